What follows belongs to an exercise in optimizing a design on an open flow for small area; a production flow would make more cautious choices.
RTL that was checked went through simulation tests only; none was proved equivalent to the original.
Runs are listed by start time; runs that overlapped did not see each other's results, and the first one shown may already differ from the original design.
The series may have gaps, and a smaller design here may also do less where the tests do not look.
For run 1, only the layout was checked, not whether the RTL still works.
Power figures rest on the tool's default switching activity, not on a simulated workload.

--- flow/design.v ---
module registers (
    input [4:0] write_addr,
    input [4:0] read_addr,
    input write,
    input clk,
    input rstn,
    input [32-1:0] write_data,
    output [32-1:0] read_data
);
    reg [32-1:0] regs [0:31];
    reg [5:0] i;
    assign read_data = regs[read_addr];
    always @(posedge clk or negedge rstn) begin
        if (!rstn) begin
            for (i = 0; i < 32; i = i+1) begin
                regs[i[4:0]] <= 'b0;
            end
        end
        else begin
            if (write) begin
                if (write_addr != 0) begin
                    regs[write_addr] <= write_data;
                end
            end
        end
    end
endmodule
--- flow/run.sh ---
#!/bin/bash
# synth_recipe.tcl (not shown) runs the flow's synth.tcl, then flattens the netlist and writes it again
# the make line also repeats each setting of config.mk as NAME=value (left out here)
make -C /OpenROAD-flow-scripts/flow DESIGN_CONFIG=/design/flow/config.mk WORK_HOME=/design/flow/orfs CLKGATE_MAP_FILE= SYNTH_SCRIPT=/design/flow/synth_recipe.tcl finish
--- flow/config.mk ---
export PLATFORM = sky130hd
export DESIGN_NAME = registers
export DESIGN_NICKNAME = registers
export VERILOG_FILES = /design/flow/design.v
export SDC_FILE = /design/flow/constraint.sdc
export NUM_CORES = 4
export LEC_CHECK = 0
export CAP_MARGIN = 20
export CORE_MARGIN = 2
export CORE_UTILIZATION = 40
export SLEW_MARGIN = 20
--- flow/constraint.sdc ---
create_clock -name core_clock -period 6.0 [get_ports {clk}]
set_input_delay 1.2000 -clock core_clock [delete_from_list [all_inputs] [get_ports {clk}]]
set_output_delay 1.2000 -clock core_clock [all_outputs]
set_load 0.01 [all_outputs]
==> results of run 1 <==
[routing by layer]
layer  vias up  wire, um  GRT usage, %
met5         -       101         0.521
met4         4      5230          8.73
met3       282     14900          5.99
met2      1528     74300          42.7
met1     17410     72100          40.4
li1      13176         -             -
[critical path, delay by kind of cell]
| family | cells | cell delay [ns] |
|---|---|---|
| and+or+nand+nor | 3 | 1.56 |
| AOI/OAI and AO/OA | 2 | 0.46 |
| buffers and inverters | 4 | 1.32 |
[logic make-up (layout without fill, tap and decap cells)]
family / Yosys count / count (layout) / share of synthesized area, %
compound gates: 372 / 372 / 6.29
buf+inv: 389 / 458 / 3.44
flops: 1024 / 1024 / 55.7
mux: 1057 / 1057 / 25.9
other cells: 0 / 1 / 0
simple gates: 725 / 725 / 8.71
[cell type report]
cell class / count / share of cell area, %
sequential: 1024 / 48.7
multi-input combinational: 2154 / 36.3
clock buffer: 164 / 6.23
timing repair buffer: 259 / 4.43
tap: 1512 / 3.60
clock inverter: 32 / 0.702
inverter: 3 / 0.0214
antenna: 1 / 0.00476
[report_power, final]
group,internal (mW),switching (mW),total (mW)
Clock,4.05,2.86,6.91
Sequential,8.21,0.673,8.88
Combinational,1.34,1.13,2.47
Total,13.6,4.67,18.3
[worst max-delay path by stage]
stage / endpoint / slack (ns) / depth (start not counted)
after CTS: read_data[1] / 0.31 / 9
final: read_data[1] / 0.22 / 9
after floorplan: read_data[30] / 1.87 / 7
after detailed placement: read_data[1] / 0.34 / 9
after global placement: read_data[24] / 0.29 / 8
after global routing: read_data[1] / 0.22 / 9
[synthesized netlist by cell type (4+ instances only)]
cell type,n
sky130_fd_sc_hd__dfrtp_1,1024
sky130_fd_sc_hd__mux2_2,1002
sky130_fd_sc_hd__nand3_1,304
sky130_fd_sc_hd__clkbuf_1,250
sky130_fd_sc_hd__a22oi_1,164
sky130_fd_sc_hd__nand4_1,114
sky130_fd_sc_hd__and3_1,70
sky130_fd_sc_hd__buf_1,63
sky130_fd_sc_hd__buf_2,63
sky130_fd_sc_hd__nor2_1,62
sky130_fd_sc_hd__nand2_1,47
sky130_fd_sc_hd__mux2i_1,46
sky130_fd_sc_hd__a22o_1,30
sky130_fd_sc_hd__a2111oi_0,27
sky130_fd_sc_hd__o32a_1,27
sky130_fd_sc_hd__and3b_1,19
sky130_fd_sc_hd__o21ai_0,19
sky130_fd_sc_hd__a21oi_1,17
sky130_fd_sc_hd__nor3_1,17
sky130_fd_sc_hd__nand3b_1,15
sky130_fd_sc_hd__or4_1,15
sky130_fd_sc_hd__nand2b_1,14
sky130_fd_sc_hd__a31oi_1,13
sky130_fd_sc_hd__a32oi_1,11
sky130_fd_sc_hd__o22ai_1,9
sky130_fd_sc_hd__buf_4,8
sky130_fd_sc_hd__nor2b_1,8
sky130_fd_sc_hd__nor4_1,8
sky130_fd_sc_hd__a221oi_1,7
sky130_fd_sc_hd__o32ai_1,7
sky130_fd_sc_hd__o2111ai_1,6
sky130_fd_sc_hd__o2bb2ai_1,6
sky130_fd_sc_hd__mux4_2,5
sky130_fd_sc_hd__nor3b_1,5
sky130_fd_sc_hd__and2_1,4
[metrics by stage]
step           std cells  utilization [%]  hold WS [ns]  cell area, um^2
2_1_floorplan       3567                -         0.423            46000
3_3_place_gp        4952             42.9         0.361            49000
3_5_place_dp        4952             42.9         0.366            49000
4_1_cts             5148             46.1         0.380            52700
5_1_grt             5148             46.0         0.387            52600
6_report            5149             46.1         0.379            52600
==> Flow_metrics.wiki, run 1 <==
{| class="wikitable"
! Metric !! Value
|-
| Total detailed-routing wirelength || 167,000 um
|-
| Total number of vias || roughly 32,000
|-
| Deepest level of the CTS H-tree || 3
|-
| Worst R2R Start || regs[25][6]
|-
| Crit Path Category || primary input to primary output
|-
| Ratio of cells with drive above 1 in the final layout || 40.3%
|-
| Count of cell types in the netlist || 68
|-
| Worst path cell trace || buf_4, nand2_1, nor2_1, buf_4, a22oi_1, and4_1, a31oi_1, buf_4, clkdlybuf4s50_1
|-
| Starting density of the core || roughly two fifths
|-
| Worst slew margin relative to its limit || 17.0%
|-
| Worst Hold Launch || regs[0][22]
|-
| Vias in the first global route || ~32,000
|-
| Reg2reg end || regs[25][6]
|-
| Mapped Cells || 3,567
|-
| Setup ws final || 0.222 ns
|-
| Sinks on the clock net || just over 1,000
|-
| Endpoints failing setup || 0
|-
| Static leakage || 23.7 nW
|-
| Final weighted congestion in routability-driven placement || roughly 0.86
|-
| Final Net Count || 3,595
|-
| Sum of negative setup slack || 0 ns
|-
| Area occupied by multi-input gates || around 19,000 um^2
|-
| Seq/Total Area, Yosys || a little under three fifths
|-
| Number of ports placed on the die boundary || between 70 and 80
|-
| Largest regs || regs x1024
|-
| Storage element area || 25,600 um^2
|-
| Leading cell type in the layout, fill and taps excluded || sky130_fd_sc_hd__dfrtp_1
|-
| Number of iterations in the first detailed-routing pass || 6
|-
| Critical Path Source || read_addr[3]
|-
| Number of vias per cell after detailed routing || ~6.3
|-
| Final critical path time including I/O delays and setup || 5.78 ns
|-
| Cell taking the most area after synthesis || sky130_fd_sc_hd__dfrtp_1
|-
| CP max stage delay || ~0.90 ns
|-
| Hold-fix buffers, CTS || 0
|-
| Maximum number of buffers from clock root to sink || 3
|-
| Initial antenna violation count || 5
|-
| Clock latency at the later pin of the worst-skew pair || 0.70 ns
|-
| Run status || complete, no violations
|-
| Worst vdd rail ir drop || about 0.22 mV
|-
| RSZ-0062 raised after global routing || false
|-
| Kind of path behind the tightest hold check || register to register
|-
| Max FO, Critical Path || 28
|-
| Critical Path Most Common Cell || sky130_fd_sc_hd__buf_4
|-
| Post-DR wirelength/cell || 32.4 um
|-
| Global-route total usage across every layer || about 28%
|-
| Hold-critical path endpoint || regs[0][22]
|-
| Warnings from Yosys || 2
|-
| Number of instances resized during post-cts repair || 0
|-
| Register with the most flip-flops || regs
|-
| Worst path required time || 4.80 ns
|-
| Wire length of the first global-routing pass || 240,000 um
|-
| CTS root buf || sky130_fd_sc_hd__clkbuf_16
|-
| Count of port buffers added during placement || 76
|-
| Number of fillers in the final layout || 10,334
|-
| Number of core rows || 124
|-
| Final Skew || 0 ns
|-
| Maximum operating frequency || approximately 170 MHz
|-
| Power Total || 18.3 mW
|-
| Area of the core || 114,000 um^2
|-
| Residual DRC count || 0
|-
| Post-synth EDFFs || 0
|-
| Num CTS Buffers || 108
|-
| TritonCTS clock tree || done
|-
| Flip-flop count of the largest register after layout || 1,024
|-
| Die height || 343 um
|-
| Dpl ws || 0.338 ns
|-
| Die Width || about 340 um
|-
| CP max-delay cell || sky130_fd_sc_hd__nor2_1
|-
| Max-slew violations || 0
|-
| Die Outline Area || ~120,000 um^2
|-
| Biggest area contributors in the synthesized netlist || sky130_fd_sc_hd__dfrtp_1 56%, sky130_fd_sc_hd__mux2_2 25%, sky130_fd_sc_hd__nand3_1 3.3%
|-
| DRC violation total after the first TritonRoute iteration || approximately 3,900
|-
| Pin count of the biggest net entering global routing || 140
|-
| Area share of the largest cell type after synthesis || 55.7%
|-
| Async S/R FF share, synth || 100%
|-
| Top_reg_cell synth || sky130_fd_sc_hd__dfrtp_1
|-
| Arrival time of the worst setup path || 4.58 ns
|-
| Synth-to-Final Area Change || 14.3%
|-
| Area of the mapped netlist || 46,000 um^2
|-
| Startpoint types || primary input
|-
| Worst Setup End Kind || primary output
|-
| Leftover overflow at the end of global routing || 0
|-
| Post-synthesis register bit count || 1,024
|-
| Mean Syn Cell Area || roughly 13 um^2
|-
| Number of setup buffers added after CTS || 0
|-
| Final hold violation count || 0
|-
| Clk pin slew, worst setup/hold paths || 0.06 ns
|-
| Post-route ant nets || 0
|-
| Commonest cells after routing, fill and taps aside || 1,024 x sky130_fd_sc_hd__dfrtp_1, 1,002 x sky130_fd_sc_hd__mux2_2, 302 x sky130_fd_sc_hd__nand3_1
|-
| Post-synthesis net count || 3,612
|-
| Worst setup slack for register-to-register paths || 5.14 ns
|-
| Share of the cycle needed by the critical path after routing || between 90% and 100%
|-
| Instance count along the most critical hold path || 0
|-
| Slew at the pin closest to its max-slew limit || 1.25 ns
|-
| Post-detail-place hpwl || 99,700 um
|-
| Count of max-cap constraint violations || 0
|-
| Cell Pwr Density || 347 nW/um^2
|-
| Worst R2R Path Depth || 1
|}
==> inputs of run 2 (changes only) <==
==> flow/design.v (replaced) <==
module registers_bit_next (
    input  q,
    input  d,
    input  we,
    input  wen,
    output nq
);
    assign nq = (q & wen) | (d & we);
endmodule
module registers_rd3 (
    input  [2:0] a,
    input  [2:0] s,
    output       yn
);
    assign yn = ~|(a & s);
endmodule
module registers_rdsum (
    input  [10:0] yn,
    output        y
);
    assign y = ~&yn;
endmodule
module registers (
    input [4:0] write_addr,
    input [4:0] read_addr,
    input write,
    input clk,
    input rstn,
    input [32-1:0] write_data,
    output [32-1:0] read_data
);
    reg [31:1] valid;
    reg [32-1:0] regs [1:31];
    wire [31:1] wsel;
    wire [31:1] rsel;
    genvar g, b;
    generate
        for (g = 1; g < 32; g = g + 1) begin : row
            wire [32-1:0] nq;
            assign wsel[g] = write && (write_addr == g);
            assign rsel[g] = valid[g] && (read_addr == g);
            wire wen = !wsel[g];
            for (b = 0; b < 32; b = b + 1) begin : bt
                registers_bit_next u_next (
                    .q(regs[g][b]), .d(write_data[b]), .we(wsel[g]), .wen(wen), .nq(nq[b])
                );
            end
            always @(posedge clk)
                regs[g] <= nq;
        end
        for (b = 0; b < 32; b = b + 1) begin : col
            wire [10:0] yn;
            for (g = 0; g < 10; g = g + 1) begin : grp
                registers_rd3 u_rd3 (
                    .a({regs[3*g+3][b], regs[3*g+2][b], regs[3*g+1][b]}),
                    .s(rsel[3*g+3:3*g+1]),
                    .yn(yn[g])
                );
            end
            assign yn[10] = ~(regs[31][b] & rsel[31]);
            registers_rdsum u_sum (.yn(yn), .y(read_data[b]));
        end
    endgenerate
    always @(posedge clk or negedge rstn) begin
        if (!rstn)
            valid <= 31'b0;
        else
            valid <= valid | wsel;
    end
endmodule
--- a/flow/config.mk
+++ b/flow/config.mk
@@ -7,5 +7,6 @@
 export LEC_CHECK = 0
 export CAP_MARGIN = 20
 export CORE_MARGIN = 2
-export CORE_UTILIZATION = 40
+export CORE_UTILIZATION = 60
 export SLEW_MARGIN = 20
+export SYNTH_HIERARCHICAL = 1
==> run 2 against run 1 <==
- fmax fell by 1.4%
- worst hold slack improved by 0.070 ns
- core utilization rose by 25 points
- largest cell class unchanged
==> Flow_metrics.wiki, run 2 <==
{| class="wikitable"
! Metric !! Value
|-
| TritonCTS clock tree || done
|-
| Maximum operating frequency || 171 MHz (-1.4%)
|-
| Arrival time of the worst setup path || 4.66 ns (+0.08 ns)
|-
| Flip-flop count of the largest register after layout || 992 (-3.1%)
|-
| Die Width || 244 um (-29%)
|-
| Synth-to-Final Area Change || 17.7%
|-
| Post-route ant nets || 0 (unchanged)
|-
| Cell Pwr Density || 422 nW/um^2 (+21%)
|-
| Deepest level of the CTS H-tree || 3 (unchanged)
|-
| Startpoint types || primary input
|-
| Worst Setup End Kind || primary output
|-
| Initial antenna violation count || 2 (-3)
|-
| Post-detail-place hpwl || 70,400 um (-29%)
|-
| Register with the most flip-flops || regs
|-
| Post-synthesis register bit count || 1,023 (-0.098%)
|-
| Residual DRC count || 0 (unchanged)
|-
| Number of setup buffers added after CTS || 0 (unchanged)
|-
| Count of cell types in the netlist || 30 (-56%)
|-
| Post-synth EDFFs || 0 (unchanged)
|-
| Run status || complete, no violations
|-
| DRC violation total after the first TritonRoute iteration || 5,373 (+36%)
|-
| Num CTS Buffers || 98 (-9.3%)
|-
| Final critical path time including I/O delays and setup || 5.86 ns (+0.0822 ns)
|-
| Final hold violation count || 0 (unchanged)
|-
| Wire length of the first global-routing pass || 188,000 um (-22%)
|-
| Worst slew margin relative to its limit || 17.6% (+0.69 points)
|-
| Mean Syn Cell Area || 12.9 um^2 (-0.26%)
|-
| Number of ports placed on the die boundary || 77 (unchanged)
|-
| Power Total || 17.2 mW (-6.0%)
|-
| Slew at the pin closest to its max-slew limit || 1.24 ns (-0.0103 ns)
|-
| Max FO, Critical Path || 16 (-43%)
|-
| Async S/R FF share, synth || 3.03% (-97 points)
|-
| Number of core rows || 88 (-29%)
|-
| Number of vias per cell after detailed routing || 7.90 (+26%)
|-
| Max-slew violations || 0 (unchanged)
|-
| Commonest cells in the synthesized netlist || 992 x sky130_fd_sc_hd__a22o_1, 992 x sky130_fd_sc_hd__dfxtp_1, 320 x sky130_fd_sc_hd__a222oi_1
|-
| Number of instances resized during post-cts repair || 0 (unchanged)
|-
| Post-synthesis net count || 2,733 (-24%)
|-
| Commonest cells after routing, fill and taps aside || 992 x sky130_fd_sc_hd__a22o_1, 992 x sky130_fd_sc_hd__dfxtp_1, 320 x sky130_fd_sc_hd__a222oi_1
|-
| Hold-fix buffers, CTS || 0 (unchanged)
|-
| RSZ-0062 raised after global routing || false
|-
| Vias in the first global route || 29,721 (-6.9%)
|-
| Die height || 244 um (-29%)
|-
| Mapped Cells || 2,688 (-25%)
|-
| Endpoints failing setup || 0 (unchanged)
|-
| Clk pin slew, worst setup/hold paths || 0.06 ns (about the same)
|-
| Post-DR wirelength/cell || 33.7 um (+4.2%)
|-
| Seq/Total Area, Yosys || 59.7% (+4.0 points)
|-
| Total number of vias || 30,139 (-7.0%)
|-
| Static leakage || 16.1 nW (-32%)
|-
| Post-route worst hold slack || 0.449 ns (+0.0705 ns)
|-
| Total detailed-routing wirelength || 129,000 um (-23%)
|-
| Global routing usage on met2 || 63.4% (+21 points)
|-
| Top_reg_cell synth || sky130_fd_sc_hd__dfxtp_1
|-
| Count of port buffers added during placement || 76 (unchanged)
|-
| Final Skew || 0 ns (unchanged)
|-
| Fin util || 71.0% (+25 points)
|-
| Met3 track utilization from global routing || 11.4% (+5.4 points)
|-
| Area of the core || 57,400 um^2 (-50%)
|-
| Grt met1 use || 53.1% (+13 points)
|-
| Share of the cycle needed by the critical path after routing || 97.7% (+1.4 points)
|-
| Count of max-cap constraint violations || 0 (unchanged)
|-
| Ratio of cells with drive above 1 in the final layout || 11.0% (-29 points)
|-
| Final weighted congestion in routability-driven placement || 0.942 (+9.6%)
|-
| Sinks on the clock net || 1,023 (-0.098%)
|-
| Instance count along the most critical hold path || 1 (+1)
|-
| Kind of path behind the tightest hold check || register to register
|-
| Maximum number of buffers from clock root to sink || 3 (unchanged)
|-
| Sum of negative setup slack || 0 ns (unchanged)
|-
| Area of the mapped netlist || 34,600 um^2 (-25%)
|-
| Worst vdd rail ir drop || 0.328 mV (+52%)
|-
| Global-route total usage across every layer || 41.5% (+13 points)
|-
| Cell taking the most area after synthesis || sky130_fd_sc_hd__dfxtp_1
|-
| Final Net Count || 3,009 (-16%)
|-
| Area share of the largest cell type after synthesis || 57.4% (+1.7 points)
|-
| Clock latency at the later pin of the worst-skew pair || 0.66 ns (-0.04 ns)
|-
| Pin count of the biggest net entering global routing || 33 (-76%)
|-
| Worst R2R Path Depth || 1 (unchanged)
|-
| Biggest area contributors in the synthesized netlist || sky130_fd_sc_hd__dfxtp_1 57%, sky130_fd_sc_hd__a22o_1 25%, sky130_fd_sc_hd__a222oi_1 9.3%
|-
| Crit Path Category || primary input to primary output
|-
| Die Outline Area || 59,600 um^2 (-49%)
|-
| Worst path required time || 4.80 ns (about the same)
|-
| Largest regs || regs x992, valid x31
|-
| Leftover overflow at the end of global routing || 0 (unchanged)
|-
| Warnings from Yosys || 9 (+7)
|-
| CTS root buf || sky130_fd_sc_hd__clkbuf_16
|-
| Starting density of the core || 60.3% (+20 points)
|-
| GR peak layer || met2
|-
| Number of iterations in the first detailed-routing pass || 11 (+5)
|}
-- run 2: worst paths after layout --
kind,start,to,slack (ns)
min in group asynchronous,rstn,valid[28],0.93
max in group asynchronous,rstn,valid[5],4.76
worst max-delay path,read_addr[1],read_data[3],0.14
worst max register to register,regs[26][15],regs[26][15],5.29
worst min-delay path,valid[13],valid[13],0.45
worst min register to register,valid[13],valid[13],0.45
-- run 2: per-module statistics from Yosys (local to each module, per instance) --
module / cells inside / times used / flops+latches
registers_bit_next: 1 / 992 / 0
registers: 1248 / 1 / 1023
registers_rdsum: 4 / 32 / 0
registers_rd3: 1 / 320 / 0
-- run 2: metal layers --
layer	part of all wire [%]	routed length, um
met1	37	48000
met2	44	57100
met3	13	16500
met4	5.5	7070
met5	0	0
-- run 2: kinds of logic after synthesis --
logic type	count (synthesis)	synth area share [%]
DFF	1023	59.7
buffers and inverters	30	0.441
and+or+nand+nor	292	4.85
AOI/OAI and AO/OA	1343	35.1
-- run 2: metrics by stage --
stage | std cells | setup WS [ns] | cell area (um^2)
after floorplan | 2688 | 1.93 | 34600
after global placement | 3627 | 0.388 | 37400
after detailed placement | 3629 | 0.266 | 37400
after CTS | 3812 | 0.299 | 40700
after global routing | 3814 | 0.124 | 40700
final | 3815 | 0.140 | 40700
-- run 2: where the power goes --
group	switching [mW]	internal [mW]
Sequential	0.772	8.16
Combinational	0.747	1.25
Clock	2.66	3.58
Total	4.18	13.0
-- run 2: area by class of cell --
cell class              instances  area, um^2
diodes                          3        7.51
clock buffers                 144        2870
clock inverters                39         389
fillers                      4100       16700
multi-input cells            1635       14000
flip-flops and latches       1023       20600
well taps                     765         957
repair buffers                206        1900
-- run 2: worst max-delay path, cell delays in order --
cell,delay [ns]
sky130_fd_sc_hd__clkdlybuf4s50_1,0.72
sky130_fd_sc_hd__nor3_1,0.15
sky130_fd_sc_hd__and3_1,0.63
sky130_fd_sc_hd__buf_4,0.39
sky130_fd_sc_hd__a222oi_1,0.47
sky130_fd_sc_hd__nand4_1,0.17
sky130_fd_sc_hd__or3_1,0.42
sky130_fd_sc_hd__clkdlybuf4s50_1,0.49
==> inputs of run 3 (changes only) <==
==> flow/flow/run.sh (new file) <==
#!/bin/bash
# The standard ORFS layout (standard.sh, standard synthesis included),
# with two changes:
#  - port buffers are buf_2 cells instead of the buffer_ports default pick;
#  - clock tree: larger sink clusters, clkbuf_16/clkbuf_8 only, no dummy loads.
# make's full output goes to flow.log; each ORFS step keeps its own log
# under orfs/logs/.
set -euo pipefail
export BUFFER_PORTS_ARGS="-buffer_cell sky130_fd_sc_hd__buf_2"
export CTS_ARGS="-sink_clustering_enable -repair_clock_nets -sink_clustering_size 30 -sink_clustering_max_diameter 60 -buf_list {sky130_fd_sc_hd__clkbuf_16 sky130_fd_sc_hd__clkbuf_8} -dont_use_dummy_load"
bash standard.sh finish > flow.log 2>&1
==> flow/standard.sh (new file) <==
#!/bin/bash
# synth_recipe.tcl (not shown) runs the flow's synth.tcl, then flattens the netlist and writes it again
# the make line also repeats each setting of config.mk as NAME=value (left out here)
make -C /OpenROAD-flow-scripts/flow DESIGN_CONFIG=/design/flow/config.mk WORK_HOME=/design/flow/orfs CLKGATE_MAP_FILE= SYNTH_SCRIPT=/design/flow/synth_recipe.tcl "${@:-finish}"
--- a/flow/config.mk
+++ b/flow/config.mk
@@ -7,6 +7,7 @@
 export LEC_CHECK = 0
 export CAP_MARGIN = 20
 export CORE_MARGIN = 2
-export CORE_UTILIZATION = 60
+export CORE_UTILIZATION = 50
+export SETUP_SLACK_MARGIN = 0.2
 export SLEW_MARGIN = 20
 export SYNTH_HIERARCHICAL = 1
removed: flow/run.sh
==> run 3 against run 2 <==
- still clean on timing, DRC and antenna
- clock skew unchanged
- count of clock-buffer cells in the layout down 84
- worst setup slack better by 0.56 ns
- clock power down 36%
- sequential power about the same
- worst hold slack better by 0.0041 ns
- die area up 20%
- core utilization down 15 points
- critical path depth unchanged
- design area down 5.3%
- global-route usage down 4.6 points
- first-iteration DRC count up 2.0%
==> Flow_metrics.wiki, run 3 <==
{| class="wikitable"
! Metric !! Value
|-
| Run status || complete, no violations
|-
| Area occupied by multi-input gates || 14,000 um^2 (+0.37%)
|-
| Cell taking the most area after synthesis || sky130_fd_sc_hd__dfxtp_1
|-
| Seq/Total Area, Yosys || 59.7% (unchanged)
|-
| Int Pwr || 11.1 mW (-15%)
|-
| Startpoint types || primary input
|-
| Count of max-cap constraint violations || 0 (unchanged)
|-
| Storage element area || 20,600 um^2 (unchanged)
|-
| Sinks on the clock net || 1,023 (unchanged)
|-
| Largest regs || regs x992, valid x31
|-
| Final hold violation count || 0 (unchanged)
|-
| Power Total || 14.8 mW (-14%)
|-
| Post-synthesis register bit count || 1,023 (unchanged)
|-
| Number of iterations in the first detailed-routing pass || 11 (unchanged)
|-
| TritonCTS clock tree || done
|-
| Mean Syn Cell Area || 12.9 um^2 (unchanged)
|-
| Setup ws final || 0.701 ns (+0.561 ns)
|-
| Flip-flop count of the largest register after layout || 992 (unchanged)
|-
| Logic gate share of total power || 12.9% (+1.3 points)
|-
| Dpl ws || 0.744 ns (+0.478 ns)
|-
| Worst vdd rail ir drop || 0.276 mV (-16%)
|-
| Die height || 267 um (+9.4%)
|-
| Number of cells after detailed placement || 3,758 (+3.6%)
|-
| Number of core rows || 96 (+9.1%)
|-
| Total number of vias || 29,651 (-1.6%)
|-
| Async S/R FF share, synth || 3.03% (unchanged)
|-
| Hold-fix buffers, CTS || 0 (unchanged)
|-
| Die Outline Area || 71,300 um^2 (+20%)
|-
| Slew at the pin closest to its max-slew limit || 1.24 ns (+0.00191 ns)
|-
| Number of instances resized during post-cts repair || 0 (unchanged)
|-
| Worst Setup End Kind || primary output
|-
| Leftover overflow at the end of global routing || 0 (unchanged)
|-
| Pin count of the biggest net entering global routing || 33 (unchanged)
|-
| Post-route worst hold slack || 0.453 ns (+0.00414 ns)
|-
| Worst slew margin relative to its limit || 17.3% (-0.32 points)
|-
| Area of the core || 68,600 um^2 (+20%)
|-
| Worst setup slack for register-to-register paths || 5.31 ns (+0.02 ns)
|-
| Post-synthesis net count || 2,733 (unchanged)
|-
| Post-route ant nets || 0 (unchanged)
|-
| Synth-to-Final Area Change || 11.5%
|-
| Total detailed-routing wirelength || 137,000 um (+6.2%)
|-
| Final weighted congestion in routability-driven placement || 0.881 (-6.5%)
|-
| Switch Pwr || 3.71 mW (-11%)
|-
| Cell Area, Placed || 37,000 um^2 (-1.3%)
|-
| Post-DR wirelength/cell || 35.7 um (+5.9%)
|-
| Die Width || 267 um (+9.4%)
|-
| Clock latency at the later pin of the worst-skew pair || 0.66 ns (about the same)
|-
| Warnings from Yosys || 9 (unchanged)
|-
| Final critical path time including I/O delays and setup || 5.30 ns (-0.561 ns)
|-
| Area share of the largest cell type after synthesis || 57.4% (unchanged)
|-
| Max-slew violations || 0 (unchanged)
|-
| DRC violation total after the first TritonRoute iteration || 5,480 (+2.0%)
|-
| CTS root buf || sky130_fd_sc_hd__clkbuf_16
|-
| Maximum operating frequency || 189 MHz (+11%)
|-
| Number of ports placed on the die boundary || 77 (unchanged)
|-
| Global-route total usage across every layer || 37.0% (-4.6 points)
|-
| Top_reg_cell synth || sky130_fd_sc_hd__dfxtp_1
|-
| Cell Pwr Density || 384 nW/um^2 (-9.0%)
|-
| Area of all placed cells without fillers || 38,600 um^2 (-5.3%)
|-
| Worst path required time || 4.80 ns (about the same)
|-
| Register with the most flip-flops || regs
|-
| Ratio of cells with drive above 1 in the final layout || 9.37% (-1.6 points)
|-
| Clk pin slew, worst setup/hold paths || 0.08 ns (+0.02 ns)
|-
| Count of port buffers added during placement || 76 (unchanged)
|-
| Final Skew || 0 ns (unchanged)
|-
| Kind of path behind the tightest hold check || register to register
|-
| Sum of negative setup slack || 0 ns (unchanged)
|-
| RSZ-0062 raised after global routing || false
|-
| Residual DRC count || 0 (unchanged)
|-
| Num CTS Buffers || 60 (-39%)
|-
| Starting density of the core || 50.4% (-9.9 points)
|-
| Number of setup buffers added after CTS || 0 (unchanged)
|-
| Number of vias per cell after detailed routing || 7.75 (-1.9%)
|-
| Deepest level of the CTS H-tree || 2 (-1)
|-
| Endpoints failing setup || 0 (unchanged)
|-
| Commonest cells after routing, fill and taps aside || 992 x sky130_fd_sc_hd__a22o_1, 992 x sky130_fd_sc_hd__dfxtp_1, 320 x sky130_fd_sc_hd__a222oi_1
|-
| Sw Share || 25.1% (+0.70 points)
|-
| Commonest cells in the synthesized netlist || 992 x sky130_fd_sc_hd__a22o_1, 992 x sky130_fd_sc_hd__dfxtp_1, 320 x sky130_fd_sc_hd__a222oi_1
|-
| Final non-filler cell total || 3,825 (+0.26%)
|-
| Post-detail-place hpwl || 73,900 um (+4.8%)
|-
| Crit Path Category || primary input to primary output
|-
| Fin util || 56.2% (-15 points)
|-
| Power share of the sequential group || 60.3% (+8.3 points)
|-
| Final Net Count || 2,938 (-2.4%)
|-
| Initial antenna violation count || 2 (unchanged)
|-
| Post-synth EDFFs || 0 (unchanged)
|-
| Share of the cycle needed by the critical path after routing || 88.3% (-9.3 points)
|-
| Maximum number of buffers from clock root to sink || 3 (unchanged)
|-
| Arrival time of the worst setup path || 4.10 ns (-0.56 ns)
|-
| Area of the mapped netlist || 34,600 um^2 (unchanged)
|-
| Vias in the first global route || 29,085 (-2.1%)
|-
| Number of fillers in the final layout || 5,654 (+38%)
|-
| Portion of total power attributed to the clock network || 26.8% (-9.6 points)
|-
| Count of cell types in the netlist || 30 (unchanged)
|-
| Mapped Cells || 2,688 (unchanged)
|-
| Static leakage || 15.1 nW (-6.2%)
|-
| Max FO, Critical Path || 20 (+4)
|-
| Wire length of the first global-routing pass || 197,000 um (+4.6%)
|-
| Biggest area contributors in the synthesized netlist || sky130_fd_sc_hd__dfxtp_1 57%, sky130_fd_sc_hd__a22o_1 25%, sky130_fd_sc_hd__a222oi_1 9.3%
|}
==> run 3: cell count changes in the layout (fill, tap and decap cells not counted), sizes merged <==
| cell | previous run | this run |
|---|---|---|
| clkinvlp | 2 | 0 |
| clkinv | 26 | 0 |
| buf | 133 | 173 |
| inv | 5 | 0 |
| clkbuf | 144 | 60 |
| bufinv | 6 | 0 |
| clkdlybuf4s50 | 73 | 0 |
==> run 3: power groups by stage <==
stage	clock network, mW	logic [mW]	registers, mW
after floorplan	0	1.40	8.79
after global routing	4.23	2.02	9.04
after detailed placement	0	1.87	9.01
after global placement	0	1.79	8.96
after CTS	3.99	1.87	8.87
final	3.97	1.91	8.92
==> run 3: cell families after synthesis <==
family          after synthesis  share of synthesized area, %
compound gates             1343                          35.1
buf+inv                      30                         0.441
flops                      1023                          59.7
simple gates                292                          4.85
==> run 3: area by class of cell <==
type	instances	share of cell area, %
diodes	3	0.0195
flip-flops and latches	1023	53.5
clock buffers	60	3.89
multi-input cells	1635	36.3
repair buffers	173	3.23
well taps	931	3.02
==> run 3: modules after synthesis (local to each module, per instance) <==
module              times used  cells inside  cell area (um^2)
registers                    1          1248             21900
registers_bit_next         992             1              8.76
registers_rd3              320             1              10.0
registers_rdsum             32             4              23.8
==> run 3: layer usage <==
metal / vias to the layer above / routed length (um) / track usage (%)
met2: 2147 / 60200 / 56.5
li1: 12109 / - / -
met5: - / 39 / 0.554
met4: 2 / 6180 / 17.1
met1: 15021 / 54100 / 49.5
met3: 372 / 16100 / 8.71
==> run 3: final timing paths <==
path,to,start,cells after the start
min,valid[21],valid[21],1
max reg2reg,regs[13][12],regs[13][12],1
max,read_data[15],read_addr[1],8
min in group asynchronous,valid[22],rstn,1
max in group asynchronous,valid[15],rstn,1
min reg2reg,valid[21],valid[21],1
==> run 3: critical path: stages <==
cell                       delay (ns)
sky130_fd_sc_hd__buf_2           0.17
sky130_fd_sc_hd__and3_1          0.18
sky130_fd_sc_hd__and3_1          0.46
sky130_fd_sc_hd__buf_4           0.38
sky130_fd_sc_hd__a222oi_1        0.53
sky130_fd_sc_hd__nand4_1         0.48
sky130_fd_sc_hd__or3_1           0.51
sky130_fd_sc_hd__buf_2           0.17
==> inputs of run 4 (changes only) <==
==> flow/run.sh (new file) <==
#!/bin/bash
# synth_recipe.tcl (not shown) runs the flow's synth.tcl, then flattens the netlist and writes it again
# the make line also repeats each setting of config.mk as NAME=value (left out here)
make -C /OpenROAD-flow-scripts/flow DESIGN_CONFIG=/design/flow/config.mk WORK_HOME=/design/flow/orfs CLKGATE_MAP_FILE= SYNTH_SCRIPT=/design/flow/synth_recipe.tcl finish
--- a/flow/config.mk
+++ b/flow/config.mk
@@ -8,6 +8,9 @@
 export CAP_MARGIN = 20
 export CORE_MARGIN = 2
 export CORE_UTILIZATION = 50
+export CTS_BUF_LIST = sky130_fd_sc_hd__clkbuf_16 sky130_fd_sc_hd__clkbuf_8
+export CTS_CLUSTER_DIAMETER = 60
+export CTS_CLUSTER_SIZE = 30
 export SETUP_SLACK_MARGIN = 0.2
 export SLEW_MARGIN = 20
 export SYNTH_HIERARCHICAL = 1
removed: flow/flow/run.sh
removed: flow/standard.sh
==> run 4 against run 3 <==
- first-iteration DRC count decreased by 9.8%
- synthesized cell count unchanged
- wire length shrank 2.8%
- largest cell class unchanged
- highest routed layer unchanged
==> Flow_metrics.wiki, run 4 <==
{| class="wikitable"
! Metric !! Value
|-
| Grt met1 use || 47.5% (-2.1 points)
|-
| Worst path cell trace || clkdlybuf4s50_1, and2_1, and3_1, buf_4, a222oi_1, nand4_1, or3_1, clkdlybuf4s50_1
|-
| Area share of the largest cell type after synthesis || 57.4% (unchanged)
|-
| Dpl ws || 0.311 ns (-0.433 ns)
|-
| Maximum number of buffers from clock root to sink || 3 (unchanged)
|-
| Count of cell types in the netlist || 30 (unchanged)
|-
| Post-route worst hold slack || 0.455 ns (+0.00178 ns)
|-
| Sinks on the clock net || 1,023 (unchanged)
|-
| Post-synthesis net count || 2,733 (unchanged)
|-
| Static leakage || 15.6 nW (+2.8%)
|-
| Register with the most flip-flops || regs
|-
| Cell Pwr Density || 392 nW/um^2 (+2.2%)
|-
| Global routing usage on met2 || 55.6% (-0.85 points)
|-
| Count of max-cap constraint violations || 0 (unchanged)
|-
| Share of the cycle needed by the critical path after routing || 95.2% (+6.9 points)
|-
| Sw Share || 26.3% (+1.3 points)
|-
| Sum of negative setup slack || 0 ns (unchanged)
|-
| Final Skew || 0 ns (unchanged)
|-
| Flip-flop count of the largest register after layout || 992 (unchanged)
|-
| Commonest cells after routing, fill and taps aside || 992 x sky130_fd_sc_hd__a22o_1, 992 x sky130_fd_sc_hd__dfxtp_1, 320 x sky130_fd_sc_hd__a222oi_1
|-
| Post-synthesis register bit count || 1,023 (unchanged)
|-
| Worst Setup End Kind || primary output
|-
| Logic gate share of total power || 12.7% (-0.2 points)
|-
| Total number of vias || 29,444 (-0.70%)
|-
| Int Pwr || 11.5 mW (+4.0%)
|-
| Area of the core || 68,600 um^2 (unchanged)
|-
| Number of iterations in the first detailed-routing pass || 10 (-1)
|-
| CP max-delay cell || sky130_fd_sc_hd__a222oi_1
|-
| Endpoints failing setup || 0 (unchanged)
|-
| DRC violation total after the first TritonRoute iteration || 4,945 (-9.8%)
|-
| Setup ws final || 0.285 ns (-0.416 ns)
|-
| Mean Syn Cell Area || 12.9 um^2 (unchanged)
|-
| Critical Path Most Common Cell || sky130_fd_sc_hd__clkdlybuf4s50_1
|-
| Leftover overflow at the end of global routing || 0 (unchanged)
|-
| Deepest level of the CTS H-tree || 2 (unchanged)
|-
| Num CTS Buffers || 57 (-5.0%)
|-
| Warnings from Yosys || 9 (unchanged)
|-
| Async S/R FF share, synth || 3.03% (unchanged)
|-
| Mapped Cells || 2,688 (unchanged)
|-
| TritonCTS clock tree || done
|-
| Cell taking the most area after synthesis || sky130_fd_sc_hd__dfxtp_1
|-
| Number of core rows || 96 (unchanged)
|-
| Number of vias per cell after detailed routing || 7.54 (-2.7%)
|-
| Clock latency at the later pin of the worst-skew pair || 0.67 ns (about the same)
|-
| Synth-to-Final Area Change || 15.4%
|-
| Fin util || 58.2% (+2.0 points)
|-
| Worst path required time || 4.80 ns (about the same)
|-
| Post-synth EDFFs || 0 (unchanged)
|-
| GR peak layer || met2
|-
| Count of port buffers added during placement || 76 (unchanged)
|-
| Final critical path time including I/O delays and setup || 5.71 ns (+0.416 ns)
|-
| Number of fillers in the final layout || 5,658 (+0.071%)
|-
| Seq/Total Area, Yosys || 59.7% (unchanged)
|-
| CP bufs+invs || 3 (unchanged)
|-
| Final hold violation count || 0 (unchanged)
|-
| Worst slew margin relative to its limit || 17.4% (+0.068 points)
|-
| Die Outline Area || 71,300 um^2 (unchanged)
|-
| Worst vdd rail ir drop || 0.271 mV (-1.9%)
|-
| Top delay family on crit path || simple AND/OR/NAND/NOR gates
|-
| Max FO, Critical Path || 32 (+60%)
|-
| Global-route total usage across every layer || 35.8% (-1.1 points)
|-
| Hold-fix buffers, CTS || 0 (unchanged)
|-
| Top_reg_cell synth || sky130_fd_sc_hd__dfxtp_1
|-
| CP max stage delay || 0.65 ns (+0.12 ns)
|-
| Crit Path Category || primary input to primary output
|-
| Biggest area contributors in the synthesized netlist || sky130_fd_sc_hd__dfxtp_1 57%, sky130_fd_sc_hd__a22o_1 25%, sky130_fd_sc_hd__a222oi_1 9.3%
|-
| Number of ports placed on the die boundary || 77 (unchanged)
|-
| Post-detail-place hpwl || 71,800 um (-2.8%)
|-
| Total detailed-routing wirelength || 133,000 um (-2.8%)
|-
| Power share of the sequential group || 56.9% (-3.4 points)
|-
| Final Net Count || 2,968 (+1.0%)
|-
| Starting density of the core || 50.4% (unchanged)
|-
| Kind of path behind the tightest hold check || register to register
|-
| Residual DRC count || 0 (unchanged)
|-
| Post-DR wirelength/cell || 34.0 um (-4.7%)
|-
| Clk pin slew, worst setup/hold paths || 0.09 ns (about the same)
|-
| Power Total || 15.7 mW (+5.8%)
|-
| Die height || 267 um (unchanged)
|-
| Arrival time of the worst setup path || 4.51 ns (+0.41 ns)
|-
| Commonest cells in the synthesized netlist || 992 x sky130_fd_sc_hd__a22o_1, 992 x sky130_fd_sc_hd__dfxtp_1, 320 x sky130_fd_sc_hd__a222oi_1
|-
| Storage element area || 20,600 um^2 (unchanged)
|-
| Vias in the first global route || 28,715 (-1.3%)
|-
| Final weighted congestion in routability-driven placement || 0.894 (+1.5%)
|-
| Area occupied by multi-input gates || 14,000 um^2 (about the same)
|-
| Portion of total power attributed to the clock network || 30.4% (+3.6 points)
|-
| Initial antenna violation count || 4 (+2)
|-
| Largest regs || regs x992, valid x31
|-
| Pin count of the biggest net entering global routing || 33 (unchanged)
|-
| RSZ-0062 raised after global routing || false
|-
| CTS root buf || sky130_fd_sc_hd__clkbuf_16
|-
| Die Width || 267 um (unchanged)
|-
| Area of the mapped netlist || 34,600 um^2 (unchanged)
|-
| Switch Pwr || 4.12 mW (+11%)
|-
| Wire length of the first global-routing pass || 191,000 um (-2.6%)
|-
| Met3 track utilization from global routing || 8.14% (-0.57 points)
|-
| Startpoint types || primary input
|-
| Post-route ant nets || 0 (unchanged)
|-
| Slew at the pin closest to its max-slew limit || 1.24 ns (-0.00102 ns)
|-
| Maximum operating frequency || 175 MHz (-7.3%)
|-
| Ratio of cells with drive above 1 in the final layout || 9.08% (-0.29 points)
|-
| Run status || complete, no violations
|-
| Max-slew violations || 0 (unchanged)
|}
run 4: cell counts after synthesis:
No cell type changed its count.
run 4: layout make-up:
cell class	instances	area share [%]
flip-flops and latches	1023	51.7
multi-input cells	1635	35.1
repair buffers	206	5.01
clock buffers	60	3.73
well taps	931	2.92
clock inverters	48	1.60
diodes	1	0.00627
run 4: worst paths after layout:
path                            slack [ns]            to    startpoint  cells after the start
max in group asynchronous             4.77      valid[6]          rstn                      2
worst max register to register        5.30  regs[29][28]  regs[29][28]                      1
worst min-delay path                  0.46     valid[21]     valid[21]                      1
worst min register to register        0.46     valid[21]     valid[21]                      1
min in group asynchronous             0.93     valid[28]          rstn                      2
worst max-delay path                  0.29  read_data[4]  read_addr[3]                      8
run 4: what timing repair did:
action	in CTS	in global routing
buffers inserted	0	0
setup endpoints to repair	0	13
gates resized for setup	0	1
run 4: Yosys stat by module, one instance, submodules excluded:
module | copies in the design | flip-flops and latches | cell area, um^2
registers | 1 | 1023 | 21900
registers_bit_next | 992 | 0 | 8.76
registers_rd3 | 320 | 0 | 10.0
registers_rdsum | 32 | 0 | 23.8
run 4: metal layers:
| metal | share of wire (%) | wire [um] |
|---|---|---|
| met4 | 4.5 | 5960 |
| met1 | 40 | 53100 |
| met2 | 44 | 59000 |
| met3 | 11 | 14800 |
| met5 | 0.021 | 28 |
run 4: power by group through the flow:
| stage | registers (mW) | logic (mW) | clock network, mW |
|---|---|---|---|
| floorplan | 8.79 | 1.40 | 0 |
| global placement | 8.95 | 1.87 | 0 |
| detailed placement | 9.00 | 1.95 | 0 |
| CTS | 8.86 | 1.96 | 4.79 |
| global route | 9.03 | 2.11 | 5.04 |
| finish | 8.91 | 1.99 | 4.76 |
run 4: stage by stage:
step	instances	instance area, um^2
after global routing	3903	39900
after detailed placement	3790	37700
after floorplan	2688	34600
final	3904	39900
after global placement	3786	37600
after CTS	3898	39800
run 4: cells by family after synthesis:
kind of cell           Yosys count  share of synthesized area (%)
and+or+nand+nor                292                           4.85
AOI/OAI and AO/OA             1343                           35.1
buffers and inverters           30                          0.441
DFF                           1023                           59.7
==> inputs of run 5 (changes only) <==
==> flow/flow/run.sh (new file) <==
#!/bin/bash
# The standard ORFS layout (standard.sh, standard synthesis included),
# with two changes:
#  - port buffers are buf_1 cells instead of the buffer_ports default pick;
#  - clock tree: larger sink clusters, clkbuf_8 only, no dummy loads.
# make's full output goes to flow.log; each ORFS step keeps its own log
# under orfs/logs/.
set -euo pipefail
export BUFFER_PORTS_ARGS="-buffer_cell sky130_fd_sc_hd__buf_1"
export CTS_ARGS="-sink_clustering_enable -repair_clock_nets -sink_clustering_size 16 -sink_clustering_max_diameter 60 -buf_list {sky130_fd_sc_hd__clkbuf_8} -dont_use_dummy_load"
bash standard.sh finish > flow.log 2>&1
==> flow/standard.sh (new file) <==
#!/bin/bash
# synth_recipe.tcl (not shown) runs the flow's synth.tcl, then flattens the netlist and writes it again
# the make line also repeats each setting of config.mk as NAME=value (left out here)
make -C /OpenROAD-flow-scripts/flow DESIGN_CONFIG=/design/flow/config.mk WORK_HOME=/design/flow/orfs CLKGATE_MAP_FILE= SYNTH_SCRIPT=/design/flow/synth_recipe.tcl "${@:-finish}"
==> flow/config.mk (replaced) <==
export PLATFORM = sky130hd
export DESIGN_NAME = registers
export DESIGN_NICKNAME = registers
export VERILOG_FILES = /design/flow/design.v
export SDC_FILE = /design/flow/constraint.sdc
export NUM_CORES = 4
export LEC_CHECK = 0
export CAP_MARGIN = 5
export CORE_MARGIN = 2
export CORE_UTILIZATION = 50
export GPL_TIMING_DRIVEN = 0
export SETUP_SLACK_MARGIN = 0.1
export SLEW_MARGIN = 5
export SYNTH_HIERARCHICAL = 1
removed: flow/run.sh
==> run 5 against run 4 <==
- worst setup slack better by 0.037 ns
- core utilization fell by 2.1 points
- largest power group unchanged
- design area is 3.6% lower
- synthesized cell count is the same
- fmax increased by 0.65%
- cell count down 2.2%
- largest cell class unchanged
- count of clock-buffer cells in the layout rose by 15
- sequential power about the same
==> Flow_metrics.wiki, run 5 <==
{| class="wikitable"
! Metric !! Value
|-
| Worst vdd rail ir drop || 0.206 mV (-24%)
|-
| Basic-gate share of the synthesized area counting and, or, nand and nor cells || 4.85% (unchanged)
|-
| Run status || complete, no violations
|-
| Count of port buffers added during placement || 76 (unchanged)
|-
| Register with the most flip-flops || regs
|-
| Number of core rows || 96 (unchanged)
|-
| Area of the core || 68,600 um^2 (unchanged)
|-
| Hold-critical path endpoint || valid[14]
|-
| Commonest cells after routing, fill and taps aside || 992 x sky130_fd_sc_hd__a22o_1, 992 x sky130_fd_sc_hd__dfxtp_1, 320 x sky130_fd_sc_hd__a222oi_1
|-
| Final weighted congestion in routability-driven placement || 0.911 (+1.9%)
|-
| Worst path required time || 4.80 ns (about the same)
|-
| Top delay family on crit path || simple AND/OR/NAND/NOR gates
|-
| Seq/Total Area, Yosys || 59.7% (unchanged)
|-
| Xor and xnor area share after synthesis || 0% (unchanged)
|-
| Mean Syn Cell Area || 12.9 um^2 (unchanged)
|-
| Global-route total usage across every layer || 35.4% (-0.40 points)
|-
| Cell Pwr Density || 366 nW/um^2 (-6.6%)
|-
| Top_reg_cell synth || sky130_fd_sc_hd__dfxtp_1
|-
| Slew at the pin closest to its max-slew limit || 1.10 ns (-0.133 ns)
|-
| Residual DRC count || 0 (unchanged)
|-
| Biggest area contributors in the synthesized netlist || sky130_fd_sc_hd__dfxtp_1 57%, sky130_fd_sc_hd__a22o_1 25%, sky130_fd_sc_hd__a222oi_1 9.3%
|-
| Count of max-cap constraint violations || 0 (unchanged)
|-
| Clock latency at the later pin of the worst-skew pair || 0.70 ns (+0.03 ns)
|-
| Instance count along the most critical hold path || 1 (unchanged)
|-
| Post-route ant nets || 0 (unchanged)
|-
| Max FO, Critical Path || 32 (unchanged)
|-
| Post-synthesis net count || 2,733 (unchanged)
|-
| Post-DR wirelength/cell || 34.1 um (+0.12%)
|-
| Die height || 267 um (unchanged)
|-
| Worst Setup End Kind || primary output
|-
| Ratio of cells with drive above 1 in the final layout || 9.20% (+0.12 points)
|-
| Critical Path Most Common Cell || sky130_fd_sc_hd__buf_1
|-
| Worst R2R Path Depth || 1 (unchanged)
|-
| Die Outline Area || 71,300 um^2 (unchanged)
|-
| Reg2reg end || regs[25][12]
|-
| Clk pin slew, worst setup/hold paths || 0.09 ns (about the same)
|-
| Die Width || 267 um (unchanged)
|-
| Mapped Cells || 2,688 (unchanged)
|-
| CP max-delay cell || sky130_fd_sc_hd__or3_1
|-
| Synth-to-Final Area Change || 11.3%
|-
| CP max stage delay || 0.62 ns (-0.03 ns)
|-
| Largest regs || regs x992, valid x31
|-
| Max-slew violations || 0 (unchanged)
|-
| DRC violation total after the first TritonRoute iteration || 4,908 (-0.75%)
|-
| Initial antenna violation count || 11 (+7)
|-
| Path length in cells of the critical path || 8 (unchanged)
|-
| Dpl ws || 0.578 ns (+0.266 ns)
|-
| CP bufs+invs || 3 (unchanged)
|-
| CTS root buf || sky130_fd_sc_hd__clkbuf_8
|-
| Deepest level of the CTS H-tree || 3 (+1)
|-
| Compound-gate portion of the synthesized area || 35.1% (unchanged)
|-
| Sinks on the clock net || 1,023 (unchanged)
|-
| Worst R2R Start || regs[25][12]
|-
| Setup ws final || 0.322 ns (+0.0369 ns)
|-
| Total number of vias || 29,017 (-1.5%)
|-
| Commonest cells in the synthesized netlist || 992 x sky130_fd_sc_hd__a22o_1, 992 x sky130_fd_sc_hd__dfxtp_1, 320 x sky130_fd_sc_hd__a222oi_1
|-
| Kind of path behind the tightest hold check || register to register
|-
| Maximum number of buffers from clock root to sink || 3 (unchanged)
|-
| Number of vias per cell after detailed routing || 7.60 (+0.80%)
|-
| Number of iterations in the first detailed-routing pass || 8 (-2)
|-
| Hold-fix buffers, CTS || 0 (unchanged)
|-
| Sum of negative setup slack || 0 ns (unchanged)
|-
| Vias in the first global route || 28,451 (-0.92%)
|-
| Pin count of the biggest net entering global routing || 33 (unchanged)
|-
| Number of ports placed on the die boundary || 77 (unchanged)
|-
| Total detailed-routing wirelength || 130,000 um (-2.1%)
|-
| Final hold violation count || 0 (unchanged)
|-
| Leftover overflow at the end of global routing || 0 (unchanged)
|-
| Post-synthesis register bit count || 1,023 (unchanged)
|-
| Num CTS Buffers || 75 (+32%)
|-
| Number of setup buffers added after CTS || 0 (unchanged)
|-
| Main combinational cell family by area after synthesis || compound AO/OA/AOI/OAI gates
|-
| Worst path cell trace || buf_1, clkbuf_1, nor3b_1, and3_2, a222oi_1, nand4_1, or3_1, buf_1
|-
| Count of cell types in the netlist || 30 (unchanged)
|-
| Final Skew || 0 ns (unchanged)
|-
| Startpoint types || primary input
|-
| RSZ-0062 raised after global routing || false
|-
| Worst slew margin relative to its limit || 26.2% (+8.8 points)
|-
| Area share of the largest cell type after synthesis || 57.4% (unchanged)
|-
| Starting density of the core || 50.4% (unchanged)
|-
| Share of the cycle needed by the critical path after routing || 94.6% (-0.62 points)
|-
| Final critical path time including I/O delays and setup || 5.68 ns (-0.0369 ns)
|-
| Wire length of the first global-routing pass || 188,000 um (-1.9%)
|-
| Fraction of the mapped netlist area in adder cells || 0% (unchanged)
|-
| Critical Path Source || read_addr[1]
|-
| Arrival time of the worst setup path || 4.48 ns (-0.03 ns)
|-
| Cell taking the most area after synthesis || sky130_fd_sc_hd__dfxtp_1
|-
| Flip-flop count of the largest register after layout || 992 (unchanged)
|-
| Post-synth EDFFs || 0 (unchanged)
|-
| Worst setup slack for register-to-register paths || 5.31 ns (about the same)
|-
| Async S/R FF share, synth || 3.03% (unchanged)
|-
| Maximum operating frequency || 176 MHz (+0.65%)
|-
| Worst Hold Launch || valid[14]
|-
| Crit Path Category || primary input to primary output
|-
| Area of the mapped netlist || 34,600 um^2 (unchanged)
|-
| Mux contribution to synthesized area || 0% (unchanged)
|-
| Post-detail-place hpwl || 75,700 um (+5.4%)
|-
| Number of instances resized during post-cts repair || 0 (unchanged)
|-
| Endpoints failing setup || 0 (unchanged)
|-
| Warnings from Yosys || 9 (unchanged)
|-
| Static leakage || 14.8 nW (-4.8%)
|-
| Final Net Count || 2,927 (-1.4%)
|-
| TritonCTS clock tree || done
|}
==> run 5: logic make-up after synthesis <==
group / after synthesis
AOI/OAI and AO/OA: 1343
buffers and inverters: 30
and+or+nand+nor: 292
DFF: 1023
==> run 5: cell type report <==
cell class                 count  area [um^2]
sequential                  1023        20600
buffer                        30          153
clock buffer                  75         1030
fill                        5650        30100
multi-input combinational   1635        14100
timing repair buffer         117         1340
tap                          931         1160
antenna                        6         15.0
==> run 5: report_power, final <==
part / total, mW / internal, mW / switching [mW]
logic: 1.92 / 1.17 / 0.752
registers: 8.88 / 8.14 / 0.737
clock network: 3.29 / 1.13 / 2.16
==> run 5: how the worst max path moves through the flow <==
stage / to
finish: read_data[15]
global route: read_data[24]
CTS: read_data[22]
detailed placement: read_data[22]
global placement: read_data[15]
floorplan: read_data[0]
==> run 5: routing by layer <==
layer | track usage, % | share of wire [%] | wire, um | vias to the layer above
met2 | 53.1 | 43 | 56200 | 1940
met4 | 18.3 | 5.1 | 6640 | 6
met5 | 0 | 0.029 | 38 | -
met1 | 47.6 | 40 | 51900 | 14635
li1 | - | - | - | 12091
met3 | 8.38 | 12 | 15300 | 345
==> run 5: per-module statistics from Yosys (local to each module, per instance) <==
module	cells	times used	flops+latches	cell area [um^2]
registers_rdsum	4	32	0	23.8
registers_bit_next	1	992	0	8.76
registers	1248	1	1023	21900
registers_rd3	1	320	0	10.0
==> run 5: per-stage QoR <==
stage                     util, %  power, mW  instance area (um^2)  hold WS, ns  cells
final                        56.1       14.1                 38500        0.454   3817
after detailed placement     54.6       10.9                 37400        0.436   3736
after CTS                    56.1       14.1                 38500        0.458   3811
after global placement       52.5       10.7                 36000        0.429   3695
after global routing         56.1       14.6                 38500        0.470   3814
after floorplan                 -       10.2                 34600        0.420   2688
==> inputs of run 6 (changes only) <==
==> flow/flow/run.sh (replaced) <==
#!/bin/bash
# The standard ORFS layout (standard.sh, standard synthesis included),
# with two changes:
#  - port buffers are buf_2 cells instead of the buffer_ports default pick;
#  - clock tree: larger sink clusters, clkbuf_8 only, no dummy loads.
# make's full output goes to flow.log; each ORFS step keeps its own log
# under orfs/logs/.
set -euo pipefail
export BUFFER_PORTS_ARGS="-buffer_cell sky130_fd_sc_hd__buf_2"
export CTS_ARGS="-sink_clustering_enable -repair_clock_nets -sink_clustering_size 16 -sink_clustering_max_diameter 60 -buf_list {sky130_fd_sc_hd__clkbuf_8} -dont_use_dummy_load"
bash standard.sh finish > flow.log 2>&1
--- a/flow/config.mk
+++ b/flow/config.mk
@@ -8,7 +8,6 @@
 export CAP_MARGIN = 5
 export CORE_MARGIN = 2
 export CORE_UTILIZATION = 50
-export GPL_TIMING_DRIVEN = 0
 export SETUP_SLACK_MARGIN = 0.1
 export SLEW_MARGIN = 5
 export SYNTH_HIERARCHICAL = 1
==> run 6 against run 5 <==
- still clean
- global-route usage is 1.7 points higher
- via count is 1.9% higher
- sequential power is 0.5% higher
- clock skew stayed put
- critical path depth stayed put
- core utilization is 0.79 points lower
- synthesized area stayed put
- critical endpoint is now read_data[21]
- largest cell class unchanged
==> Flow_metrics.wiki, run 6 <==
{| class="wikitable"
! Metric !! Value
|-
| Final hold violation count || 0 (unchanged)
|-
| Warnings from Yosys || 9 (unchanged)
|-
| Worst Setup End Kind || primary output
|-
| Max-slew violations || 0 (unchanged)
|-
| Worst path required time || 4.80 ns (about the same)
|-
| Critical Path Most Common Cell || sky130_fd_sc_hd__buf_2
|-
| Seq/Total Area, Yosys || 59.7% (unchanged)
|-
| Static leakage || 14.9 nW (+0.40%)
|-
| Residual DRC count || 0 (unchanged)
|-
| Register with the most flip-flops || regs
|-
| Flip-flop count of the largest register after layout || 992 (unchanged)
|-
| Starting density of the core || 50.4% (unchanged)
|-
| DRC violation total after the first TritonRoute iteration || 5,370 (+9.4%)
|-
| CP max-delay cell || sky130_fd_sc_hd__and3_1
|-
| Arrival time of the worst setup path || 4.18 ns (-0.30 ns)
|-
| Mux contribution to synthesized area || 0% (unchanged)
|-
| Kind of path behind the tightest hold check || register to register
|-
| Post-synthesis net count || 2,733 (unchanged)
|-
| Post-route ant nets || 0 (unchanged)
|-
| Count of max-cap constraint violations || 0 (unchanged)
|-
| Number of instances resized during post-cts repair || 0 (unchanged)
|-
| Final Net Count || 2,947 (+0.68%)
|-
| Total detailed-routing wirelength || 137,000 um (+5.4%)
|-
| Wire length of the first global-routing pass || 197,000 um (+4.7%)
|-
| Main combinational cell family by area after synthesis || compound AO/OA/AOI/OAI gates
|-
| Die Width || 267 um (unchanged)
|-
| Top_reg_cell synth || sky130_fd_sc_hd__dfxtp_1
|-
| Number of setup buffers added after CTS || 0 (unchanged)
|-
| Worst slew margin relative to its limit || 0.533% (-26 points)
|-
| Final Skew || 0 ns (unchanged)
|-
| Cell taking the most area after synthesis || sky130_fd_sc_hd__dfxtp_1
|-
| Worst vdd rail ir drop || 0.202 mV (-2.1%)
|-
| Slew at the pin closest to its max-slew limit || 1.49 ns (+0.388 ns)
|-
| Final weighted congestion in routability-driven placement || 0.881 (-3.3%)
|-
| Xor and xnor area share after synthesis || 0% (unchanged)
|-
| Biggest area contributors in the synthesized netlist || sky130_fd_sc_hd__dfxtp_1 57%, sky130_fd_sc_hd__a22o_1 25%, sky130_fd_sc_hd__a222oi_1 9.3%
|-
| Post-synthesis register bit count || 1,023 (unchanged)
|-
| Crit Path Category || primary input to primary output
|-
| Sum of negative setup slack || 0 ns (unchanged)
|-
| Sinks on the clock net || 1,023 (unchanged)
|-
| Startpoint types || primary input
|-
| Num CTS Buffers || 75 (unchanged)
|-
| Number of cells after detailed placement || 3,756 (+0.54%)
|-
| Worst path cell trace || buf_2, nor2b_1, and3_1, buf_4, a222oi_1, nand4_1, or3_1, buf_2
|-
| Ratio of cells with drive above 1 in the final layout || 9.59% (+0.38 points)
|-
| Final critical path time including I/O delays and setup || 5.38 ns (-0.297 ns)
|-
| Maximum number of buffers from clock root to sink || 3 (unchanged)
|-
| Share of the cycle needed by the critical path after routing || 89.7% (-5.0 points)
|-
| Largest regs || regs x992, valid x31
|-
| Area share of the largest cell type after synthesis || 57.4% (unchanged)
|-
| Max FO, Critical Path || 15 (-53%)
|-
| Top delay family on crit path || simple AND/OR/NAND/NOR gates
|-
| Commonest cells after routing, fill and taps aside || 992 x sky130_fd_sc_hd__a22o_1, 992 x sky130_fd_sc_hd__dfxtp_1, 320 x sky130_fd_sc_hd__a222oi_1
|-
| Area of the mapped netlist || 34,600 um^2 (unchanged)
|-
| Post-synth EDFFs || 0 (unchanged)
|-
| Leftover overflow at the end of global routing || 0 (unchanged)
|-
| Final non-filler cell total || 3,834 (+0.45%)
|-
| Run status || complete, no violations
|-
| Mapped Cells || 2,688 (unchanged)
|-
| Compound-gate portion of the synthesized area || 35.1% (unchanged)
|-
| Number of core rows || 96 (unchanged)
|-
| TritonCTS clock tree || done
|-
| Post-detail-place hpwl || 73,600 um (-2.8%)
|-
| Total number of vias || 29,571 (+1.9%)
|-
| Area of the core || 68,600 um^2 (unchanged)
|-
| Mean Syn Cell Area || 12.9 um^2 (unchanged)
|-
| Clk pin slew, worst setup/hold paths || 0.09 ns (about the same)
|-
| Deepest level of the CTS H-tree || 3 (unchanged)
|-
| Synth-to-Final Area Change || 9.69%
|-
| Basic-gate share of the synthesized area counting and, or, nand and nor cells || 4.85% (unchanged)
|-
| Count of cell types in the netlist || 30 (unchanged)
|-
| CP bufs+invs || 3 (unchanged)
|-
| Global-route total usage across every layer || 37.1% (+1.7 points)
|-
| Maximum operating frequency || 186 MHz (+5.5%)
|-
| Initial antenna violation count || 5 (-6)
|-
| Endpoints failing setup || 0 (unchanged)
|-
| Post-DR wirelength/cell || 35.8 um (+5.0%)
|-
| Count of port buffers added during placement || 76 (unchanged)
|-
| Number of ports placed on the die boundary || 77 (unchanged)
|-
| Cell Pwr Density || 371 nW/um^2 (+1.4%)
|-
| RSZ-0062 raised after global routing || false
|-
| Die height || 267 um (unchanged)
|-
| Commonest cells in the synthesized netlist || 992 x sky130_fd_sc_hd__a22o_1, 992 x sky130_fd_sc_hd__dfxtp_1, 320 x sky130_fd_sc_hd__a222oi_1
|-
| Pin count of the biggest net entering global routing || 33 (unchanged)
|-
| Clock latency at the later pin of the worst-skew pair || 0.69 ns (about the same)
|-
| CP max stage delay || 0.57 ns (-0.05 ns)
|-
| Die Outline Area || 71,300 um^2 (unchanged)
|-
| Async S/R FF share, synth || 3.03% (unchanged)
|-
| Number of fillers in the final layout || 5,738 (+1.6%)
|-
| CTS root buf || sky130_fd_sc_hd__clkbuf_8
|-
| Number of iterations in the first detailed-routing pass || 14 (+6)
|-
| Number of vias per cell after detailed routing || 7.71 (+1.5%)
|-
| Vias in the first global route || 29,000 (+1.9%)
|-
| Hold-fix buffers, CTS || 0 (unchanged)
|-
| Fraction of the mapped netlist area in adder cells || 0% (unchanged)
|}
==> run 6: power breakdown <==
group | total (mW) | switching (mW) | internal, mW | leakage (nW)
clock | 3.27 | 2.15 | 1.13 | 0.539
combinational | 1.90 | 0.727 | 1.17 | 5.73
sequential | 8.92 | 0.769 | 8.15 | 8.61
==> run 6: logic make-up after synthesis <==
| family | after synthesis |
|---|---|
| flip-flops | 1023 |
| buffers and inverters | 30 |
| AO/OA/AOI/OAI | 1343 |
| AND/OR/NAND/NOR | 292 |
==> run 6: area by class of cell <==
type / instances / area [um^2] / share of cell area (%)
antenna: 3 / 7.51 / 0.0198
clock buffer: 75 / 1030 / 2.72
multi-input combinational: 1635 / 14000 / 36.9
sequential: 1023 / 20600 / 54.4
tap: 931 / 1160 / 3.07
timing repair buffer: 167 / 1100 / 2.90
==> run 6: path summary, 6_finish.rpt <==
kind / cells past startpoint / start / end / slack [ns]
worst min-delay path: 1 / valid[21] / valid[21] / 0.46
max in group asynchronous: 1 / rstn / valid[7] / 4.97
worst max register to register: 1 / regs[5][23] / regs[5][23] / 5.31
worst max-delay path: 8 / read_addr[4] / read_data[21] / 0.62
min in group asynchronous: 1 / rstn / valid[22] / 0.54
worst min register to register: 1 / valid[21] / valid[21] / 0.46
==> run 6: per-layer routing <==
layer,global-route usage [%],routed length [um],vias up
met2,57.1,60800,2007
li1,-,-,12124
met1,49.1,54700,15086
met3,8.99,15200,352
met5,1.32,119,-
met4,17.5,6350,2
==> run 6: Yosys stat by module (local to each module, per instance) <==
module	cells inside	flip-flops and latches	area (um^2)
registers_rdsum	4	0	23.8
registers_bit_next	1	0	8.76
registers_rd3	1	0	10.0
registers	1248	1023	21900
==> run 6: stage by stage <==
step / utilization [%] / worst slack (ns) / area (um^2) / hold slack, ns / total power, mW
2_1_floorplan: - / 1.93 / 34600 / 0.420 / 10.2
3_3_place_gp: 53.8 / 0.748 / 36900 / 0.431 / 10.8
3_5_place_dp: 53.8 / 0.736 / 36900 / 0.438 / 10.9
4_1_cts: 55.3 / 0.742 / 37900 / 0.457 / 14.0
5_1_grt: 55.3 / 0.622 / 37900 / 0.466 / 14.6
6_report: 55.3 / 0.619 / 37900 / 0.458 / 14.1
==> inputs of run 7 (changes only) <==
==> flow/flow/run.sh (replaced) <==
#!/bin/bash
# The standard ORFS layout (standard.sh, standard synthesis included),
# with two changes:
#  - port buffers are buf_1 cells instead of the buffer_ports default pick;
#  - clock tree: larger sink clusters, clkbuf_8 only, no dummy loads.
# make's full output goes to flow.log; each ORFS step keeps its own log
# under orfs/logs/.
set -euo pipefail
export BUFFER_PORTS_ARGS="-buffer_cell sky130_fd_sc_hd__buf_1"
export CTS_ARGS="-sink_clustering_enable -repair_clock_nets -sink_clustering_size 16 -sink_clustering_max_diameter 60 -buf_list {sky130_fd_sc_hd__clkbuf_8} -dont_use_dummy_load"
bash standard.sh finish > flow.log 2>&1
==> run 7 against run 6 <==
- design area rose by 0.50%
- sequential share of layout area down 0.27 points
- critical path depth did not move
- synthesized area stayed put
- first-iteration DRC count up 2.5%
- largest cell class unchanged
- worst setup slack got worse by 0.17 ns
- register-to-register slack is essentially flat
==> Flow_metrics.wiki, run 7 <==
{| class="wikitable"
! Metric !! Value
|-
| Run status || complete, no violations
|-
| Kind of path behind the tightest hold check || register to register
|-
| Number of ports placed on the die boundary || 77 (unchanged)
|-
| Worst path required time || 4.80 ns (about the same)
|-
| Die height || 267 um (unchanged)
|-
| Main combinational cell family by area after synthesis || compound AO/OA/AOI/OAI gates
|-
| Xor and xnor area share after synthesis || 0% (unchanged)
|-
| Clock latency at the later pin of the worst-skew pair || 0.69 ns (about the same)
|-
| Basic-gate share of the synthesized area counting and, or, nand and nor cells || 4.85% (unchanged)
|-
| Post-synthesis register bit count || 1,023 (unchanged)
|-
| Cell Area, Placed || 37,100 um^2 (+0.43%)
|-
| Worst Setup End Kind || primary output
|-
| Total number of vias || 29,747 (+0.60%)
|-
| Worst vdd rail ir drop || 0.199 mV (-1.7%)
|-
| Area occupied by multi-input gates || 14,000 um^2 (about the same)
|-
| Count of cell types in the netlist || 30 (unchanged)
|-
| Total detailed-routing wirelength || 134,000 um (-2.1%)
|-
| Area share of the largest cell type after synthesis || 57.4% (unchanged)
|-
| Vias in the first global route || 28,934 (-0.23%)
|-
| Number of instances resized during post-cts repair || 0 (unchanged)
|-
| Worst R2R Path Depth || 1 (unchanged)
|-
| CP max-delay cell || sky130_fd_sc_hd__and3_1
|-
| Max-slew violations || 0 (unchanged)
|-
| Reg2reg end || regs[22][1]
|-
| Die Outline Area || 71,300 um^2 (unchanged)
|-
| Max FO, Critical Path || 15 (unchanged)
|-
| Mean Syn Cell Area || 12.9 um^2 (unchanged)
|-
| Endpoints failing setup || 0 (unchanged)
|-
| CP max stage delay || 0.70 ns (+0.13 ns)
|-
| Sum of negative setup slack || 0 ns (unchanged)
|-
| Maximum number of buffers from clock root to sink || 3 (unchanged)
|-
| Share of the cycle needed by the critical path after routing || 92.5% (+2.8 points)
|-
| Static leakage || 14.8 nW (-0.26%)
|-
| Dpl ws || 0.621 ns (-0.115 ns)
|-
| Maximum operating frequency || 180 MHz (-3.0%)
|-
| Number of setup buffers added after CTS || 0 (unchanged)
|-
| Deepest level of the CTS H-tree || 3 (unchanged)
|-
| Global-route total usage across every layer || 36.6% (-0.56 points)
|-
| Post-DR wirelength/cell || 34.7 um (-3.0%)
|-
| Register with the most flip-flops || regs
|-
| Leftover overflow at the end of global routing || 0 (unchanged)
|-
| Storage element area || 20,600 um^2 (unchanged)
|-
| Flip-flop count of the largest register after layout || 992 (unchanged)
|-
| RSZ-0062 raised after global routing || false
|-
| Number of vias per cell after detailed routing || 7.68 (-0.39%)
|-
| Post-route ant nets || 0 (unchanged)
|-
| CTS root buf || sky130_fd_sc_hd__clkbuf_8
|-
| Worst Hold Launch || valid[24]
|-
| Final weighted congestion in routability-driven placement || 0.898 (+2.0%)
|-
| Seq/Total Area, Yosys || 59.7% (unchanged)
|-
| Number of iterations in the first detailed-routing pass || 8 (-6)
|-
| Warnings from Yosys || 9 (unchanged)
|-
| Count of max-cap constraint violations || 0 (unchanged)
|-
| Crit Path Category || primary input to primary output
|-
| Mux contribution to synthesized area || 0% (unchanged)
|-
| Area of the mapped netlist || 34,600 um^2 (unchanged)
|-
| Post-synth EDFFs || 0 (unchanged)
|-
| Die Width || 267 um (unchanged)
|-
| Commonest cells after routing, fill and taps aside || 992 x sky130_fd_sc_hd__a22o_1, 992 x sky130_fd_sc_hd__dfxtp_1, 320 x sky130_fd_sc_hd__a222oi_1
|-
| Residual DRC count || 0 (unchanged)
|-
| Worst slew margin relative to its limit || 8.01% (+7.5 points)
|-
| Post-synthesis net count || 2,733 (unchanged)
|-
| Final Net Count || 2,983 (+1.2%)
|-
| Mapped Cells || 2,688 (unchanged)
|-
| Worst setup slack for register-to-register paths || 5.32 ns (about the same)
|-
| Async S/R FF share, synth || 3.03% (unchanged)
|-
| Num CTS Buffers || 77 (+2.7%)
|-
| Number of core rows || 96 (unchanged)
|-
| Arrival time of the worst setup path || 4.35 ns (+0.17 ns)
|-
| TritonCTS clock tree || done
|-
| Final hold violation count || 0 (unchanged)
|-
| Compound-gate portion of the synthesized area || 35.1% (unchanged)
|-
| Pin count of the biggest net entering global routing || 33 (unchanged)
|-
| Critical Path Most Common Cell || sky130_fd_sc_hd__buf_1
|-
| Starting density of the core || 50.4% (unchanged)
|-
| Cell taking the most area after synthesis || sky130_fd_sc_hd__dfxtp_1
|-
| Ratio of cells with drive above 1 in the final layout || 8.41% (-1.2 points)
|-
| Final critical path time including I/O delays and setup || 5.55 ns (+0.168 ns)
|-
| Commonest cells in the synthesized netlist || 992 x sky130_fd_sc_hd__a22o_1, 992 x sky130_fd_sc_hd__dfxtp_1, 320 x sky130_fd_sc_hd__a222oi_1
|-
| DRC violation total after the first TritonRoute iteration || 5,505 (+2.5%)
|-
| Area of all placed cells without fillers || 38,100 um^2 (+0.50%)
|-
| Hold-fix buffers, CTS || 0 (unchanged)
|-
| Hold-critical path endpoint || valid[24]
|-
| Worst R2R Start || regs[22][1]
|-
| Fraction of the mapped netlist area in adder cells || 0% (unchanged)
|-
| Largest regs || regs x992, valid x31
|-
| Post-detail-place hpwl || 73,700 um (+0.25%)
|-
| Cell Pwr Density || 370 nW/um^2 (-0.32%)
|-
| Wire length of the first global-routing pass || 195,000 um (-1.1%)
|-
| Count of port buffers added during placement || 76 (unchanged)
|-
| Startpoint types || primary input
|-
| Area of the core || 68,600 um^2 (unchanged)
|-
| Sinks on the clock net || 1,023 (unchanged)
|-
| Top_reg_cell synth || sky130_fd_sc_hd__dfxtp_1
|-
| Worst path cell trace || buf_1, nor3b_1, and3_1, buf_4, a222oi_1, nand4_1, or3_1, buf_1
|-
| Synth-to-Final Area Change || 10.2%
|-
| Biggest area contributors in the synthesized netlist || sky130_fd_sc_hd__dfxtp_1 57%, sky130_fd_sc_hd__a22o_1 25%, sky130_fd_sc_hd__a222oi_1 9.3%
|-
| Setup ws final || 0.451 ns (-0.168 ns)
|-
| Number of fillers in the final layout || 5,771 (+0.58%)
|-
| Initial antenna violation count || 10 (+5)
|-
| Instance count along the most critical hold path || 1 (unchanged)
|-
| Final Skew || 0 ns (unchanged)
|-
| Slew at the pin closest to its max-slew limit || 1.38 ns (-0.112 ns)
|-
| Clk pin slew, worst setup/hold paths || 0.09 ns (about the same)
|}
## run 7: cell counts after synthesis
Identical to the previous run, type by type.
## run 7: layout make-up
cell class              instances  area share [%]
multi-input cells            1635            36.7
repair buffers                201            3.31
clock buffers                  77            2.78
flip-flops and latches       1023            54.1
diodes                          5          0.0328
well taps                     931            3.05
## run 7: worst max-delay path by stage
| stage | start | end | slack [ns] |
|---|---|---|---|
| 2_1_floorplan | read_addr[1] | read_data[0] | 1.93 |
| 3_3_place_gp | read_addr[1] | read_data[1] | 0.69 |
| 3_5_place_dp | read_addr[1] | read_data[1] | 0.62 |
| 4_1_cts | read_addr[1] | read_data[1] | 0.62 |
| 5_1_grt | read_addr[1] | read_data[1] | 0.37 |
| 6_report | read_addr[1] | read_data[1] | 0.45 |
## run 7: cell families (layout without fill, tap and decap cells)
family | after synthesis | count (layout)
compound gates | 1343 | 1343
buf+inv | 30 | 278
flops | 1023 | 1023
other cells | 0 | 5
simple gates | 292 | 292
## run 7: metrics by stage
stage / hold slack [ns] / total power [mW] / utilization (%) / std cells
final: 0.457 / 14.1 / 55.6 / 3872
after global placement: 0.430 / 10.7 / 54.0 / 3790
after floorplan: 0.420 / 10.2 / - / 2688
after CTS: 0.457 / 14.1 / 55.6 / 3867
after detailed placement: 0.436 / 10.9 / 54.0 / 3790
after global routing: 0.470 / 14.6 / 55.6 / 3872
## run 7: worst max-delay path: cells and delay by family
kind	cells	cell delay [ns]
simple gates	4	1.65
buf+inv	3	1.00
compound gates	1	0.48
## run 7: report_power, final
group	switching (mW)	internal, mW	leakage [nW]
sequential	0.746	8.15	8.61
clock	2.16	1.16	0.554
combinational	0.733	1.17	5.68
## run 7: modules after synthesis, one instance, submodules excluded
| module | flops+latches | area (um^2) | copies in the design | cells inside |
|---|---|---|---|---|
| registers_rdsum | 0 | 23.8 | 32 | 4 |
| registers | 1023 | 21900 | 1 | 1248 |
| registers_bit_next | 0 | 8.76 | 992 | 1 |
| registers_rd3 | 0 | 10.0 | 320 | 1 |
## run 7: per-layer routing
| metal | global-route usage (%) | part of all wire [%] |
|---|---|---|
| met5 | 0 | 0.045 |
| met4 | 17.2 | 4.4 |
| met3 | 9.02 | 12 |
| met2 | 55.0 | 44 |
| met1 | 49.4 | 40 |
==> inputs of run 8 (changes only) <==
==> flow/flow/run.sh (replaced) <==
#!/bin/bash
# The standard ORFS layout (standard.sh, standard synthesis included),
# with two changes:
#  - port buffers are buf_2 cells instead of the buffer_ports default pick;
#  - clock tree: larger sink clusters, clkbuf_8 only, no dummy loads.
# make's full output goes to flow.log; each ORFS step keeps its own log
# under orfs/logs/.
set -euo pipefail
export BUFFER_PORTS_ARGS="-buffer_cell sky130_fd_sc_hd__buf_2"
export CTS_ARGS="-sink_clustering_enable -repair_clock_nets -sink_clustering_size 16 -sink_clustering_max_diameter 60 -buf_list {sky130_fd_sc_hd__clkbuf_8} -dont_use_dummy_load"
bash standard.sh finish > flow.log 2>&1
--- a/flow/config.mk
+++ b/flow/config.mk
@@ -7,7 +7,7 @@
 export LEC_CHECK = 0
 export CAP_MARGIN = 5
 export CORE_MARGIN = 2
-export CORE_UTILIZATION = 50
+export CORE_UTILIZATION = 45
 export SETUP_SLACK_MARGIN = 0.1
 export SLEW_MARGIN = 5
 export SYNTH_HIERARCHICAL = 1
==> run 8 against run 7 <==
- still clean
- register-to-register slack barely moved
- die area up 11%
- synthesized cell count unchanged
- via count fell by 0.78%
- largest cell class unchanged
==> Flow_metrics.wiki, run 8 <==
{| class="wikitable"
! Metric !! Value
|-
| Number of setup buffers added after CTS || 0 (unchanged)
|-
| Mean Syn Cell Area || 12.9 um^2 (unchanged)
|-
| Int Pwr || 10.5 mW (+0.57%)
|-
| Clock latency at the later pin of the worst-skew pair || 0.71 ns (+0.02 ns)
|-
| Number of vias per cell after detailed routing || 7.50 (-2.3%)
|-
| Number of core rows || 101 (+5.2%)
|-
| Run status || complete, no violations
|-
| Post-DR wirelength/cell || 34.9 um (+0.61%)
|-
| Warnings from Yosys || 9 (unchanged)
|-
| Initial antenna violation count || 8 (-2)
|-
| Post-route worst hold slack || 0.455 ns (-0.00218 ns)
|-
| Number of instances resized during post-cts repair || 0 (unchanged)
|-
| Share of the cycle needed by the critical path after routing || 87.0% (-5.5 points)
|-
| Number of iterations in the first detailed-routing pass || 10 (+2)
|-
| Deepest level of the CTS H-tree || 3 (unchanged)
|-
| Commonest cells after routing, fill and taps aside || 992 x sky130_fd_sc_hd__a22o_1, 992 x sky130_fd_sc_hd__dfxtp_1, 320 x sky130_fd_sc_hd__a222oi_1
|-
| Seq/Total Area, Yosys || 59.7% (unchanged)
|-
| Dpl ws || 1.02 ns (+0.401 ns)
|-
| Critical Path Most Common Cell || sky130_fd_sc_hd__buf_2
|-
| Worst Setup End Kind || primary output
|-
| Post-synthesis register bit count || 1,023 (unchanged)
|-
| Async S/R FF share, synth || 3.03% (unchanged)
|-
| Area share of the largest cell type after synthesis || 57.4% (unchanged)
|-
| CP bufs+invs || 3 (unchanged)
|-
| Flip-flop count of the largest register after layout || 992 (unchanged)
|-
| Top delay family on crit path || simple AND/OR/NAND/NOR gates
|-
| DRC violation total after the first TritonRoute iteration || 5,341 (-3.0%)
|-
| CP max stage delay || 1.14 ns (+0.44 ns)
|-
| Largest regs || regs x992, valid x31
|-
| Final hold violation count || 0 (unchanged)
|-
| Count of max-cap constraint violations || 0 (unchanged)
|-
| Max FO, Critical Path || 17 (+2)
|-
| Logic gate share of total power || 13.5% (about the same)
|-
| Reg2reg end || regs[22][12]
|-
| Area of the mapped netlist || 34,600 um^2 (unchanged)
|-
| Final Net Count || 2,944 (-1.3%)
|-
| RSZ-0062 raised after global routing || false
|-
| Portion of total power attributed to the clock network || 24.0% (+0.5 points)
|-
| Hold-fix buffers, CTS || 0 (unchanged)
|-
| Vias in the first global route || 28,945 (+0.038%)
|-
| Instance count along the most critical hold path || 1 (unchanged)
|-
| Count of cell types in the netlist || 30 (unchanged)
|-
| Count of port buffers added during placement || 76 (unchanged)
|-
| CTS root buf || sky130_fd_sc_hd__clkbuf_8
|-
| Sinks on the clock net || 1,023 (unchanged)
|-
| Pin count of the biggest net entering global routing || 33 (unchanged)
|-
| Worst R2R Start || regs[22][12]
|-
| Worst setup slack for register-to-register paths || 5.31 ns (about the same)
|-
| Max-slew violations || 0 (unchanged)
|-
| CP max-delay cell || sky130_fd_sc_hd__and3_1
|-
| Cell taking the most area after synthesis || sky130_fd_sc_hd__dfxtp_1
|-
| Worst R2R Path Depth || 1 (unchanged)
|-
| Static leakage || 14.9 nW (+0.16%)
|-
| Critical Path Source || read_addr[2]
|-
| Die Width || 281 um (+5.3%)
|-
| Sw Share || 26.0% (+0.16 points)
|-
| Number of fillers in the final layout || 6,627 (+15%)
|-
| Worst vdd rail ir drop || 0.183 mV (-8.0%)
|-
| Area occupied by multi-input gates || 14,000 um^2 (about the same)
|-
| Cell Pwr Density || 374 nW/um^2 (+1.0%)
|-
| Total number of vias || 29,516 (-0.78%)
|-
| Register with the most flip-flops || regs
|-
| Final weighted congestion in routability-driven placement || 0.842 (-6.3%)
|-
| Synth-to-Final Area Change || 10.0%
|-
| Mapped Cells || 2,688 (unchanged)
|-
| Leftover overflow at the end of global routing || 0 (unchanged)
|-
| Endpoints failing setup || 0 (unchanged)
|-
| Starting density of the core || 45.5% (-5.0 points)
|-
| Wire length of the first global-routing pass || 196,000 um (+0.91%)
|-
| Biggest area contributors in the synthesized netlist || sky130_fd_sc_hd__dfxtp_1 57%, sky130_fd_sc_hd__a22o_1 25%, sky130_fd_sc_hd__a222oi_1 9.3%
|-
| Sum of negative setup slack || 0 ns (unchanged)
|-
| Post-synth EDFFs || 0 (unchanged)
|-
| Post-detail-place hpwl || 72,200 um (-2.0%)
|-
| Storage element area || 20,600 um^2 (unchanged)
|-
| End of the critical path || read_data[4]
|-
| Final critical path time including I/O delays and setup || 5.22 ns (-0.331 ns)
|-
| Num CTS Buffers || 81 (+5.2%)
|-
| Ratio of cells with drive above 1 in the final layout || 9.49% (+1.1 points)
|-
| Worst path cell trace || buf_2, nor2b_1, and3_1, buf_4, a222oi_1, nand4_1, or3_1, buf_2
|-
| Crit Path Category || primary input to primary output
|-
| Die height || 281 um (+5.3%)
|-
| Maximum operating frequency || 192 MHz (+6.3%)
|-
| TritonCTS clock tree || done
|-
| Worst path required time || 4.80 ns (about the same)
|-
| Area of all placed cells without fillers || 38,100 um^2 (-0.22%)
|-
| Switch Pwr || 3.69 mW (+1.4%)
|-
| Residual DRC count || 0 (unchanged)
|-
| Power share of the sequential group || 62.5% (-0.5 points)
|-
| Post-route ant nets || 0 (unchanged)
|-
| Die Outline Area || 79,100 um^2 (+11%)
|-
| Post-synthesis net count || 2,733 (unchanged)
|-
| Maximum number of buffers from clock root to sink || 3 (unchanged)
|-
| Slew at the pin closest to its max-slew limit || 1.37 ns (-0.00538 ns)
|-
| Commonest cells in the synthesized netlist || 992 x sky130_fd_sc_hd__a22o_1, 992 x sky130_fd_sc_hd__dfxtp_1, 320 x sky130_fd_sc_hd__a222oi_1
|-
| Setup ws final || 0.782 ns (+0.331 ns)
|-
| Worst slew margin relative to its limit || 8.15% (+0.14 points)
|-
| Final Skew || 0 ns (unchanged)
|-
| Arrival time of the worst setup path || 4.02 ns (-0.33 ns)
|-
| Global-route total usage across every layer || 33.4% (-3.1 points)
|-
| Top_reg_cell synth || sky130_fd_sc_hd__dfxtp_1
|-
| Clk pin slew, worst setup/hold paths || 0.06 ns (-0.03 ns)
|-
| Kind of path behind the tightest hold check || register to register
|-
| Area of the core || 76,100 um^2 (+11%)
|-
| Cell Area, Placed || 36,900 um^2 (-0.38%)
|-
| Path length in cells of the critical path || 8 (unchanged)
|-
| Startpoint types || primary input
|-
| Number of ports placed on the die boundary || 77 (unchanged)
|-
| Total detailed-routing wirelength || 137,000 um (+2.2%)
|}
-- run 8: layout make-up --
| cell class | instances | share of cell area [%] |
|---|---|---|
| diodes | 6 | 0.0395 |
| clock buffers | 81 | 2.93 |
| multi-input cells | 1635 | 36.8 |
| flip-flops and latches | 1023 | 54.2 |
| well taps | 1030 | 3.39 |
| repair buffers | 158 | 2.62 |
-- run 8: logic make-up after synthesis --
group	after synthesis	share of synthesized area (%)
and+or+nand+nor	292	4.85
DFF	1023	59.7
buffers and inverters	30	0.441
AOI/OAI and AO/OA	1343	35.1
-- run 8: stage by stage --
stage	total power [mW]	utilization (%)	instances
2_1_floorplan	10.2	-	2688
3_3_place_gp	10.7	48.5	3846
3_5_place_dp	10.9	48.5	3846
4_1_cts	14.2	50.0	3927
5_1_grt	14.7	50.0	3930
6_report	14.2	50.0	3933
-- run 8: worst min path at each step --
stage / startpoint / end / slack (ns)
2_1_floorplan: valid[10] / valid[10] / 0.42
3_3_place_gp: valid[3] / valid[3] / 0.43
3_5_place_dp: valid[20] / valid[20] / 0.44
4_1_cts: valid[2] / valid[2] / 0.45
5_1_grt: valid[25] / valid[25] / 0.47
6_report: valid[1] / valid[1] / 0.45
-- run 8: routing by layer --
metal	track usage (%)	up-vias	part of all wire, %
met5	0.938	-	0.073
met4	15.1	2	4.5
met3	8.20	353	11
met2	50.5	2014	44
met1	45.1	15031	40
li1	-	12116	-
-- run 8: power by group through the flow --
stage | Combinational [mW] | Sequential (mW) | Clock, mW
floorplan | 1.40 | 8.79 | 0
global placement | 1.81 | 8.92 | 0
detailed placement | 1.88 | 8.99 | 0
CTS | 1.89 | 8.85 | 3.43
global route | 2.03 | 9.02 | 3.66
finish | 1.93 | 8.89 | 3.41
-- run 8: per-module statistics from Yosys, one instance, submodules excluded --
module / cells / flops+latches / area, um^2
registers_rdsum: 4 / 0 / 23.8
registers_rd3: 1 / 0 / 10.0
registers: 1248 / 1023 / 21900
registers_bit_next: 1 / 0 / 8.76
==> inputs of run 9 (changes only) <==
--- a/flow/flow/run.sh
+++ b/flow/flow/run.sh
@@ -7,5 +7,5 @@
 # under orfs/logs/.
 set -euo pipefail
 export BUFFER_PORTS_ARGS="-buffer_cell sky130_fd_sc_hd__buf_2"
-export CTS_ARGS="-sink_clustering_enable -repair_clock_nets -sink_clustering_size 16 -sink_clustering_max_diameter 60 -buf_list {sky130_fd_sc_hd__clkbuf_8} -dont_use_dummy_load"
+export CTS_ARGS="-sink_clustering_enable -repair_clock_nets -sink_clustering_size 18 -sink_clustering_max_diameter 60 -buf_list {sky130_fd_sc_hd__clkbuf_8} -dont_use_dummy_load"
 bash standard.sh finish > flow.log 2>&1
--- a/flow/config.mk
+++ b/flow/config.mk
@@ -7,7 +7,7 @@
 export LEC_CHECK = 0
 export CAP_MARGIN = 5
 export CORE_MARGIN = 2
-export CORE_UTILIZATION = 45
+export CORE_UTILIZATION = 50
 export SETUP_SLACK_MARGIN = 0.1
 export SLEW_MARGIN = 5
 export SYNTH_HIERARCHICAL = 1
==> run 9 against run 8 <==
- design area is 0.42% lower
- clock skew is the same
- first-iteration DRC count grew 4.5%
- highest routed layer unchanged
- still clean
- largest power group unchanged
==> Flow_metrics.wiki, run 9 <==
{| class="wikitable"
! Metric !! Value
|-
| Vias in the first global route || 29,011 (+0.23%)
|-
| Instance count along the most critical hold path || 1 (unchanged)
|-
| Sum of negative setup slack || 0 ns (unchanged)
|-
| Slew at the pin closest to its max-slew limit || 1.37 ns (-0.00531 ns)
|-
| Crit Path Category || primary input to primary output
|-
| Biggest area contributors in the synthesized netlist || sky130_fd_sc_hd__dfxtp_1 57%, sky130_fd_sc_hd__a22o_1 25%, sky130_fd_sc_hd__a222oi_1 9.3%
|-
| Startpoint types || primary input
|-
| Worst Setup End Kind || primary output
|-
| Synth-to-Final Area Change || 9.54%
|-
| Worst path required time || 4.80 ns (about the same)
|-
| Cell taking the most area after synthesis || sky130_fd_sc_hd__dfxtp_1
|-
| Run status || complete, no violations
|-
| Hold-critical path endpoint || valid[7]
|-
| Static leakage || 14.9 nW (about the same)
|-
| Mean Syn Cell Area || 12.9 um^2 (unchanged)
|-
| Worst vdd rail ir drop || 0.225 mV (+23%)
|-
| Number of vias per cell after detailed routing || 7.75 (+3.3%)
|-
| Clock latency at the later pin of the worst-skew pair || 0.68 ns (-0.03 ns)
|-
| TritonCTS clock tree || done
|-
| Fin util || 55.2% (+5.2 points)
|-
| Number of core rows || 96 (-5.0%)
|-
| Number of iterations in the first detailed-routing pass || 10 (unchanged)
|-
| Commonest cells after routing, fill and taps aside || 992 x sky130_fd_sc_hd__a22o_1, 992 x sky130_fd_sc_hd__dfxtp_1, 320 x sky130_fd_sc_hd__a222oi_1
|-
| Total number of vias || 29,704 (+0.64%)
|-
| Number of ports placed on the die boundary || 77 (unchanged)
|-
| Clk pin slew, worst setup/hold paths || 0.06 ns (about the same)
|-
| RSZ-0062 raised after global routing || false
|-
| Final hold violation count || 0 (unchanged)
|-
| Seq/Total Area, Yosys || 59.7% (unchanged)
|-
| Arrival time of the worst setup path || 4.14 ns (+0.12 ns)
|-
| Area of the mapped netlist || 34,600 um^2 (unchanged)
|-
| Flip-flop count of the largest register after layout || 992 (unchanged)
|-
| Final Net Count || 2,943 (-0.034%)
|-
| Post-synth EDFFs || 0 (unchanged)
|-
| Maximum operating frequency || 187 MHz (-2.3%)
|-
| Post-synthesis net count || 2,733 (unchanged)
|-
| Cell Pwr Density || 370 nW/um^2 (-0.95%)
|-
| Worst slew margin relative to its limit || 8.72% (+0.57 points)
|-
| Die Width || 267 um (-5.1%)
|-
| Die Outline Area || 71,300 um^2 (-9.9%)
|-
| Worst setup slack for register-to-register paths || 5.32 ns (about the same)
|-
| Wire length of the first global-routing pass || 196,000 um (-0.12%)
|-
| CTS root buf || sky130_fd_sc_hd__clkbuf_8
|-
| Count of port buffers added during placement || 76 (unchanged)
|-
| Post-detail-place hpwl || 73,600 um (+1.8%)
|-
| DRC violation total after the first TritonRoute iteration || 5,584 (+4.5%)
|-
| Count of max-cap constraint violations || 0 (unchanged)
|-
| Register with the most flip-flops || regs
|-
| Share of the cycle needed by the critical path after routing || 89.0% (+2.1 points)
|-
| Die height || 267 um (-5.1%)
|-
| Async S/R FF share, synth || 3.03% (unchanged)
|-
| Reg2reg end || regs[13][12]
|-
| Area of the core || 68,600 um^2 (-9.8%)
|-
| Leftover overflow at the end of global routing || 0 (unchanged)
|-
| Mapped Cells || 2,688 (unchanged)
|-
| Final weighted congestion in routability-driven placement || 0.881 (+4.6%)
|-
| Worst R2R Start || regs[13][12]
|-
| Hold-fix buffers, CTS || 0 (unchanged)
|-
| Max-slew violations || 0 (unchanged)
|-
| Max FO, Critical Path || 20 (+3)
|-
| Total detailed-routing wirelength || 137,000 um (-0.34%)
|-
| Worst R2R Path Depth || 1 (unchanged)
|-
| Number of instances resized during post-cts repair || 0 (unchanged)
|-
| Area occupied by multi-input gates || 14,000 um^2 (unchanged)
|-
| Area share of the largest cell type after synthesis || 57.4% (unchanged)
|-
| Endpoints failing setup || 0 (unchanged)
|-
| Pin count of the biggest net entering global routing || 33 (unchanged)
|-
| Final Skew || 0 ns (unchanged)
|-
| Count of cell types in the netlist || 30 (unchanged)
|-
| Top_reg_cell synth || sky130_fd_sc_hd__dfxtp_1
|-
| Maximum number of buffers from clock root to sink || 3 (unchanged)
|-
| Worst Hold Launch || valid[7]
|-
| Starting density of the core || 50.4% (+5.0 points)
|-
| Sinks on the clock net || 1,023 (unchanged)
|-
| Commonest cells in the synthesized netlist || 992 x sky130_fd_sc_hd__a22o_1, 992 x sky130_fd_sc_hd__dfxtp_1, 320 x sky130_fd_sc_hd__a222oi_1
|-
| Post-route ant nets || 0 (unchanged)
|-
| Number of fillers in the final layout || 5,725 (-14%)
|-
| Residual DRC count || 0 (unchanged)
|-
| Largest regs || regs x992, valid x31
|-
| Num CTS Buffers || 71 (-12%)
|-
| Final critical path time including I/O delays and setup || 5.34 ns (+0.124 ns)
|-
| Ratio of cells with drive above 1 in the final layout || 9.46% (-0.031 points)
|-
| Global-route total usage across every layer || 37.0% (+3.6 points)
|-
| Warnings from Yosys || 9 (unchanged)
|-
| Number of setup buffers added after CTS || 0 (unchanged)
|-
| Post-DR wirelength/cell || 35.7 um (+2.3%)
|-
| Deepest level of the CTS H-tree || 3 (unchanged)
|-
| Initial antenna violation count || 6 (-2)
|-
| Post-synthesis register bit count || 1,023 (unchanged)
|-
| Storage element area || 20,600 um^2 (unchanged)
|-
| Kind of path behind the tightest hold check || register to register
|}
run 9: cell types whose count changed in the layout (fill, tap and decap cells not counted), sizes merged:
cell	change
clkbuf	-10
buf	+9
diode	-2
run 9: critical path, stage by stage:
cell and delay, ns:
sky130_fd_sc_hd__buf_2 0.15, sky130_fd_sc_hd__and3_1 0.21, sky130_fd_sc_hd__and3_1 0.46, sky130_fd_sc_hd__buf_4 0.38, sky130_fd_sc_hd__a222oi_1 0.54, sky130_fd_sc_hd__nand4_1 0.52, sky130_fd_sc_hd__or3_1 0.52, sky130_fd_sc_hd__buf_2 0.15
run 9: cells by family after synthesis:
group	count (synthesis)	share of synthesized area, %
AND/OR/NAND/NOR	292	4.85
flip-flops	1023	59.7
AO/OA/AOI/OAI	1343	35.1
buffers and inverters	30	0.441
run 9: layout make-up:
cell class              count  share of cell area, %
well taps                 931                   3.07
clock buffers              71                   2.58
flip-flops and latches   1023                   54.5
repair buffers            167                   2.91
multi-input cells        1635                   37.0
diodes                      4                 0.0264
run 9: per-stage QoR:
stage / hold slack (ns) / setup slack [ns] / total power [mW] / cells / instance area (um^2)
floorplan: 0.420 / 1.93 / 10.2 / 2688 / 34600
global route: 0.469 / 0.726 / 14.5 / 3829 / 37900
CTS: 0.457 / 0.742 / 14.0 / 3827 / 37900
finish: 0.454 / 0.658 / 14.0 / 3831 / 37900
global placement: 0.431 / 0.748 / 10.8 / 3756 / 36900
detailed placement: 0.438 / 0.736 / 10.9 / 3756 / 36900
run 9: worst max-delay path by stage:
stage | startpoint | end | slack (ns) | cells past startpoint
after floorplan | read_addr[1] | read_data[0] | 1.93 | 6
after global placement | read_addr[4] | read_data[15] | 0.75 | 8
after detailed placement | read_addr[1] | read_data[29] | 0.74 | 8
after CTS | read_addr[1] | read_data[29] | 0.74 | 8
after global routing | read_addr[1] | read_data[17] | 0.73 | 8
final | read_addr[4] | read_data[29] | 0.66 | 8
run 9: report_power, final:
| group | switching (mW) | internal, mW | leakage [nW] |
|---|---|---|---|
| Sequential | 0.768 | 8.15 | 8.61 |
| Clock | 2.14 | 1.07 | 0.511 |
| Combinational | 0.728 | 1.17 | 5.73 |
run 9: routing by layer:
metal	vias to the layer above	share of wire [%]	GRT usage [%]	wire length (um)
li1	12094	-	-	-
met1	15161	40	49.0	54700
met2	2073	44	56.4	60400
met3	374	11	9.43	15000
met4	2	4.8	17.9	6570
met5	-	0.068	0.970	93
run 9: Yosys stat by module (local to each module, per instance):
module	cells inside	area (um^2)
registers	1248	21900
registers_bit_next	1	8.76
registers_rd3	1	10.0
registers_rdsum	4	23.8

==> re-timing with driven ports <==
Ports are ideal in the flow. The routed layouts listed here were re-timed in OpenROAD. Step 1 assumes that a clkbuf_16 drives the clock port and a buf_2 every other input. Step 2 adds t to the input delays and takes it off the output delays; t is the mean of the earliest and latest rising clock arrival at the registers after step 1. Input paths then give back, and output paths get back, about the clock's delay inside the block. Three values: no drivers, after step 1, after step 2; two values: the first two.
| run | shift t [ns] | slack for setup (ns) | hold slack, ns | clock arrival spread, ns |
|---|---|---|---|---|
| run 1 | 0.769 | 0.222 / 0.183 / 0.183 | 0.379 / 0.379 / 0.379 | 0.034 / 0.034 |
| run 2 | 0.724 | 0.140 / 0.117 / 0.117 | 0.449 / 0.449 / 0.449 | 0.032 / 0.031 |
| run 3 | 0.719 | 0.701 / 0.662 / 0.662 | 0.453 / 0.453 / 0.453 | 0.066 / 0.066 |
| run 4 | 0.730 | 0.285 / 0.264 / 0.264 | 0.455 / 0.455 / 0.455 | 0.039 / 0.039 |
| run 5 | 0.753 | 0.322 / 0.289 / 0.289 | 0.454 / 0.454 / 0.454 | 0.052 / 0.052 |
| run 6 | 0.746 | 0.619 / 0.597 / 0.597 | 0.458 / 0.458 / 0.458 | 0.046 / 0.046 |
| run 7 | 0.759 | 0.451 / 0.424 / 0.424 | 0.457 / 0.457 / 0.457 | 0.064 / 0.064 |
| run 8 | 0.768 | 0.782 / 0.754 / 0.754 | 0.455 / 0.455 / 0.455 | 0.074 / 0.074 |
| run 9 | 0.739 | 0.658 / 0.621 / 0.621 | 0.454 / 0.454 / 0.454 | 0.069 / 0.070 |
After both steps every run listed still meets setup and hold.
